Background: an optimization exercise with open tools, aiming at small area. Do not read the settings as production practice. The RTL was checked by simulation tests, not by an equivalence proof against the original design. Order is by start time. A run may have started before the one above it ended, and the first run may already hold edits. Not every run is shown, and edits may drop behaviour that the tests do not exercise. The clock cells of runs 5 to 7 come from the design's own scripts or RTL, not from TritonCTS. The flow treats the clock pin as an ideal source. Dropping or thinning the clock tree relies on that and would not hold on a real chip. Power is estimated from default activity; no workload was simulated.

`flow/design.v`:
```
module hbridgecontroller(
input PCLK, 				 
input PRESERN, 				 
input PSEL, 				 
input PENABLE, 				 
output wire PREADY, 		 
output wire PSLVERR,		 
input PWRITE,				 
input [31:0] PADDR,			 
input wire [31:0] PWDATA,	 
output reg [31:0] PRDATA,	 
output reg motor1_pwm,
output reg motor2_pwm,
output reg [1:0] motor1_ctrl,
output reg [1:0] motor2_ctrl
); 
assign PSLVERR = 0;
assign PREADY = 1;
wire write_enable = (PENABLE && PWRITE && PSEL);
wire read_enable = (!PWRITE && PSEL); 
wire M1CTRL_WRITE = write_enable && (PADDR[15:0] == 16'h0000);
wire M1CTRL_READ = read_enable && (PADDR[15:0] == 16'h0000);
wire M2CTRL_WRITE = write_enable && (PADDR[15:0] == 16'h0004);
wire M2CTRL_READ = read_enable && (PADDR[15:0] == 16'h0004);
wire M1SPEED_WRITE = write_enable && (PADDR[15:0] == 16'h0008);
wire M1SPEED_READ = read_enable && (PADDR[15:0] == 16'h0008);
wire M2SPEED_WRITE = write_enable && (PADDR[15:0] == 16'h000c);
wire M2SPEED_READ = read_enable && (PADDR[15:0] == 16'h000c);
reg [31:0] counter;
parameter PWM_PERIOD = 200000;   
reg [31:0] M1_duty, M2_duty;
reg [31:0] M1_duty_v, M2_duty_v;
always @(posedge PCLK)
begin
    if (!PRESERN) counter = 0;
    else if (counter >= PWM_PERIOD) counter = 0;
    else counter = counter + 1;
    if (counter < M1_duty && M1_duty > (PWM_PERIOD >> 4)) motor1_pwm <= 1;
    else motor1_pwm <= 0;
    if (counter < M2_duty && M2_duty > (PWM_PERIOD >> 4)) motor2_pwm <= 1;
    else motor2_pwm <= 0;
end
always @(posedge PCLK)
begin
    M1_duty_v = M1_duty;
    M2_duty_v = M2_duty;
	if(!PRESERN)
	begin
        M1_duty_v = 0;
        M2_duty_v = 0;
        motor1_ctrl = 2'b10;
        motor2_ctrl = 2'b10;
    end
    if (M1CTRL_WRITE)
    begin
        if (PWDATA != 0) motor1_ctrl = 2'b01;
        else motor1_ctrl = 2'b10;
    end
    else if (M1CTRL_READ)
    begin
        if (motor1_ctrl == 2'b10) PRDATA = 1;
        else PRDATA = 0;
    end
    if (M2CTRL_WRITE)
    begin
        if (PWDATA != 0) motor2_ctrl = 2'b01;
        else motor2_ctrl = 2'b10;
    end
    else if (M2CTRL_READ)
    begin
        if (motor2_ctrl == 2'b10) PRDATA = 1;
        else PRDATA = 0;
    end
    else if (M1SPEED_WRITE) 
    begin
        M1_duty_v = (PWM_PERIOD * PWDATA[15:0]) >> 8;
        if (M1_duty_v > PWM_PERIOD) M1_duty_v = PWM_PERIOD;
    end
    else if (M1SPEED_READ) PRDATA = ( M1_duty_v / PWM_PERIOD );
    else if (M2SPEED_WRITE) 
    begin
        M2_duty_v = (PWM_PERIOD * PWDATA[15:0]) >> 8;
        if (M2_duty_v > PWM_PERIOD) M2_duty_v = PWM_PERIOD;
    end
    else if (M2SPEED_READ) PRDATA = ( M2_duty_v / PWM_PERIOD );
    M1_duty <= M1_duty_v;
    M2_duty <= M2_duty_v;
end
endmodule
```
`flow/run.sh`:
```
#!/bin/bash
# synth_recipe.tcl (not shown) runs the flow's synth.tcl, then flattens the netlist and writes it again
# the make line also repeats each setting of config.mk as NAME=value (left out here)
make -C /OpenROAD-flow-scripts/flow DESIGN_CONFIG=/design/flow/config.mk WORK_HOME=/design/flow/orfs CLKGATE_MAP_FILE= SYNTH_SCRIPT=/design/flow/synth_recipe.tcl finish
```
`flow/config.mk`:
```
export PLATFORM = sky130hd
export DESIGN_NAME = hbridgecontroller
export DESIGN_NICKNAME = hbridgecontroller
export VERILOG_FILES = /design/flow/design.v
export SDC_FILE = /design/flow/constraint.sdc
export NUM_CORES = 4
export LEC_CHECK = 0
export CAP_MARGIN = 20
export CORE_MARGIN = 2
export CORE_UTILIZATION = 40
export SLEW_MARGIN = 20
```
`flow/constraint.sdc`:
```
create_clock -name core_clock -period 30.0 [get_ports {PCLK}]
set_input_delay 6.0000 -clock core_clock [delete_from_list [all_inputs] [get_ports {PCLK}]]
set_output_delay 6.0000 -clock core_clock [all_outputs]
set_load 0.01 [all_outputs]
```
==> results.yml, run 1 <==
detailed_routing:
  wl_per_cell_um: 17.45
  drt_pass1_iterations: 6
  viasPerCell: 5.978
  via_count: 24490
  ant_nets: 0
  drc: 0
  wirelength_mm: 71.48
  drt_iter0_drc: 1683
critical_path:
  crit_fanout: 60
  arrival_ns: 23.02
  start_kind: "primary input"
  critical_path_class: "in2reg"
  critPathMaxStageDelay_ns: 0.79
  cp.required_ns: 30.32
  cp-end-kind: "flop"
  cpMostUsedCell: "mux2i_1"
  cp_slowest_cell: "mux2i_1"
synthesis:
  avgSynthCellArea_um2: 7.587
  synth_top_area_share_pct: 10.88
  yosysUniqueCellTypes: 178
  synth-main-ff-cell: "dfxtp_1"
  synth_top_area_cell: "dfxtp_1"
  synth_edf_count: 0
  synth_cells: 3249
  yosysWarningCount: 1
  synthTopCellsByArea: "dfxtp_1, ha_1, nand2_1"
  async_reset_ff_share_pct: 0
  ys_seq_elements: 134
  syn-cell-area_um2: 24650
  yosysSeqAreaShare_pct: 10.88
cells_and_area:
  final_nets: 3572
  final_util_pct: 43.38
  antenna-diode-count: 0
  drive_gt1_share_pct: 10.98
  syn_to_final_growth_pct: 7.989
  fill_cells: 6366
cts:
  postCtsHoldBufs: 0
  htree_levels: 4
  cts_root_buf: "clkbuf_16"
  clk_latency_ns: 0.44
  clk_path_buf_depth: 2
  cts.repair.resized: 0
  clock-sinks: 134
  cts_tree: "built"
  postCtsSetupBuffers: 0
  clk_pin_slew_ns: 0.07
  cts_inserted_buffers: 17
pwr:
  p_leak_nw: 10.18
  vdd_drop_max_mv: 0.04942
  p_int_w: 0.0004112
  swShare_pct: 37.81
  power_frac_clock_pct: 32.7
  comb_power_share_pct: 40.2
  p_seq_share_pct: 27.1
  netSwitchingPower_w: 0.0002500
  total_power_w: 0.0006612
  pwr_density_cell_nw_per_um2: 24.84
grt:
  track_usage_pct: 22.26
  grt_start_max_net_pins: 61
  grt_first_pass_wirelength_mm: 118.9
  antenna_found_initial: 0
  overflow: 0
  grt_pass1_vias: 22668
placed_design:
  place_ws_ns: 7.204
  io_buffers: 90
  dp_hpwl_mm: 56.66
  gp_congestion: 0.8769
die:
  core_area_um2: 61370
  start_util_pct: 40.17
  die-height_um: 252.3
  dieArea_um2: 63630
  num_rows: 91
  io_pins: 109
  die_x_um: 252.3
sta:
  fin_crit_ns: 22.70
  slew_headroom_pct: 27.15
  rsz0062_at_grt: "false"
  fmax_ghz: 0.04404
  final.setup.worst_slack_ns: 7.295
  hold_slack_ns: 0.4359
  setup_tns_ns: 0
  setup_viol_count_final: 0
  finalCritPeriodShare_pct: 75.68
  slew_viol_final: 0
  finClkSkew_ns: 0.01299
  hold_viol_final: 0
  worstMarginPinSlew_ns: 1.093
worst_hold_path:
  min_path_type: "reg2reg"
outcome:
  status: "finished clean"
flow_run:
  max_cap_violations: 0
-- synth_stat cells (12+ instances only) --
cell / instances
a211o_1: 19
a211oi_1: 53
a211oi_2: 19
a21o_1: 42
a21oi_1: 179
a21oi_2: 13
a221oi_1: 14
a22o_1: 14
a22oi_1: 15
a31oi_1: 37
and2_1: 49
and3_1: 35
buf_2: 31
buf_4: 13
buf_6: 26
clkbuf_1: 40
dfxtp_1: 134
fa_1: 44
ha_1: 165
inv_1: 201
mux2_2: 31
mux2i_1: 64
nand2_1: 313
nand2b_1: 35
nand3_1: 113
nand4_1: 56
nor2_1: 264
nor2b_1: 23
nor3_1: 120
nor4_1: 41
o2111ai_1: 20
o211ai_1: 52
o211ai_2: 12
o21a_1: 24
o21ai_0: 167
o21ai_1: 38
o21bai_1: 17
o22ai_1: 16
o31ai_1: 34
or2_2: 26
or3_1: 21
or4_1: 19
xnor2_1: 111
xor2_1: 42
-- registers in the layout, indices dropped and copies added, names as in the netlist --
| register | flops |
|---|---|
| M1_duty | 32 |
| M2_duty | 32 |
| PRDATA | 32 |
| counter | 32 |
| motor1_ctrl | 2 |
| motor2_ctrl | 2 |
| motor1_pwm | 1 |
| motor2_pwm | 1 |
-- per-stage QoR --
| step | instance area [um2] | instances |
|---|---|---|
| floorplan | 24810 | 3291 |
| global placement | 26030 | 4065 |
| detailed placement | 26030 | 4065 |
| CTS | 26610 | 4097 |
| global route | 26620 | 4097 |
| finish | 26620 | 4097 |
-- power by group through the flow --
| stage | logic (W) | registers, W | clock network (W) |
|---|---|---|---|
| after floorplan | 0.000207 | 0.000183 | 0 |
| after global placement | 0.000263 | 0.000183 | 0 |
| after detailed placement | 0.000265 | 0.000183 | 0 |
| after CTS | 0.000268 | 0.000179 | 0.000219 |
| after global routing | 0.000304 | 0.000179 | 0.000226 |
| final | 0.000266 | 0.000179 | 0.000217 |
-- cells in the final DEF, fill, tap and decap left out, types with 44 or more instances in the layout --
cell type        instances
ha_1                   165
and2_1                  49
a21oi_1                179
nand2_1                313
fa_1                    44
dfxtp_1                134
o21ai_0                167
conb_1                  44
inv_1                  201
o211ai_1                52
xnor2_1                110
nand3_1                113
clkdlybuf4s50_1         89
nor2_1                 264
a211oi_1                53
nand4_1                 56
mux2i_1                 64
nor3_1                 120
-- routing by layer --
metal	share of wire (%)	GRT usage (%)	vias up
met4	1.5	4.751	0
met1	50	32.38	11669
met5	0	0	-
met2	45	35.63	467
li1	-	-	12297
met3	3.7	1.916	57
-- worst paths after layout --
path,start,end,slack (ns),depth (start not counted)
min,PRDATA[2]$_DFF_P_,PRDATA[2]$_DFF_P_,0.44,2
min reg2reg,PRDATA[2]$_DFF_P_,PRDATA[2]$_DFF_P_,0.44,2
max reg2reg,M1_duty[31]$_DFF_P_,PRDATA[0]$_DFF_P_,12.83,50
max,PRESERN,PRDATA[0]$_DFF_P_,7.30,51
-- layout make-up --
type                       count  area, um2  share of cell area [%]
clock buffer                  17      425.4                   1.598
inverter                     205      772.0                   2.900
tap                          790      988.4                   3.713
sequential                   134       2683                   10.08
multi-input combinational   2832      20600                   77.37
timing repair buffer         104       1001                   3.760
clock inverter                15      155.1                  0.5828
-- worst max-delay path: cells and delay by family --
| family | cells | cell delay, ns |
|---|---|---|
| buffers and inverters | 3 | 1.27 |
| XOR/XNOR | 3 | 1.11 |
| AO/OA/AOI/OAI | 28 | 8.44 |
| AND/OR/NAND/NOR | 12 | 3.61 |
| multiplexers | 5 | 2.52 |
-- cell families (layout without fill, tap and decap cells) --
logic type / after synthesis / after routing / synth area share (%)
buffers and inverters: 325 / 341 / 6.238
other: 2 / 44 / 0.03047
multiplexers: 111 / 111 / 5.020
XOR/XNOR: 164 / 164 / 6.162
adder cells (fa/ha/maj): 221 / 221 / 12.45
AND/OR/NAND/NOR: 1241 / 1241 / 26.38
AO/OA/AOI/OAI: 1051 / 1051 / 32.83
flip-flops: 134 / 134 / 10.88
==> run 2: changes to the inputs <==
==> flow/design.v (replaced) <==
module hbridgecontroller(
input PCLK,
input PRESERN,
input PSEL,
input PENABLE,
output wire PREADY,
output wire PSLVERR,
input PWRITE,
input [31:0] PADDR,
input wire [31:0] PWDATA,
output wire [31:0] PRDATA,
output reg motor1_pwm,
output reg motor2_pwm,
output wire [1:0] motor1_ctrl,
output wire [1:0] motor2_ctrl
);
assign PSLVERR = 1'b0;
assign PREADY = 1'b1;
wire mapped = ~|PADDR[15:4] & ~|PADDR[1:0];
wire wr = PSEL & PENABLE & PWRITE & mapped;
wire rd = PSEL & ~PWRITE & mapped;
wire [3:0] wsel = {4{wr}} & {PADDR[3] & PADDR[2], PADDR[3] & ~PADDR[2],
                             ~PADDR[3] & PADDR[2], ~PADDR[3] & ~PADDR[2]};
reg [8:0] q;
reg [9:0] r;
reg [8:0] m1, m2;
reg [1:0] k1, k2;
reg rev1, rev2;
reg rdata;
assign PRDATA = {31'b0, rdata};
assign motor1_ctrl = {~rev1, rev1};
assign motor2_ctrl = {~rev2, rev2};
wire [15:0] P = PWDATA[15:0];
wire [6:0] H = P[15:9];
wire h0   = (H == 7'd0);
wire h41  = (H == 7'd41);
wire h42  = (H == 7'd42);
wire h83  = (H == 7'd83);
wire h84  = (H == 7'd84);
wire h125 = (H == 7'd125);
wire h126 = (H == 7'd126);
wire ka = h41 | h42 | h125 | h126;       
wire kb = h83 | h84 | h125 | h126;       
wire lo = h41 | h83 | h125;              
wire [6:0] B = {kb & ka, kb & ~ka, ka | kb, ka ^ kb, ka, kb, ka};
wire [9:0] ac;
wire [8:0] mw;
assign ac[0] = 1'b0;
genvar i;
generate
    for (i = 0; i < 9; i = i + 1) begin : add29
        if (i < 7) begin : fa
            assign mw[i] = P[i] ^ B[i] ^ ac[i];
            assign ac[i+1] = (P[i] & B[i]) | (P[i] & ac[i]) | (B[i] & ac[i]);
        end else begin : ha
            assign mw[i] = P[i] ^ ac[i];
            assign ac[i+1] = P[i] & ac[i];
        end
    end
endgenerate
wire valid = (h0 & (~mw[8] | ~|mw[7:0])) |
             ((ka | kb) & ~(lo ^ ac[9]) & ~mw[8]);
wire lowd = ~|mw[8:4] | (h0 & (mw == 9'd16));
wire keep = valid & ~lowd & PRESERN;
wire [8:0] mst = {(~valid | mw[8]) & PRESERN, mw[7:0] & {8{keep}}};
wire [1:0] kst = {kb, ka} & {2{keep}};
wire ld1 = ~PRESERN | wsel[2];
wire ld2 = ~PRESERN | wsel[3];
wire ovf = (r[9:1] == 9'b110000110) & (r[0] | q[0] | q[1]);
wire wrap = q[8] & r[0];                 
wire restart = ~PRESERN | wrap;
wire clr = restart | ovf;
wire [10:0] rc;
wire [9:0] rinc;
wire [9:0] qc;
wire [8:0] qinc;
assign rc[0] = 1'b1;
assign qc[0] = ovf;
generate
    for (i = 0; i < 10; i = i + 1) begin : rincr
        assign rinc[i] = r[i] ^ rc[i];
        assign rc[i+1] = r[i] & rc[i];
    end
    for (i = 0; i < 9; i = i + 1) begin : qincr
        assign qinc[i] = q[i] ^ qc[i];
        assign qc[i+1] = q[i] & qc[i];
    end
endgenerate
wire [9:0] rn = {rinc[9:1] & {9{~clr}}, (rinc[0] & ~clr) | restart};
wire [8:0] qn = qinc & {9{~restart}};
wire rl0 = ~qn[0] & ~qn[1];                  
wire rl1 = ~(qn[0] ^ qn[1]);                 
wire rl2 = ~(qn[0] & ~qn[1]);                
wire e0 = ~|rn & rl0;                        
wire e1 = ~|rn[9:7];                         
wire e2 = ~rn[9] & ~rn[8] & ~(&rn[7:0] & ~rl2);                  
wire e3 = ~rn[9] & ~(rn[8] & rn[7]) & ~(rn[8] & &rn[6:0] & ~rl1);  
function cmp(input [8:0] m, input [1:0] k, input [3:0] e, input [8:0] qv);
    integer j;
    reg b;
    begin
        b = e[k];
        for (j = 0; j < 9; j = j + 1)
            b = (~qv[j] & m[j]) | (~qv[j] & b) | (m[j] & b);
        cmp = b;
    end
endfunction
always @(posedge PCLK) begin
    q <= qn;
    r <= rn;
    motor1_pwm <= cmp(m1, k1, {e3, e2, e1, e0}, qn);
    motor2_pwm <= cmp(m2, k2, {e3, e2, e1, e0}, qn);
    if (ld1) begin m1 <= mst; k1 <= kst; end
    if (ld2) begin m2 <= mst; k2 <= kst; end
    if (~PRESERN | wsel[0]) rev1 <= PRESERN & |PWDATA;
    if (~PRESERN | wsel[1]) rev2 <= PRESERN & |PWDATA;
    if (rd)
        case (PADDR[3:2])
            2'd0: rdata <= ~rev1;
            2'd1: rdata <= ~rev2;
            2'd2: rdata <= m1[8];
            2'd3: rdata <= m2[8];
        endcase
end
endmodule
--- a/flow/config.mk
+++ b/flow/config.mk
@@ -5,6 +5,7 @@
 export SDC_FILE = /design/flow/constraint.sdc
 export NUM_CORES = 4
 export LEC_CHECK = 0
+export ABC_AREA = 1
 export CAP_MARGIN = 20
 export CORE_MARGIN = 2
 export CORE_UTILIZATION = 40
==> results.yml, run 2 <==
critical_path:
  cpMostUsedCell: "fa_1"
  reg2reg_depth: 24
  critPathMaxStageDelay_ns: 0.50
  cp.required_ns: 30.12
  cp_cell_sequence: "clkdlybuf4s50_1 > nand2_1 > nor2_1 > a22oi_1 > nor2_1 > ha_1 > inv_1 > fa_1 > fa_1 > fa_1 > inv_1 > fa_1 > fa_1 > fa_1 > ha_1 > nor3_1 > nand2_1 > nor2_1 > nor2_1 > o32ai_1 > nand3_1 > nor2_1"
  critical_path_class: "in2reg"
  cp-end-kind: "flop"
  start_kind: "primary input"
  cp_slowest_cell: "clkdlybuf4s50_1"
  crit_fanout: 10
  arrival_ns: 10.60
cts:
  clk_path_buf_depth: 2
  cts_root_buf: "clkbuf_8"
  htree_levels: 2
  clock-sinks: 46
  cts_inserted_buffers: 5
  clk_pin_slew_ns: 0.08
  cts.repair.resized: 0
  postCtsSetupBuffers: 0
  clk_latency_ns: 0.29
  cts_tree: "built"
  postCtsHoldBufs: 0
detailed_routing:
  wirelength_mm: 5.617
  drt_pass1_iterations: 4
  ant_nets: 0
  via_count: 2436
  drc: 0
  viasPerCell: 4.545
  wl_per_cell_um: 10.48
  drt_iter0_drc: 79
cells_and_area:
  final_nets: 532
  antenna-diode-count: 0
  drive_gt1_share_pct: 6.452
  top_register: "r"
  layout_commonest_cell: "inv_1"
  mostFrequentLayoutCells: "inv_1, clkdlybuf4s50_1, nand2_1"
  syn_to_final_growth_pct: 21.26
  largest_reg_flops: 10
pwr:
  p_leak_nw: 1.835
  pwr_density_cell_nw_per_um2: 35.68
  total_power_w: 0.0001355
  vdd_drop_max_mv: 0.02034
sta:
  rsz0062_at_grt: "false"
  finalCritPeriodShare_pct: 34.95
  setup_viol_count_final: 0
  slew_viol_final: 0
  hold_viol_final: 0
  finClkSkew_ns: 0.003719
  fmax_ghz: 0.09538
  setup_tns_ns: 0
  fin_crit_ns: 10.48
die:
  num_rows: 32
  die-height_um: 92.47
  start_util_pct: 40.94
  die_x_um: 92.47
  dieArea_um2: 8550
  core_area_um2: 7647
  io_pins: 109
synthesis:
  synth_top_area_share_pct: 23.98
  synthTopCellsByArea: "edfxtp_1, dfxtp_1, ha_1"
  async_reset_ff_share_pct: 0
  avgSynthCellArea_um2: 8.415
  yosysUniqueCellTypes: 36
  synth_cells: 372
  yosysSeqAreaShare_pct: 37.41
  synth.most_common_cell: "inv_1"
  synth_top_area_cell: "edfxtp_1"
  synth-main-ff-cell: "edfxtp_1"
  ys_seq_elements: 46
  ys_top_cells_by_count: "inv_1, nand2_1, buf_4"
  synth_edf_count: 25
  syn-cell-area_um2: 3131
  yosysWarningCount: 1
worst_hold_path:
  min_path_type: "reg2reg"
  holdPathStages: 2
grt:
  grt_start_max_net_pins: 20
  antenna_found_initial: 0
  track_usage_pct: 13.84
  grt_first_pass_wirelength_mm: 9.687
  grt_pass1_vias: 2362
  overflow: 0
flow_run:
  max_cap_violations: 0
placed_design:
  gp_congestion: 0.8630
  dp_hpwl_mm: 4.785
  io_buffers: 59
outcome:
  status: "finished clean"
-- run 2: changes by cell type in the layout (fill, tap and decap cells not counted), moves of 93 or more --
| cell | previous run | this run |
|---|---|---|
| nand2_1 | 313 | 50 |
| dfxtp_1 | 134 | 21 |
| a21oi_1 | 179 | 5 |
| nand3_1 | 113 | 20 |
| ha_1 | 165 | 24 |
| o21ai_0 | 167 | 3 |
| inv_1 | 201 | 67 |
| nor2_1 | 264 | 34 |
| nor3_1 | 120 | 7 |
| xnor2_1 | 110 | 1 |
-- run 2: logic make-up after synthesis --
| group | Yosys count | synth area share [%] |
|---|---|---|
| other | 2 | 0.2399 |
| buffers and inverters | 112 | 18.23 |
| adders and majority gates | 30 | 13.43 |
| AOI/OAI and AO/OA | 36 | 8.313 |
| xor gates and xnor gates | 3 | 0.8395 |
| DFF | 46 | 37.41 |
| and+or+nand+nor | 143 | 21.54 |
-- run 2: per-layer routing --
| metal | wire length [um] | global-route usage [%] |
|---|---|---|
| met1 | 2458 | 16.08 |
| met2 | 2780 | 25.30 |
| met3 | 270 | 2.848 |
| met4 | 106 | 4.478 |
| met5 | 0 | 0 |
-- run 2: power breakdown --
group | internal [W] | switching (W)
logic | 0.0000108 | 0.0000105
registers | 0.0000688 | 0.00000148
clock network | 0.0000244 | 0.0000194
total | 0.000104 | 0.0000314
-- run 2: area by class of cell --
class / instances / area, um2
Fill cell: 736 / 3851
Multi-Input combinational cell: 245 / 1505
Sequential cell: 46 / 1171
Timing Repair Buffer: 61 / 605.6
Inverter: 74 / 277.8
Tap cell: 102 / 127.6
Clock buffer: 5 / 68.82
Clock inverter: 3 / 40.04
-- run 2: path summary, 6_finish.rpt --
check | startpoint | endpoint | slack, ns
max | PWDATA[15] | k1[0]$_DFFE_PP_ | 19.52
min | q[8]$_DFF_P_ | q[8]$_DFF_P_ | 0.51
max reg2reg | r[0]$_DFF_P_ | motor2_pwm$_DFF_P_ | 26.85
min reg2reg | q[8]$_DFF_P_ | q[8]$_DFF_P_ | 0.51
-- run 2: through the flow --
| stage | utilization, % | instances | cell area, um2 | setup WS, ns | hold WS (ns) |
|---|---|---|---|---|---|
| floorplan | - | 403 | 3247 | 20.17 | 0.4634 |
| global placement | 48.22 | 528 | 3687 | 19.24 | 0.4751 |
| detailed placement | 48.22 | 528 | 3687 | 19.19 | 0.5052 |
| CTS | 49.64 | 536 | 3796 | 19.47 | 0.5168 |
| global route | 49.64 | 536 | 3796 | 19.01 | 0.5320 |
| finish | 49.64 | 536 | 3796 | 19.52 | 0.5125 |
-- run 2: worst max-delay path, delay by kind of cell --
kind / cells / cell delay [ns]
simple gates: 9 / 1.48
fa+ha+maj: 8 / 2.24
compound gates: 2 / 0.26
buf+inv: 3 / 0.63
==> run 3: changes to the inputs <==
==> flow/flow/run.sh (new file) <==
#!/bin/bash
# Own layout flow: the standard flow (standard.sh) with
#  - ABC's area-oriented mapper (&nf) in synthesis instead of ORFS's delay-oriented one;
#    everything before ABC, including flip-flop mapping, is the standard flow's synthesis unchanged,
#  - the smallest buffer (buf_1) for the port buffers,
#  - one tie cell per constant instead of one per constant output.
# Each tool's output goes to a log of its own in this folder.
set -euo pipefail
W=$PWD
F=$W/flow
# synthesis: synth_recipe.tcl with ORFS's abc call pointed at flow/abc_area.script
{
  head -n 1 synth_recipe.tcl
  cat <<TCL
proc abc {args} {
  set i [lsearch -exact \$args -script]
  if {\$i >= 0} { lset args [expr {\$i + 1}] $F/abc_area.script }
  yosys abc {*}\$args
}
TCL
  tail -n +2 synth_recipe.tcl
} > flow_synth.tcl
sed "s#SYNTH_SCRIPT=[^ ]*synth_recipe.tcl#SYNTH_SCRIPT=$W/flow_synth.tcl#" standard.sh > flow_standard.sh
grep -q "SYNTH_SCRIPT=$W/flow_synth.tcl" flow_standard.sh
export BUFFER_PORTS_ARGS="-buffer_cell sky130_fd_sc_hd__buf_1"
export SKIP_REPAIR_TIE_FANOUT=1
bash flow_standard.sh synth > synth.log 2>&1
bash flow_standard.sh > layout.log 2>&1
==> flow/flow/abc_area.script (new file) <==
strash
&get -n
&st
&b
&syn3
&dch -f
&nf -a -p -F 10 -A 10 -R 1000
&put
topo
==> flow/standard.sh (new file) <==
#!/bin/bash
# synth_recipe.tcl (not shown) runs the flow's synth.tcl, then flattens the netlist and writes it again
# the make line also repeats each setting of config.mk as NAME=value (left out here)
make -C /OpenROAD-flow-scripts/flow DESIGN_CONFIG=/design/flow/config.mk WORK_HOME=/design/flow/orfs CLKGATE_MAP_FILE= SYNTH_SCRIPT=/design/flow/synth_recipe.tcl "${@:-finish}"
removed: flow/run.sh
==> results.yml, run 3 <==
cells_and_area:
  fin_cells: 385
  top_register: "r"
  final_util_pct: 43.57
  final_nets: 403
  syn_to_final_growth_pct: 5.705
  antenna-diode-count: 0
  largest_reg_flops: 10
  mostFrequentLayoutCells: "buf_1, edfxtp_1, ha_1"
  fill_cells: 658
  layout_commonest_cell: "buf_1"
  drive_gt1_share_pct: 3.607
detailed_routing:
  wirelength_mm: 4.515
  drc: 0
  ant_nets: 0
  via_count: 1871
  wl_per_cell_um: 11.73
  viasPerCell: 4.860
  drt_iter0_drc: 38
  drt_pass1_iterations: 6
synthesis:
  synth-main-ff-cell: "edfxtp_1"
  synthTopCellsByArea: "edfxtp_1, dfxtp_1, ha_1"
  synth.most_common_cell: "buf_4"
  avgSynthCellArea_um2: 10.28
  yosysWarningCount: 1
  synth_mux_area_share_pct: 1.527
  yosysUniqueCellTypes: 44
  synth_cells: 271
  yosysSeqAreaShare_pct: 42.05
  async_reset_ff_share_pct: 0
  synth_top_family_by_area: "adder cells"
  synth-xor-area-share_pct: 0.9434
  synth_edf_count: 25
  ys_seq_elements: 46
  synth_fa_ha_area_share_pct: 16.89
  syn-cell-area_um2: 2785
  ys_top_cells_by_count: "buf_4, edfxtp_1, ha_1"
  yosys.area_share.simple_pct: 16.13
  synth_top_area_share_pct: 26.95
  synth_top_area_cell: "edfxtp_1"
  synth_compound_gate_area_share_pct: 9.524
die:
  core_area_um2: 6756
  num_rows: 30
  die_x_um: 87.45
  start_util_pct: 41.22
  die-height_um: 87.45
  dieArea_um2: 7647
  io_pins: 109
worst_hold_path:
  min_path_type: "reg2reg"
sta:
  slew_viol_final: 0
  rsz0062_at_grt: "false"
  hold_viol_final: 0
  setup_viol_count_final: 0
  setup_tns_ns: 0
  finClkSkew_ns: 0.007459
  hold_slack_ns: 0.5540
  fmax_ghz: 0.09706
  finalCritPeriodShare_pct: 34.34
  fin_crit_ns: 10.30
grt:
  overflow: 0
  antenna_found_initial: 0
  grt_first_pass_wirelength_mm: 7.389
  track_usage_pct: 12.36
  grt_start_max_net_pins: 33
  grt_pass1_vias: 1718
critical_path:
  critical_path_class: "in2reg"
  critPathMaxStageDelay_ns: 0.43
  cp.required_ns: 30.12
  cpMostUsedCell: "fa_1"
  cp_cell_sequence: "buf_1 > or3_1 > a221o_1 > clkinv_1 > ha_1 > clkinv_1 > fa_1 > fa_1 > fa_1 > clkinv_1 > fa_1 > fa_1 > fa_1 > ha_1 > nor3_1 > a21oi_1 > o32ai_1 > nand3_1 > nor2b_1"
  crit_fanout: 10
  start_kind: "primary input"
  cp-end-kind: "flop"
  arrival_ns: 10.43
  cp_slowest_cell: "fa_1"
placed_design:
  io_buffers: 59
  gp_congestion: 0.7852
  dp.cells: 377
  dp_hpwl_mm: 3.716
cts:
  clk_path_buf_depth: 2
  postCtsSetupBuffers: 0
  cts_root_buf: "clkbuf_8"
  clk_latency_ns: 0.29
  htree_levels: 2
  clk_pin_slew_ns: 0.08
  clock-sinks: 46
  cts_tree: "built"
  cts_inserted_buffers: 5
  cts.repair.resized: 0
  postCtsHoldBufs: 0
pwr:
  total_power_w: 0.0001200
  p_leak_nw: 1.113
  pwr_density_cell_nw_per_um2: 40.77
  vdd_drop_max_mv: 0.01562
flow_run:
  max_cap_violations: 0
outcome:
  status: "finished clean"
## run 3: logic make-up (layout without fill, tap and decap cells)
family / Yosys count / after routing
AOI/OAI and AO/OA: 39 / 39
and+or+nand+nor: 85 / 85
buffers and inverters: 58 / 92
xor gates and xnor gates: 3 / 3
adders and majority gates: 35 / 35
other: 2 / 2
DFF: 46 / 46
muxes: 3 / 3
## run 3: per-layer routing
layer	GRT usage, %	wire (um)	up-vias	part of all wire [%]
li1	-	-	998	-
met1	16.55	2156	834	48
met2	19.28	2114	37	47
met3	3.128	194	2	4.3
met4	4.615	49	0	1.1
met5	0	0	-	0
## run 3: power breakdown
part | switching (W) | total (W) | internal [W]
registers | 0.00000140 | 0.0000703 | 0.0000689
logic | 0.00000883 | 0.0000147 | 0.00000590
clock network | 0.0000191 | 0.0000350 | 0.0000159
total | 0.0000293 | 0.000120 | 0.0000907
## run 3: path summary, 6_finish.rpt
kind,start,end,slack (ns),depth (start not counted)
setup / recovery,PWDATA[11],m2[7]$_DFFE_PP_,19.70,19
hold / removal,m1[7]$_DFFE_PP_,motor1_pwm$_DFF_P_,0.55,2
setup reg to reg,r[0]$_DFF_P_,motor2_pwm$_DFF_P_,24.89,23
hold reg to reg,m1[7]$_DFFE_PP_,motor1_pwm$_DFF_P_,0.55,2
## run 3: per-stage QoR
step | area [um2] | setup WS (ns)
floorplan | 2785 | 19.87
global placement | 2859 | 19.39
detailed placement | 2859 | 19.35
CTS | 2944 | 19.65
global route | 2944 | 19.32
finish | 2944 | 19.70
## run 3: critical path: cells and delay by family
family | cells | cell delay, ns
AOI/OAI and AO/OA | 3 | 0.67
and+or+nand+nor | 4 | 1.23
adders and majority gates | 8 | 2.19
buffers and inverters | 4 | 0.35
## run 3: cell type report
type	instances	area (um2)	share of cell area, %
clock inverter	3	16.27	0.5525
sequential	46	1171	39.78
timing repair buffer	62	244.0	8.287
multi-input combinational	167	1261	42.84
tap	80	100.1	3.400
clock buffer	5	68.82	2.337
inverter	22	82.58	2.805
==> run 4: changes to the inputs <==
==> flow/flow/run.sh (replaced) <==
#!/bin/bash
# Own layout flow: the standard flow (standard.sh) with
#  - synthesis as the standard flow's, except that ABC maps the logic with flow/abc_area.script
#    (AIG restructuring, then ABC's area-oriented mapper &nf) and adders are left to ABC
#    (ADDER_MAP_FILE empty) instead of ORFS's delay-oriented script; the flip-flops are
#    mapped before ABC runs, exactly as in the standard flow's synthesis,
#  - the smallest buffer (buf_1) for the port buffers,
#  - one tie cell per constant value instead of one per constant output.
# Each tool's output goes to a log of its own in this folder.
set -euo pipefail
W=$PWD
F=$W/flow
{
  head -n 1 synth_recipe.tcl
  cat <<TCL
proc abc {args} {
  set i [lsearch -exact \$args -script]
  if {\$i >= 0} { lset args [expr {\$i + 1}] $F/abc_area.script }
  yosys abc {*}\$args
}
TCL
  tail -n +2 synth_recipe.tcl
} > flow_synth.tcl
sed "s#SYNTH_SCRIPT=[^ ]*synth_recipe.tcl#SYNTH_SCRIPT=$W/flow_synth.tcl ADDER_MAP_FILE=#" standard.sh > flow_standard.sh
grep -q "SYNTH_SCRIPT=$W/flow_synth.tcl ADDER_MAP_FILE=" flow_standard.sh
export BUFFER_PORTS_ARGS="-buffer_cell sky130_fd_sc_hd__buf_1"
export SKIP_REPAIR_TIE_FANOUT=1
bash flow_standard.sh synth > synth.log 2>&1
bash flow_standard.sh > layout.log 2>&1
==> flow/flow/abc_area.script (replaced) <==
strash
&get -n
&st
&deepsyn -T 60
&dch -f
&nf -a -p -F 10 -A 10 -R 1000
&put
topo
==> results.yml, run 4 <==
sta:
  rsz0062_at_grt: "false"
  final.setup.worst_slack_ns: 20.12
  worstMarginPinSlew_ns: 0.5408
  finalCritPeriodShare_pct: 32.93
  hold_viol_final: 0
  slew_viol_final: 0
  slew_headroom_pct: 63.57
  setup_viol_count_final: 0
  finClkSkew_ns: 0.007873
  fmax_ghz: 0.1012
  fin_crit_ns: 9.878
  setup_tns_ns: 0
cells_and_area:
  fill_cells: 611
  syn_to_final_growth_pct: 5.633
  top_register: "r"
  mostFrequentLayoutCells: "buf_1, nor2_1, edfxtp_1"
  layout_commonest_cell: "buf_1"
  largest_reg_flops: 10
  final_nets: 383
  drive_gt1_share_pct: 3.175
  fin_cells: 392
  antenna-diode-count: 0
synthesis:
  synth.most_common_cell: "buf_4"
  synth_top_area_share_pct: 28.64
  synth-main-ff-cell: "edfxtp_1"
  synth_edf_count: 25
  syn-cell-area_um2: 2621
  avgSynthCellArea_um2: 9.295
  ys_top_cells_by_count: "buf_4, nor2_1, edfxtp_1"
  ys_seq_elements: 46
  synth_cells: 282
  yosysWarningCount: 1
  synth_top_area_cell: "edfxtp_1"
  yosysUniqueCellTypes: 40
  async_reset_ff_share_pct: 0
  synthTopCellsByArea: "edfxtp_1, dfxtp_1, buf_4"
  yosysSeqAreaShare_pct: 44.68
detailed_routing:
  drt_iter0_drc: 77
  drt_pass1_iterations: 4
  drc: 0
  wirelength_mm: 4.681
  viasPerCell: 5.010
  via_count: 1964
  ant_nets: 0
  wl_per_cell_um: 11.94
flow_run:
  max_cap_violations: 0
pwr:
  p_leak_nw: 0.8940
  pwr_density_cell_nw_per_um2: 42.62
  vdd_drop_max_mv: 0.01944
grt:
  overflow: 0
  antenna_found_initial: 0
  track_usage_pct: 13.07
  grt_first_pass_wirelength_mm: 7.741
  grt_pass1_vias: 1818
  grt_start_max_net_pins: 33
placed_design:
  dp_hpwl_mm: 3.773
  dp.cells: 384
  io_buffers: 59
  gp_congestion: 0.7984
  place_ws_ns: 19.81
worst_hold_path:
  min_path_type: "reg2reg"
critical_path:
  critical_path_class: "in2reg"
  arrival_ns: 9.98
  crit_family: "simple AND/OR/NAND/NOR gates"
  crit_fanout: 7
  cp_slowest_cell: "maj3_1"
  cp.required_ns: 30.11
  start_kind: "primary input"
  critPathMaxStageDelay_ns: 0.38
  crit_buf_inv: 2
  cp_cell_sequence: "buf_1 > nor2_1 > nor2_1 > o21a_1 > and2_0 > maj3_1 > xnor2_1 > mux2i_1 > maj3_1 > nand2_1 > o21a_1 > maj3_1 > clkinv_1 > nor2_1 > o21ai_0 > nand2_1 > o21ai_0 > o21ai_0 > nand2b_1 > o21bai_1 > nor3_1"
  cp-end-kind: "flop"
cts:
  htree_levels: 2
  cts_root_buf: "clkbuf_8"
  cts_inserted_buffers: 5
  cts.repair.resized: 0
  clk_latency_ns: 0.29
  clock-sinks: 46
  clk_path_buf_depth: 2
  postCtsSetupBuffers: 0
  cts_tree: "built"
  clk_pin_slew_ns: 0.08
  postCtsHoldBufs: 0
die:
  die-height_um: 84.95
  die_x_um: 84.95
  num_rows: 29
  dieArea_um2: 7217
  core_area_um2: 6350
  start_util_pct: 41.28
  io_pins: 109
outcome:
  status: "finished clean"
==> run 4: worst paths after layout <==
path | start | end | slack (ns) | depth (start not counted)
setup reg to reg | r[0]$_DFF_P_ | motor1_pwm$_DFF_P_ | 25.69 | 16
setup / recovery | PWDATA[9] | m1[0]$_DFFE_PP_ | 20.12 | 21
hold / removal | m1[8]$_DFFE_PP_ | motor1_pwm$_DFF_P_ | 0.56 | 1
hold reg to reg | m1[8]$_DFFE_PP_ | motor1_pwm$_DFF_P_ | 0.56 | 1
==> run 4: logic make-up (layout without fill, tap and decap cells) <==
logic type | count (synthesis) | in the layout | share of synthesized area (%)
and+or+nand+nor | 103 | 103 | 19.62
buffers and inverters | 53 | 86 | 12.74
AOI/OAI and AO/OA | 50 | 50 | 12.27
DFF | 46 | 46 | 44.68
xor gates and xnor gates | 16 | 16 | 5.346
adders and majority gates | 10 | 10 | 3.819
other | 2 | 2 | 0.2865
muxes | 2 | 2 | 1.241
==> run 4: power breakdown <==
part            total, W  switching [W]  internal (W)
Combinational  0.0000126     0.00000756    0.00000500
Clock          0.0000352      0.0000194     0.0000159
Sequential     0.0000702     0.00000156     0.0000687
Total           0.000118      0.0000285     0.0000895
==> run 4: area by class of cell <==
type / count / area, um2 / area share, %
inverter: 17 / 63.81 / 2.305
multi-input combinational: 183 / 1116 / 40.31
timing repair buffer: 61 / 236.5 / 8.540
clock buffer: 5 / 68.82 / 2.485
clock inverter: 3 / 16.27 / 0.5874
tap: 77 / 96.34 / 3.479
sequential: 46 / 1171 / 42.30
==> run 4: metrics by stage <==
| stage | area [um2] | hold slack [ns] | utilization, % | total power [W] |
|---|---|---|---|---|
| floorplan | 2621 | 0.4904 | - | 0.00008259 |
| global placement | 2684 | 0.5166 | 42.27 | 0.00008409 |
| detailed placement | 2684 | 0.5355 | 42.27 | 0.00008426 |
| CTS | 2769 | 0.5550 | 43.61 | 0.0001199 |
| global route | 2769 | 0.5793 | 43.61 | 0.0001243 |
| finish | 2769 | 0.5574 | 43.61 | 0.0001180 |
==> run 4: metal layers <==
layer	share of wire (%)	global-route usage, %	vias to the layer above
met5	0	0	-
met4	1.3	4.762	0
met3	4.6	2.724	4
met2	49	22.37	40
met1	45	16.25	889
li1	-	-	1031
==> run 5: changes to the inputs <==
--- a/flow/design.v
+++ b/flow/design.v
@@ -31,17 +31,8 @@
 assign motor1_ctrl = {~rev1, rev1};
 assign motor2_ctrl = {~rev2, rev2};
 wire [15:0] P = PWDATA[15:0];
-wire [6:0] H = P[15:9];
-wire h0   = (H == 7'd0);
-wire h41  = (H == 7'd41);
-wire h42  = (H == 7'd42);
-wire h83  = (H == 7'd83);
-wire h84  = (H == 7'd84);
-wire h125 = (H == 7'd125);
-wire h126 = (H == 7'd126);
-wire ka = h41 | h42 | h125 | h126;       
-wire kb = h83 | h84 | h125 | h126;       
-wire lo = h41 | h83 | h125;              
+wire ka = P[14];
+wire kb = P[15];
 wire [6:0] B = {kb & ka, kb & ~ka, ka | kb, ka ^ kb, ka, kb, ka};
 wire [9:0] ac;
 wire [8:0] mw;
@@ -58,8 +49,12 @@
         end
     end
 endgenerate
+wire [4:0] H = P[13:9];
+wire [4:0] L = {kb, ka, ka & kb, kb & ~ka, ka | kb};           
+wire [4:0] L1 = {kb, ka, kb, ka, 1'b0};                      
+wire h0 = ~ka & ~kb & ~|H;
 wire valid = (h0 & (~mw[8] | ~|mw[7:0])) |
-             ((ka | kb) & ~(lo ^ ac[9]) & ~mw[8]);
+             ((ka | kb) & (ac[9] ? (H == L) : ((H == L1) & ~mw[8])));
 wire lowd = ~|mw[8:4] | (h0 & (mw == 9'd16));
 wire keep = valid & ~lowd & PRESERN;
 wire [8:0] mst = {(~valid | mw[8]) & PRESERN, mw[7:0] & {8{keep}}};
==> flow/flow/run.sh (replaced) <==
#!/bin/bash
# Own layout flow: the standard flow (standard.sh) with
#  - synthesis as the standard flow's, except that ABC maps the logic with flow/abc_area.script
#    (AIG restructuring, then ABC's area-oriented mapper &nf) and adders are left to ABC
#    (ADDER_MAP_FILE empty) instead of ORFS's delay-oriented script; the flip-flops are
#    mapped before ABC runs, exactly as in the standard flow's synthesis. Synthesis runs four times,
#    with four seeds for ABC's restructuring, and the layout uses the smallest result,
#  - the smallest buffer (buf_1) for the port buffers,
#  - one tie cell per constant value instead of one per constant output,
#  - in place of ORFS's clock tree, three clkbuf_8 buffers driven by the clock port, each driving
#    a group of nearby flip-flops (flow/clock_buffers.tcl, run before CTS's step).
# Each tool's output goes to a log of its own in this folder.
set -euo pipefail
W=$PWD
F=$W/flow
sed "s#SYNTH_SCRIPT=[^ ]*synth_recipe.tcl#SYNTH_SCRIPT=$W/flow_synth.tcl ADDER_MAP_FILE=#" standard.sh > flow_standard.sh
grep -q "SYNTH_SCRIPT=$W/flow_synth.tcl ADDER_MAP_FILE=" flow_standard.sh
export BUFFER_PORTS_ARGS="-buffer_cell sky130_fd_sc_hd__buf_1"
export SKIP_REPAIR_TIE_FANOUT=1
export PRE_CTS_TCL=$F/clock_buffers.tcl
export FLOW_CLOCK_BUFFER=sky130_fd_sc_hd__clkbuf_8
export FLOW_CLOCK_GROUPS=3

synth_variant() {
  local s=$1
  sed "s/&deepsyn -T 60/&deepsyn -T 60 -S $s/" $F/abc_area.script > $W/abc_s$s.script
  {
    head -n 1 synth_recipe.tcl
    cat <<TCL
proc abc {args} {
  set i [lsearch -exact \$args -script]
  if {\$i >= 0} { lset args [expr {\$i + 1}] $W/abc_s$s.script }
  yosys abc {*}\$args
}
TCL
    tail -n +2 synth_recipe.tcl
  } > $W/flow_synth_s$s.tcl
  sed "s#WORK_HOME=[^ ]*#WORK_HOME=$W/orfs_s$s#; s#SYNTH_SCRIPT=$W/flow_synth.tcl#SYNTH_SCRIPT=$W/flow_synth_s$s.tcl#" \
    flow_standard.sh > $W/flow_standard_s$s.sh
  bash $W/flow_standard_s$s.sh synth > $W/synth_s$s.log 2>&1
}
SEEDS="1 2 3 4"
for s in $SEEDS; do synth_variant $s & done
wait
best=""
best_area=""
for s in $SEEDS; do
  f=$W/orfs_s$s/reports/sky130hd/hbridgecontroller/base/synth_stat.txt
  [[ -f $f ]] || continue
  a=$(awk '/Chip area for module/ {print $NF}' $f)
  echo "seed $s: synthesis area $a" | tee -a $W/synth_choice.log
  if [[ -z $best ]] || awk "BEGIN {exit !($a < $best_area)}"; then best=$s; best_area=$a; fi
done
[[ -n $best ]]
echo "using seed $best" | tee -a $W/synth_choice.log
cp $W/abc_s$best.script $W/abc_chosen.script
cp $W/flow_synth_s$best.tcl $W/flow_synth.tcl
rm -rf $W/orfs
mv $W/orfs_s$best $W/orfs
bash flow_standard.sh > layout.log 2>&1
==> flow/flow/clock_buffers.tcl (new file) <==
# A few clock buffers, each at the centre of a group of flip-flops and driven by the clock
# port, drive the flip-flops' clock pins: they replace ORFS's clock tree, which is more than
# this design's few flip-flops need. FLOW_CLOCK_BUFFER names the buffer, FLOW_CLOCK_GROUPS
# the number of groups (k-means on the flip-flops' positions).
set cts_block [ord::get_db_block]
set cts_port_net [[$cts_block findBTerm PCLK] getNet]
set cts_master [[ord::get_db] findMaster $::env(FLOW_CLOCK_BUFFER)]
set cts_k $::env(FLOW_CLOCK_GROUPS)
set cts_sinks {}
foreach cts_it [$cts_port_net getITerms] {
  set cts_loc [[$cts_it getInst] getLocation]
  lappend cts_sinks [list $cts_it [lindex $cts_loc 0] [lindex $cts_loc 1]]
}
set cts_sinks [lsort -integer -index 1 $cts_sinks]
set cts_n [llength $cts_sinks]
# start: k groups along x, then Lloyd iterations
set cts_cx {}
set cts_cy {}
for {set g 0} {$g < $cts_k} {incr g} {
  set s [lindex $cts_sinks [expr {int(($g + 0.5) * $cts_n / $cts_k)}]]
  lappend cts_cx [lindex $s 1]
  lappend cts_cy [lindex $s 2]
}
for {set iter 0} {$iter < 50} {incr iter} {
  set cts_grp {}
  foreach s $cts_sinks {
    set best 0
    set bd 1e30
    for {set g 0} {$g < $cts_k} {incr g} {
      set d [expr {abs([lindex $s 1] - [lindex $cts_cx $g]) + abs([lindex $s 2] - [lindex $cts_cy $g])}]
      if {$d < $bd} { set bd $d; set best $g }
    }
    lappend cts_grp $best
  }
  for {set g 0} {$g < $cts_k} {incr g} {
    set sx 0; set sy 0; set c 0
    foreach s $cts_sinks gi $cts_grp {
      if {$gi == $g} { set sx [expr {$sx + [lindex $s 1]}]; set sy [expr {$sy + [lindex $s 2]}]; incr c }
    }
    if {$c > 0} {
      lset cts_cx $g [expr {$sx / $c}]
      lset cts_cy $g [expr {$sy / $c}]
    }
  }
}
for {set g 0} {$g < $cts_k} {incr g} {
  set buf [odb::dbInst_create $cts_block $cts_master clkbuf_${g}_PCLK]
  set net [odb::dbNet_create $cts_block clknet_${g}_PCLK]
  $net setSigType CLOCK
  set c 0
  foreach s $cts_sinks gi $cts_grp {
    if {$gi == $g} {
      set it [lindex $s 0]
      $it disconnect
      $it connect $net
      incr c
    }
  }
  [$buf findITerm A] connect $cts_port_net
  [$buf findITerm X] connect $net
  $buf setLocation [lindex $cts_cx $g] [lindex $cts_cy $g]
  $buf setPlacementStatus PLACED
  puts "clock buffer $g ($::env(FLOW_CLOCK_BUFFER)) drives $c clock pins"
}
proc clock_tree_synthesis {args} {
  set_propagated_clock [all_clocks]
}
==> results.yml, run 5 <==
outcome:
  status: "finished clean"
synthesis:
  synth_top_area_share_pct: 29.30
  synth-main-ff-cell: "edfxtp_1"
  syn-cell-area_um2: 2562
  yosysWarningCount: 1
  synth_top_area_cell: "edfxtp_1"
  async_reset_ff_share_pct: 0
  synth.most_common_cell: "buf_4"
  synth_cells: 282
  avgSynthCellArea_um2: 9.087
  ys_top_cells_by_count: "buf_4, nor2_1, edfxtp_1"
  synthTopCellsByArea: "edfxtp_1, dfxtp_1, buf_4"
  yosysSeqAreaShare_pct: 45.70
  synth_edf_count: 25
  ys_seq_elements: 46
  yosysUniqueCellTypes: 39
die:
  num_rows: 29
  die_x_um: 84.04
  die-height_um: 84.04
  core_area_um2: 6277
  io_pins: 109
  dieArea_um2: 7063
  start_util_pct: 40.82
sta:
  worstMarginPinSlew_ns: 0.5475
  slew_headroom_pct: 62.56
  slew_viol_final: 0
  setup_tns_ns: 0
  setup_viol_count_final: 0
  rsz0062_at_grt: "false"
  hold_viol_final: 0
  fmax_ghz: 0.1039
  finalCritPeriodShare_pct: 32.08
  finClkSkew_ns: 0.03592
  fin_crit_ns: 9.623
critical_path:
  cp_slowest_cell: "a2111oi_0"
  arrival_ns: 9.63
  crit_fanout: 10
  critPathMaxStageDelay_ns: 0.44
  crit_start: "PRESERN"
  crit_family: "compound AO/OA/AOI/OAI gates"
  r2r_end: "motor2_pwm$_DFF_P_"
  cp-end-kind: "flop"
  crit_buf_inv: 1
  reg2reg_depth: 16
  critical_path_class: "in2reg"
  cp.required_ns: 30.01
  reg2reg_slack_ns: 25.87
  cpMostUsedCell: "o21ai_0"
  cp_cell_sequence: "buf_1 > nand2_1 > or2_0 > or3_1 > a2111oi_0 > o21ai_0 > and2_0 > o211ai_1 > a21oi_1 > a221oi_1 > o21ai_0 > o21ai_0 > a21oi_1 > a221oi_1 > o21ai_0 > maj3_1"
  start_kind: "primary input"
  reg2reg_from: "r[0]$_DFF_P_"
  endpoint: "motor2_pwm$_DFF_P_"
  cp_num_cells: 16
detailed_routing:
  drt_pass1_iterations: 4
  wirelength_mm: 4.489
  drc: 0
  viasPerCell: 5.088
  ant_nets: 0
  via_count: 1969
  wl_per_cell_um: 11.60
  drt_iter0_drc: 81
pwr:
  netSwitchingPower_w: 0.00002404
  swShare_pct: 22.34
  p_int_w: 0.00008358
  pwr_density_cell_nw_per_um2: 40.36
  total_power_w: 0.0001076
  vdd_drop_max_mv: 0.01794
  power_frac_clock_pct: 21.7
  p_leak_nw: 0.8705
  p_seq_share_pct: 65.5
  comb_power_share_pct: 12.8
cts:
  clk_pin_slew_ns: 0.10
  clk_latency_ns: 0.16
  postCtsHoldBufs: 0
  cts.repair.resized: 0
  postCtsSetupBuffers: 0
cells_and_area:
  syn_to_final_growth_pct: 4.053
  final_nets: 381
  mostFrequentLayoutCells: "buf_1, nor2_1, edfxtp_1"
  top_register: "r"
  antenna-diode-count: 0
  drive_gt1_share_pct: 1.935
  largest_reg_flops: 10
  fin_cells: 387
  layout_commonest_cell: "buf_1"
grt:
  track_usage_pct: 12.02
  grt_pass1_vias: 1749
  grt_start_max_net_pins: 33
  overflow: 0
  grt_first_pass_wirelength_mm: 7.458
  antenna_found_initial: 0
worst_hold_path:
  hp-start: "r[3]$_DFF_P_"
  min_path_type: "reg2reg"
placed_design:
  gp_congestion: 0.7559
  dp.cells: 384
  io_buffers: 59
  dp_hpwl_mm: 3.614
flow_run:
  max_cap_violations: 0
-- run 5: final cells by class --
class / count / area (um2)
inverter: 18 / 67.56
buffer: 3 / 41.29
tap: 77 / 96.34
fill: 627 / 3611
timing repair buffer: 61 / 236.5
sequential: 46 / 1171
multi-input combinational: 182 / 1054
-- run 5: cells by family (layout without fill, tap and decap cells) --
| group | after synthesis | count (layout) | share of synthesized area (%) |
|---|---|---|---|
| AO/OA/AOI/OAI | 63 | 63 | 14.84 |
| XOR/XNOR | 10 | 10 | 3.418 |
| adder cells (fa/ha/maj) | 2 | 2 | 0.7813 |
| buffers and inverters | 54 | 82 | 13.18 |
| flip-flops | 46 | 46 | 45.70 |
| multiplexers | 2 | 2 | 1.269 |
| other | 2 | 2 | 0.2931 |
| AND/OR/NAND/NOR | 103 | 103 | 20.51 |
-- run 5: worst min-delay path by stage --
| stage | to | slack [ns] | depth (start not counted) |
|---|---|---|---|
| after CTS | r[3]$_DFF_P_ | 0.52 | 2 |
| after global routing | r[6]$_DFF_P_ | 0.55 | 1 |
| after global placement | r[6]$_DFF_P_ | 0.49 | 1 |
| final | r[3]$_DFF_P_ | 0.51 | 2 |
| after detailed placement | r[6]$_DFF_P_ | 0.50 | 1 |
| after floorplan | r[6]$_DFF_P_ | 0.47 | 1 |
-- run 5: power by group through the flow --
stage                     Combinational [W]  Clock (W)  Sequential [W]
after floorplan                   0.0000124          0       0.0000714
after global placement            0.0000136          0       0.0000719
after detailed placement          0.0000138          0       0.0000719
after CTS                         0.0000139  0.0000244       0.0000705
after global routing              0.0000155  0.0000268       0.0000709
final                             0.0000137  0.0000234       0.0000705
-- run 5: worst reg2reg max path, cell delays in order (launching register included) --
cell	delay, ns
dfxtp_1	0.39
o311ai_0	0.43
nor2_1	0.15
or2_0	0.37
or3_1	0.43
a2111oi_0	0.44
o21ai_0	0.14
and2_0	0.20
o211ai_1	0.10
a21oi_1	0.09
a221oi_1	0.21
o21ai_0	0.13
o21ai_0	0.09
a21oi_1	0.10
a221oi_1	0.21
o21ai_0	0.14
maj3_1	0.35
-- run 5: stage by stage --
| stage | instance area [um2] | setup slack, ns | util [%] | hold WS (ns) |
|---|---|---|---|---|
| floorplan | 2562 | 21.17 | - | 0.4664 |
| finish | 2666 | 20.38 | 42.48 | 0.5146 |
| detailed placement | 2625 | 20.20 | 41.82 | 0.5001 |
| global placement | 2625 | 20.20 | 41.82 | 0.4906 |
| CTS | 2666 | 20.35 | 42.48 | 0.5177 |
| global route | 2666 | 19.93 | 42.48 | 0.5535 |
-- run 5: routing by layer --
layer / wire, um / up-vias / GRT usage, % / share of wire [%]
met5: 0 / - / 0 / 0
met4: 50 / 0 / 1.320 / 1.1
met3: 203 / 3 / 1.286 / 4.5
met2: 2094 / 53 / 21.43 / 47
met1: 2140 / 879 / 16.20 / 48
li1: - / 1034 / - / -
==> run 6: changes to the inputs <==
--- a/flow/design.v
+++ b/flow/design.v
@@ -21,7 +21,7 @@
 wire rd = PSEL & ~PWRITE & mapped;
 wire [3:0] wsel = {4{wr}} & {PADDR[3] & PADDR[2], PADDR[3] & ~PADDR[2],
                              ~PADDR[3] & PADDR[2], ~PADDR[3] & ~PADDR[2]};
-reg [8:0] q;
+reg [7:0] q;
 reg [9:0] r;
 reg [8:0] m1, m2;
 reg [1:0] k1, k2;
@@ -56,19 +56,21 @@
 wire valid = (h0 & (~mw[8] | ~|mw[7:0])) |
              ((ka | kb) & (ac[9] ? (H == L) : ((H == L1) & ~mw[8])));
 wire lowd = ~|mw[8:4] | (h0 & (mw == 9'd16));
-wire keep = valid & ~lowd & PRESERN;
-wire [8:0] mst = {(~valid | mw[8]) & PRESERN, mw[7:0] & {8{keep}}};
-wire [1:0] kst = {kb, ka} & {2{keep}};
+wire zero = valid & lowd;
+wire [8:0] mst = {(~valid | mw[8]) & PRESERN, mw[7:5] & {3{PRESERN}},
+                  mw[4:0] & {5{~zero & PRESERN}}};
+wire [1:0] kst = {kb, ka} & {2{~zero & PRESERN}};
 wire ld1 = ~PRESERN | wsel[2];
 wire ld2 = ~PRESERN | wsel[3];
-wire ovf = (r[9:1] == 9'b110000110) & (r[0] | q[0] | q[1]);
-wire wrap = q[8] & r[0];                 
+wire q255 = &q;
+wire ovf = (r[9:1] == 9'b110000110) & (r[0] | q[0] | q[1]) & ~q255;
+wire wrap = r[9] & r[8] & r[3] & r[2] & r[1];    
 wire restart = ~PRESERN | wrap;
 wire clr = restart | ovf;
 wire [10:0] rc;
 wire [9:0] rinc;
-wire [9:0] qc;
-wire [8:0] qinc;
+wire [8:0] qc;
+wire [7:0] qinc;
 assign rc[0] = 1'b1;
 assign qc[0] = ovf;
 generate
@@ -76,13 +78,14 @@
         assign rinc[i] = r[i] ^ rc[i];
         assign rc[i+1] = r[i] & rc[i];
     end
-    for (i = 0; i < 9; i = i + 1) begin : qincr
+    for (i = 0; i < 8; i = i + 1) begin : qincr
         assign qinc[i] = q[i] ^ qc[i];
         assign qc[i+1] = q[i] & qc[i];
     end
 endgenerate
 wire [9:0] rn = {rinc[9:1] & {9{~clr}}, (rinc[0] & ~clr) | restart};
-wire [8:0] qn = qinc & {9{~restart}};
+wire [7:0] qn = qinc & {8{~restart}};
+wire last = rn[9] & rn[8] & rn[3] & rn[2] & rn[1];   
 wire rl0 = ~qn[0] & ~qn[1];                  
 wire rl1 = ~(qn[0] ^ qn[1]);                 
 wire rl2 = ~(qn[0] & ~qn[1]);                
@@ -90,21 +93,21 @@
 wire e1 = ~|rn[9:7];                         
 wire e2 = ~rn[9] & ~rn[8] & ~(&rn[7:0] & ~rl2);                  
 wire e3 = ~rn[9] & ~(rn[8] & rn[7]) & ~(rn[8] & &rn[6:0] & ~rl1);  
-function cmp(input [8:0] m, input [1:0] k, input [3:0] e, input [8:0] qv);
+function cmp(input [8:0] m, input [1:0] k, input [3:0] e, input [7:0] qv, input lst);
     integer j;
     reg b;
     begin
         b = e[k];
-        for (j = 0; j < 9; j = j + 1)
+        for (j = 0; j < 8; j = j + 1)
             b = (~qv[j] & m[j]) | (~qv[j] & b) | (m[j] & b);
-        cmp = b;
+        cmp = b | (m[8] & ~lst);
     end
 endfunction
 always @(posedge PCLK) begin
     q <= qn;
     r <= rn;
-    motor1_pwm <= cmp(m1, k1, {e3, e2, e1, e0}, qn);
-    motor2_pwm <= cmp(m2, k2, {e3, e2, e1, e0}, qn);
+    motor1_pwm <= cmp(m1, k1, {e3, e2, e1, e0}, qn, last);
+    motor2_pwm <= cmp(m2, k2, {e3, e2, e1, e0}, qn, last);
     if (ld1) begin m1 <= mst; k1 <= kst; end
     if (ld2) begin m2 <= mst; k2 <= kst; end
     if (~PRESERN | wsel[0]) rev1 <= PRESERN & |PWDATA;
==> results.yml, run 6 <==
pwr:
  vdd_drop_max_mv: 0.02278
  pwr_density_cell_nw_per_um2: 41.96
  p_leak_nw: 0.8553
worst_hold_path:
  min_path_type: "reg2reg"
  hp-start: "r[9]$_DFF_P_"
sta:
  finalCritPeriodShare_pct: 32.11
  setup_viol_count_final: 0
  fmax_ghz: 0.1038
  finClkSkew_ns: 0.01628
  worstMarginPinSlew_ns: 0.8249
  rsz0062_at_grt: "false"
  setup_tns_ns: 0
  hold_viol_final: 0
  fin_crit_ns: 9.634
  slew_viol_final: 0
  slew_headroom_pct: 44.43
synthesis:
  synth_cells: 274
  yosysWarningCount: 1
  ys_seq_elements: 45
  synth_top_area_cell: "edfxtp_1"
  yosysSeqAreaShare_pct: 46.09
  async_reset_ff_share_pct: 0
  synth-main-ff-cell: "edfxtp_1"
  syn-cell-area_um2: 2497
  synth.most_common_cell: "buf_4"
  avgSynthCellArea_um2: 9.115
  synth_edf_count: 25
  synth_top_area_share_pct: 30.06
  synthTopCellsByArea: "edfxtp_1, dfxtp_1, buf_4"
  yosysUniqueCellTypes: 41
  ys_top_cells_by_count: "buf_4, edfxtp_1, nor2_1"
detailed_routing:
  ant_nets: 0
  wl_per_cell_um: 12.24
  wirelength_mm: 4.614
  drc: 0
  drt_pass1_iterations: 4
  viasPerCell: 5.143
  via_count: 1939
  drt_iter0_drc: 70
flow_run:
  max_cap_violations: 0
cells_and_area:
  mostFrequentLayoutCells: "buf_1, edfxtp_1, nor2_1"
  syn_to_final_growth_pct: 4.058
  fin_cells: 377
  drive_gt1_share_pct: 1.987
  layout_commonest_cell: "buf_1"
  largest_registers: "r: 10 flops, m1: 9 flops, m2: 9 flops"
  antenna-diode-count: 0
  largest_reg_flops: 10
  final_nets: 373
  top_register: "r"
critical_path:
  reg2reg_from: "r[4]$_DFF_P_"
  crit_fanout: 8
  cp.required_ns: 29.86
  critPathMaxStageDelay_ns: 0.67
  crit_buf_inv: 1
  crit_start: "PWDATA[15]"
  cp-end-kind: "flop"
  start_kind: "primary input"
  cp_cell_sequence: "buf_1 > xor2_1 > and3_1 > nor3_1 > nand3_1 > a21oi_1 > nor2_1 > a21oi_1 > xnor2_1 > a22o_1 > xor2_1 > or4_1 > o21ai_0 > nand2_1"
  critical_path_class: "in2reg"
  crit_family: "simple AND/OR/NAND/NOR gates"
  cp_slowest_cell: "o21ai_0"
  arrival_ns: 9.50
placed_design:
  io_buffers: 59
  dp.cells: 374
  dp_hpwl_mm: 3.730
  gp_congestion: 0.7951
grt:
  grt_pass1_vias: 1808
  grt_first_pass_wirelength_mm: 7.831
  antenna_found_initial: 0
  track_usage_pct: 12.92
  overflow: 0
  grt_start_max_net_pins: 33
die:
  dieArea_um2: 6891
  start_util_pct: 41.69
  core_area_um2: 5991
  num_rows: 28
  die-height_um: 83.02
  die_x_um: 83.02
  io_pins: 109
cts:
  postCtsHoldBufs: 0
  clk_pin_slew_ns: 0.09
  cts.repair.resized: 0
  postCtsSetupBuffers: 0
  clk_latency_ns: 0.15
outcome:
  status: "finished clean"
-- run 6: cell types whose count changed after synthesis, moves of 3 or more --
cell | before | now
or3_1 | 9 | 5
nor2_1 | 29 | 24
a21oi_1 | 18 | 23
nor2b_1 | 7 | 3
a221oi_1 | 4 | 0
or4_1 | 0 | 3
xor2_1 | 3 | 7
-- run 6: per-stage QoR --
step / total power, W / worst slack (ns) / hold WS (ns) / area, um2 / utilization [%]
detailed placement: 0.00008769 / 20.15 / 0.4756 / 2557 / 42.69
finish: 0.0001091 / 20.37 / 0.4986 / 2599 / 43.38
global route: 0.0001154 / 20.00 / 0.5262 / 2599 / 43.38
global placement: 0.00008743 / 20.12 / 0.4745 / 2557 / 42.69
floorplan: 0.00008510 / 20.98 / 0.4451 / 2497 / -
CTS: 0.0001103 / 20.32 / 0.4997 / 2599 / 43.38
-- run 6: cells by family (layout without fill, tap and decap cells) --
family,Yosys count,after routing,share of synthesized area (%)
and+or+nand+nor,91,91,18.34
AOI/OAI and AO/OA,70,70,16.58
muxes,1,1,0.9017
xor gates and xnor gates,13,13,4.559
DFF,45,45,46.09
buffers and inverters,52,80,13.23
other,2,2,0.3007
-- run 6: routing by layer --
metal / global-route usage (%) / up-vias / part of all wire, % / wire length, um
met5: 0 / - / 0 / 0
met4: 2.235 / 0 / 1.8 / 82
met3: 0.9940 / 6 / 4.7 / 217
met2: 22.95 / 51 / 46 / 2137
met1: 17.43 / 870 / 47 / 2177
li1: - / 1012 / - / -
-- run 6: final cells by class --
class,count,area [um2]
fill,589,3392
timing repair buffer,61,236.5
sequential,45,1151
tap,75,93.84
multi-input combinational,177,1016
buffer,3,41.29
inverter,16,60.06
-- run 6: worst reg2reg max path, delay by kind of cell (launching register included) --
| family | cells | cell delay (ns) |
|---|---|---|
| compound gates | 12 | 1.93 |
| simple gates | 5 | 1.45 |
| flops | 1 | 0.35 |
-- run 6: power by group --
group | internal, W | switching [W] | total (W)
sequential | 0.0000692 | 0.00000213 | 0.0000714
clock | 0.00000921 | 0.0000136 | 0.0000228
combinational | 0.00000569 | 0.00000918 | 0.0000149
total | 0.0000841 | 0.0000249 | 0.000109
-- run 6: worst paths after layout --
path                             end  cells past startpoint  slack (ns)
setup reg to reg  motor2_pwm$_DFF_P_                     17       26.15
hold / removal          r[9]$_DFF_P_                      2        0.50
hold reg to reg         r[9]$_DFF_P_                      2        0.50
setup / recovery      rev1$_DFFE_PP_                     14       20.37
==> run 7: changes to the inputs <==
--- a/flow/flow/run.sh
+++ b/flow/flow/run.sh
@@ -3,8 +3,10 @@
 #  - synthesis as the standard flow's, except that ABC maps the logic with flow/abc_area.script
 #    (AIG restructuring, then ABC's area-oriented mapper &nf) and adders are left to ABC
 #    (ADDER_MAP_FILE empty) instead of ORFS's delay-oriented script; the flip-flops are
-#    mapped before ABC runs, exactly as in the standard flow's synthesis. Synthesis runs four times,
-#    with four seeds for ABC's restructuring, and the layout uses the smallest result,
+#    mapped before ABC runs, exactly as in the standard flow's synthesis. Synthesis runs eight times
+#    (four at a time), with eight seeds for ABC's restructuring, and the layout uses the
+#    smallest result; ABC does not use the _0 variants of cells whose _1 variant has the
+#    same area and drives more,
 #  - the smallest buffer (buf_1) for the port buffers,
 #  - one tie cell per constant value instead of one per constant output,
 #  - in place of ORFS's clock tree, three clkbuf_8 buffers driven by the clock port, each driving
@@ -30,6 +32,7 @@
 proc abc {args} {
   set i [lsearch -exact \$args -script]
   if {\$i >= 0} { lset args [expr {\$i + 1}] $W/abc_s$s.script }
+  foreach c {o21ai_0 and2_0 or2_0 a21boi_0 o311ai_0} { lappend args -dont_use sky130_fd_sc_hd__\$c }
   yosys abc {*}\$args
 }
 TCL
@@ -39,8 +42,10 @@
     flow_standard.sh > $W/flow_standard_s$s.sh
   bash $W/flow_standard_s$s.sh synth > $W/synth_s$s.log 2>&1
 }
-SEEDS="1 2 3 4"
-for s in $SEEDS; do synth_variant $s & done
+SEEDS="1 2 3 4 5 6 7 8"
+for s in 1 2 3 4; do synth_variant $s & done
+wait
+for s in 5 6 7 8; do synth_variant $s & done
 wait
 best=""
 best_area=""
==> results.yml, run 7 <==
critical_path:
  cp_cell_sequence: "buf_1 > xor2_1 > and3_1 > nor3_1 > clkinv_1 > maj3_1 > nor2_1 > nor2_1 > a21oi_1 > a21oi_1 > and2_1 > o41ai_1 > a21boi_1 > nor4_1 > clkbuf_2 > a21oi_1"
  start_kind: "primary input"
  cp_slowest_cell: "nor4_1"
  reg2reg_slack_ns: 26.11
  crit_buf_inv: 3
  cp.required_ns: 29.89
  arrival_ns: 9.56
  critical_path_class: "in2reg"
  cpMostUsedCell: "a21oi_1"
  crit_family: "simple AND/OR/NAND/NOR gates"
  critPathMaxStageDelay_ns: 0.47
  reg2reg_from: "r[3]$_DFF_P_"
  crit_start: "PWDATA[15]"
  cp-end-kind: "flop"
  crit_fanout: 8
detailed_routing:
  drc: 0
  drt_iter0_drc: 46
  top_layer: "met4"
  wirelength_mm: 4.455
  wl_met2_mm: 2.061
  met1_length_mm: 2.078
  via_count: 1895
  viasPerCell: 5.122
  ant_nets: 0
  drt_pass1_iterations: 4
  routed-wl-met3_um: 280
  wl_per_cell_um: 12.04
grt:
  track_usage_pct: 11.85
  grt_pass1_vias: 1675
  antenna_found_initial: 0
  overflow: 0
  grt_first_pass_wirelength_mm: 7.272
  grt_start_max_net_pins: 33
synthesis:
  synth_edf_count: 25
  yosysWarningCount: 1
  avgSynthCellArea_um2: 9.291
  synthTopCellsByArea: "edfxtp_1, dfxtp_1, buf_4"
  ys_seq_elements: 45
  synth.most_common_cell: "buf_4"
  yosysSeqAreaShare_pct: 46.23
  syn-cell-area_um2: 2490
  ys_top_cells_by_count: "buf_4, nor2_1, edfxtp_1"
  yosysUniqueCellTypes: 40
  async_reset_ff_share_pct: 0
  synth_cells: 268
  synth-main-ff-cell: "edfxtp_1"
  synth_top_area_share_pct: 30.15
  synth_top_area_cell: "edfxtp_1"
cts:
  clk_latency_ns: 0.16
  postCtsSetupBuffers: 0
  cts.repair.resized: 0
  clk_pin_slew_ns: 0.10
  postCtsHoldBufs: 0
pwr:
  comb_power_share_pct: 13.7
  swShare_pct: 23.60
  pwr_density_cell_nw_per_um2: 43.38
  p_seq_share_pct: 65.0
  netSwitchingPower_w: 0.00002642
  power_frac_clock_pct: 21.3
  p_leak_nw: 0.8481
  p_int_w: 0.00008555
  vdd_drop_max_mv: 0.02354
placed_design:
  gp_congestion: 0.7873
  place_ws_ns: 19.67
  io_buffers: 59
  dp_hpwl_mm: 3.559
cells_and_area:
  layout_commonest_cell: "buf_1"
  mostFrequentLayoutCells: "buf_1, nor2_1, edfxtp_1"
  final_nets: 366
  drive_gt1_share_pct: 1.695
  largest_reg_flops: 10
  top_register: "r"
  largest_registers: "r: 10 flops, m1: 9 flops, m2: 9 flops"
  antenna-diode-count: 0
  syn_to_final_growth_pct: 3.669
worst_hold_path:
  hp-start: "r[9]$_DFF_P_"
  min_path_type: "reg2reg"
die:
  io_pins: 109
  num_rows: 28
  core_area_um2: 5956
  dieArea_um2: 6872
  die-height_um: 82.90
  start_util_pct: 41.81
  die_x_um: 82.90
sta:
  rsz0062_at_grt: "false"
  fin_crit_ns: 9.665
  setup_tns_ns: 0
  worstMarginPinSlew_ns: 0.9794
  setup_viol_count_final: 0
  slew_viol_final: 0
  finClkSkew_ns: 0.01389
  final.setup.worst_slack_ns: 20.34
  hold_viol_final: 0
  finalCritPeriodShare_pct: 32.22
  fmax_ghz: 0.1035
  slew_headroom_pct: 34.27
flow_run:
  max_cap_violations: 0
outcome:
  status: "finished clean"
-- run 7: changes by cell type in the layout (fill, tap and decap cells not counted), sizes merged, moves of 3 or more --
cell and change:
nor2b +4, nor2 +3, a21oi -10, a221oi +4
o21ai -5, and4 +3, or2 -3
-- run 7: power groups by stage --
| stage | registers [W] | logic (W) | clock network, W |
|---|---|---|---|
| 6_report | 0.0000728 | 0.0000153 | 0.0000239 |
| 3_5_place_dp | 0.0000742 | 0.0000154 | 0 |
| 2_1_floorplan | 0.0000734 | 0.0000137 | 0 |
| 5_1_grt | 0.0000733 | 0.0000174 | 0.0000273 |
| 3_3_place_gp | 0.0000742 | 0.0000151 | 0 |
| 4_1_cts | 0.0000728 | 0.0000154 | 0.0000250 |
-- run 7: stage by stage --
| stage | std cells | total power [W] | utilization, % | hold WS [ns] | cell area [um2] |
|---|---|---|---|---|---|
| 4_1_cts | 369 | 0.0001132 | 43.26 | 0.5270 | 2576 |
| 6_report | 370 | 0.0001120 | 43.34 | 0.5268 | 2581 |
| 5_1_grt | 370 | 0.0001181 | 43.34 | 0.5760 | 2581 |
| 2_1_floorplan | 268 | 0.00008707 | - | 0.4672 | 2490 |
| 3_5_place_dp | 366 | 0.00008954 | 42.56 | 0.5110 | 2535 |
| 3_3_place_gp | 366 | 0.00008932 | 42.56 | 0.5112 | 2535 |
-- run 7: logic make-up after synthesis --
| kind of cell | share of synthesized area [%] |
|---|---|
| and+or+nand+nor | 19.30 |
| xor gates and xnor gates | 3.869 |
| AOI/OAI and AO/OA | 16.03 |
| muxes | 0.9045 |
| buffers and inverters | 12.96 |
| other | 0.3016 |
| DFF | 46.23 |
| adders and majority gates | 0.4020 |
-- run 7: tightest hold or removal path: cells and delay by family (launching register included) --
family / cells / cell delay [ns]
AND/OR/NAND/NOR: 2 / 0.16
flip-flops: 1 / 0.33
-- run 7: final timing paths --
check                                     endpoint  depth (start not counted)
worst max-delay path               m2[2]$_DFFE_PP_                         16
worst min-delay path                  r[9]$_DFF_P_                          2
worst max register to register  motor1_pwm$_DFF_P_                         16
worst min register to register        r[9]$_DFF_P_                          2
-- run 7: final cells by class --
cell class                      count  area [um2]
Fill cell                         580        3374
Sequential cell                    45        1151
Multi-Input combinational cell    173        1016
Timing Repair Buffer               60       226.5
Tap cell                           75       93.84
Inverter                           14       52.55
Buffer                              3       41.29
-- run 7: routing by layer --
| metal | global-route usage, % | vias to the layer above |
|---|---|---|
| li1 | - | 1006 |
| met1 | 16.14 | 837 |
| met2 | 20.89 | 49 |
| met3 | 1.392 | 3 |
| met4 | 1.341 | 0 |
| met5 | 0 | - |

afterwards: timing with drivers on the ports:
Ports are ideal in the flow. The routed layouts listed here were re-timed in OpenROAD.
Step 1, drivers: a clkbuf_16 drives PCLK and a buf_2 each remaining input, both assumed.
Step 2 adds t to the input delays and takes it off the output delays; t is the mean of the earliest and latest rising clock arrival at the registers after step 1. Input paths then give back, and output paths get back, about the clock's delay inside the block.
Three values: no drivers, after step 1, after step 2; two values: the first two.
run	t, ns	setup WS [ns]	pins driven straight from the clock port
run 1	0.490	7.295 / 7.328 / 6.838	1
run 2	0.319	19.515 / 19.519 / 19.201	1
run 3	0.313	19.697 / 19.706 / 19.393	1
run 4	0.307	20.122 / 20.129 / 19.821	1
run 5	0.187	20.377 / 20.397 / 20.210	3
run 6	0.191	20.366 / 20.390 / 20.199	3
run 7	0.198	20.335 / 20.360 / 20.162	3
After both steps setup and hold are still met in every run listed. For run 1, which loses most, drivers alone change the setup slack by +0.033 ns; drivers and shift together by -0.457 ns.
